From an optimization exercise on the open Yosys and OpenROAD flow, aimed at small area; shortcuts taken in it are not production practice.
In this exercise RTL edits were held to simulation tests only and were not proved equivalent to the original.
Runs are listed by start time; runs that overlapped did not see each other's results, and the first one shown may already differ from the original design.
Some runs may be left out. An edit can pass the tests and still lose a function that they never use.
Power figures rest on the tool's default switching activity, not on a simulated workload.

**flow/design.v**
```verilog
module bcd_decoder (
                    input [2:0]      bcd_bit_idx ,
                    input [1:0]      bcd_digit_idx ,
                    input            bcd_bit,
                    output [8:0] value);
    reg [6:0]                    bcd_multiplier;
    always @(*) begin
        case (bcd_digit_idx)
          2'd0:
            bcd_multiplier = 7'd1;
          2'd1:
            bcd_multiplier = 7'd10;
          2'd2:
            bcd_multiplier = 7'd100;
          default:
            bcd_multiplier = 7'd0;
          endcase
    end
    assign value = (bcd_bit << bcd_bit_idx) * bcd_multiplier;
endmodule
module irig_timestamp(
                      input             clk,
                      input             rst,
                      input [2:0]       ts_select,
                      input             ts_finish,
                      input [4:0]       bit_idx ,
                      input [1:0]       digit_idx ,
                      input             bit_value,
                      output reg [5:0]  ts_second,
                      output reg [5:0]  ts_minute,
                      output reg [4:0]  ts_hour,
                      output reg [8:0]  ts_day,
                      output reg [6:0]  ts_year,
                      output reg [16:0] ts_sec_day);
    localparam TS_SELECT_SECOND = 3'd1,
      TS_SELECT_MINUTE = 3'd2,
      TS_SELECT_HOUR = 3'd3,
      TS_SELECT_DAY = 3'd4,
      TS_SELECT_YEAR = 3'd5,
      TS_SELECT_SEC_DAY = 3'd6;
    reg [5:0]                           ts_second_int;
    reg [5:0]                           ts_minute_int;
    reg [4:0]                           ts_hour_int;
    reg [8:0]                           ts_day_int;
    reg [6:0]                           ts_year_int;
    reg [16:0]                          ts_sec_day_int;
    reg                                 ts_reset;
    wire [8:0]                        value;
    bcd_decoder bd1(.bcd_bit_idx(bit_idx),
                    .bcd_digit_idx(digit_idx),
                    .bcd_bit(bit_value),
                    .value(value));
    always @(posedge clk) begin
        if (rst | ts_reset) begin
            if (rst) begin
                ts_second <= 6'b0;
                ts_minute <= 6'b0;
                ts_hour <= 5'b0;
                ts_day <= 9'b0;
                ts_year <= 7'b0;
                ts_sec_day <= 17'b0;
            end
            ts_second_int <= 6'b0;
            ts_minute_int <= 6'b0;
            ts_hour_int <= 5'b0;
            ts_day_int <= 9'b0;
            ts_year_int <= 7'b0;
            ts_sec_day_int <= 17'b0;
            ts_reset <= 1'b0;
        end
        else if (ts_finish & ~ts_reset) begin
            ts_second <= ts_second_int;
            ts_minute <= ts_minute_int;
            ts_hour <= ts_hour_int;
            ts_day <= ts_day_int;
            ts_year <= ts_year_int;
            ts_sec_day <= ts_sec_day_int;
            ts_reset <= 1'b1;
        end
        else begin
            case (ts_select)
              TS_SELECT_SECOND:
                ts_second_int <= ts_second_int + value[5:0];
              TS_SELECT_MINUTE:
                ts_minute_int <= ts_minute_int + value[5:0];
              TS_SELECT_HOUR:
                ts_hour_int <= ts_hour_int + value[4:0];
              TS_SELECT_DAY:
                ts_day_int <= ts_day_int + value;
              TS_SELECT_YEAR:
                ts_year_int <= ts_year_int + value[6:0];
              TS_SELECT_SEC_DAY:
                ts_sec_day_int <= ts_sec_day_int | (bit_value << bit_idx);
            endcase
        end
    end
endmodule
module irig_state (
                   input            clk,
                   input            rst,
                   input            irig_d0,
                   input            irig_d1,
                   input            irig_mark,
                   output reg       pps_gate, 
                   output reg       ts_finish,
                   output reg [2:0] ts_select,
                   output reg [4:0] bit_idx,
                   output reg [1:0] digit_idx,
                   output reg       bit_value,
                   output reg [3:0] state_o);
    localparam ST_UNLOCKED = 4'd0,
      ST_PRELOCK  = 4'b1,
      ST_START    = 4'd2,
      ST_SECOND   = 4'd3,
      ST_MINUTE   = 4'd4,
      ST_HOUR     = 4'd5,
      ST_DAY      = 4'd6,
      ST_DAY2     = 4'd7,
      ST_YEAR     = 4'd8,
      ST_UNUSED1  = 4'd9,
      ST_UNUSED2  = 4'd10,
      ST_SEC_DAY  = 4'd11,
      ST_SEC_DAY2 = 4'd12;
    localparam TS_SELECT_SECOND = 3'd1,
      TS_SELECT_MINUTE = 3'd2,
      TS_SELECT_HOUR = 3'd3,
      TS_SELECT_DAY = 3'd4,
      TS_SELECT_YEAR = 3'd5,
      TS_SELECT_SEC_DAY = 3'd6;
    reg [3:0]                       irig_cnt;
    reg                             pps_en;
    reg [3:0]                       state, next_state;
    always @(posedge clk) begin
        if (rst) begin
            state <= ST_UNLOCKED;
            pps_gate <= 1'b0;
            irig_cnt <= 4'b0;
        end
        else begin
            state <= next_state;
            pps_gate <= pps_en;
            if (irig_mark)
              irig_cnt <= 4'b0;
            else 
              irig_cnt <= irig_cnt + (irig_d0 | irig_d1);
        end
    end
    always @(*) begin
        state_o = state;
        next_state = state;
        pps_en = 1'b0;
        ts_finish = 1'b0;
        ts_select = 3'b0;
          bit_idx = 4'b0;
          digit_idx = 2'b0;
          bit_value = 1'b0;
        case (state)
          ST_UNLOCKED: begin
              if (irig_mark)
                next_state = ST_PRELOCK;
          end
          ST_PRELOCK: begin
              if (irig_mark)
                next_state = ST_SECOND;
              else if (irig_d0 || irig_d1)
                next_state = ST_UNLOCKED;          
          end
          ST_START: begin              
              pps_en = 1'b1;
              if (irig_mark)
                next_state = ST_SECOND;
              else if (irig_d0 || irig_d1)
                next_state = ST_UNLOCKED;
          end
          ST_SECOND: begin
              ts_select = TS_SELECT_SECOND;
              bit_idx = (irig_cnt > 4'd4) ? irig_cnt-4'd5 : irig_cnt;
              digit_idx = (irig_cnt > 4'd4) ? 2'b1 : 2'b0;
              bit_value = irig_d1 && !(irig_cnt == 4'd4);                
              if (irig_mark)
                next_state = ST_MINUTE;
          end
          ST_MINUTE: begin
              ts_select = TS_SELECT_MINUTE;
              bit_idx = (irig_cnt > 4'd4) ? irig_cnt-4'd5 : irig_cnt;
              digit_idx = (irig_cnt > 4'd4) ? 2'b1 : 2'b0;
              bit_value = irig_d1 && !(irig_cnt == 4'd4) && !(irig_cnt == 4'd8);
              if (irig_mark)
                next_state = ST_HOUR;
          end       
          ST_HOUR: begin
              ts_select = TS_SELECT_HOUR;
              bit_idx = (irig_cnt > 4'd4) ? irig_cnt-4'd5 : irig_cnt;
              digit_idx = (irig_cnt > 4'd4) ? 2'b1 : 2'b0;
              bit_value = irig_d1 && !(irig_cnt == 4'd4) && !(irig_cnt >= 4'd8);
              if (irig_mark)
                next_state = ST_DAY;
          end
          ST_DAY: begin
              ts_select = TS_SELECT_DAY;
              bit_idx = (irig_cnt > 4'd4) ? irig_cnt-4'd5 : irig_cnt;
              digit_idx = (irig_cnt > 4'd4) ? 2'd1 : 2'd0;
              bit_value = irig_d1 && !(irig_cnt == 4'd4);
              if (irig_mark)
                next_state = ST_DAY2;
          end
          ST_DAY2: begin
              ts_select = TS_SELECT_DAY;
              bit_idx = irig_cnt;
              digit_idx = 2'd2;
              bit_value = irig_d1 && !(irig_cnt > 4'd1);
              if (irig_mark)
                next_state = ST_YEAR;
          end
          ST_YEAR: begin
              ts_select = TS_SELECT_YEAR;
              bit_idx = (irig_cnt > 4'd4) ? irig_cnt-4'd5 : irig_cnt;
              digit_idx = (irig_cnt > 4'd4) ? 2'd1 : 2'd0;
              bit_value = irig_d1 && !(irig_cnt == 4'd4);
              if (irig_mark)
                next_state = ST_UNUSED1;
          end
          ST_UNUSED1: begin
              if (irig_mark)
                next_state = ST_UNUSED2;
          end
          ST_UNUSED2: begin
              if (irig_mark)
                next_state = ST_SEC_DAY;
          end
          ST_SEC_DAY: begin
              ts_select = TS_SELECT_SEC_DAY;
              bit_idx = irig_cnt;
              bit_value = irig_d1;
              if (irig_mark)
                next_state = ST_SEC_DAY2;
          end
          ST_SEC_DAY2: begin
              ts_select = TS_SELECT_SEC_DAY;
              bit_idx = irig_cnt+5'd9;
              bit_value = irig_d1;
              if (irig_mark) begin
                  next_state = ST_START;
                  pps_en = 1'b1;
                  ts_finish = 1'b1;
              end
          end
        endcase
    end
endmodule
module irig_width_decode (
                          input      clk,
                          input      irigb,
                          output reg irig_mark,
                          output reg irig_d0,
                          output reg irig_d1,
                          input      rst
                          );
    localparam CYCLES_ZERO = 17'd19000;
    localparam CYCLES_ONE  = 17'd49000;
    localparam CYCLES_MARK = 17'd79000;
    reg [16:0]                       clk_cnt;
    reg                              irigb_last;
    always @(posedge clk) begin
        if (rst) begin
            clk_cnt <= 17'b0;
            irigb_last <= 1'b0;
            irig_d0 <= 1'b0;
            irig_d1 <= 1'b0;
            irig_mark <= 1'b0;
        end else begin
            irig_mark <= (clk_cnt >= CYCLES_MARK) && !irigb && irigb_last && !irig_mark;
            irig_d1   <= (clk_cnt >= CYCLES_ONE) && (clk_cnt < CYCLES_MARK) && !irigb && irigb_last && !irig_d1;
            irig_d0   <= (clk_cnt >= CYCLES_ZERO) && (clk_cnt < CYCLES_ONE) && !irigb && irigb_last && !irig_d0;
            if (irigb && !irigb_last)
              clk_cnt <= 17'b0;
            else if (!irigb)  
              clk_cnt <= clk_cnt;
            else
              clk_cnt <= clk_cnt + 17'b1;
            irigb_last <= irigb;
        end
    end
endmodule
module irig(input         clk,  
            input         rst,
            input         irigb,
            output        pps,
            output [5:0]  ts_second,
            output [5:0]  ts_minute,
            output [4:0]  ts_hour,
            output [8:0]  ts_day,
            output [6:0]  ts_year,
            output [16:0] ts_sec_day,
            output [3:0]  state);
    wire                  irig_d0;
    wire                  irig_d1;
    wire                  irig_mark;
    wire                  pps_gate;
    wire [2:0]            ts_select;
    wire                  ts_finish;
    wire [4:0]            bit_idx;
    wire [1:0]            digit_idx;
    wire                  bit_value;
    wire [3:0]            state_o;
    irig_width_decode id1(.clk(clk),
                          .rst(rst),
                          .irigb(irigb),
                          .irig_mark(irig_mark),
                          .irig_d0(irig_d0),
                          .irig_d1(irig_d1));
    irig_state is1(.clk(clk),
                   .rst(rst),
                   .irig_d0(irig_d0),
                   .irig_d1(irig_d1),
                   .irig_mark(irig_mark),
                   .pps_gate(pps_gate),
                   .ts_select(ts_select),
                   .ts_finish(ts_finish),
                   .bit_idx(bit_idx),
                   .digit_idx(digit_idx),
                   .bit_value(bit_value),
                   .state_o(state_o));
    irig_timestamp it1(.clk(clk),
                       .rst(rst),
                       .bit_idx(bit_idx),
                       .digit_idx(digit_idx),
                       .bit_value(bit_value),
                       .ts_select(ts_select),
                       .ts_finish(ts_finish),
                       .ts_second(ts_second),
                       .ts_minute(ts_minute),
                       .ts_hour(ts_hour),
                       .ts_day(ts_day),
                       .ts_year(ts_year),
                       .ts_sec_day(ts_sec_day));
    assign pps = irigb & pps_gate;
    assign state = state_o;
endmodule
```
**flow/config.mk**
```make
export PLATFORM = sky130hd
export DESIGN_NAME = irig
export DESIGN_NICKNAME = irig
export VERILOG_FILES = /design/flow/design.v
export SDC_FILE = /design/flow/constraint.sdc
export NUM_CORES = 4
export LEC_CHECK = 0
export CAP_MARGIN = 20
export CORE_MARGIN = 2
export CORE_UTILIZATION = 40
export SLEW_MARGIN = 20
```
**flow/constraint.sdc**
```tcl
create_clock -name core_clock -period 10.0 [get_ports {clk}]
set_input_delay 2.0000 -clock core_clock [delete_from_list [all_inputs] [get_ports {clk}]]
set_output_delay 2.0000 -clock core_clock [all_outputs]
set_load 0.01 [all_outputs]
```
**flow/run.sh**
```bash
#!/bin/bash
# synth_recipe.tcl (not shown) runs the flow's synth.tcl, then flattens the netlist and writes it again
# the make line also repeats each setting of config.mk as NAME=value (left out here)
make -C /OpenROAD-flow-scripts/flow DESIGN_CONFIG=/design/flow/config.mk WORK_HOME=/design/flow/orfs CLKGATE_MAP_FILE= SYNTH_SCRIPT=/design/flow/synth_recipe.tcl finish
```
==> results of run 1 <==
==> worst register-to-register path: cells and delay by family, from the launching register on <==
kind            cells  cell delay (ns)
compound gates      9             2.04
fa+ha+maj           6             2.41
buf+inv             2             0.09
flops               1             0.84
simple gates        8             2.10
==> state kept, by name, indices dropped and copies added (netlist names), 6 cells and up <==
name and cells:
it1.ts_sec_day_int 17, it1.ts_second_int 6, it1.ts_year_int 7, it1.ts_year 7
it1.ts_minute_int 6, it1.ts_minute 6, it1.ts_day 9, id1.clk_cnt 17
it1.ts_second 6, it1.ts_day_int 9, it1.ts_sec_day 17
==> through the flow <==
step	util	setup slack [ns]	hold WS (ns)	std cells	cell area [um^2]
after floorplan	-	3.53	0.400	755	7320
after global placement	0.449	2.67	0.410	1010	8060
after detailed placement	0.449	2.37	0.413	1010	8060
after CTS	0.477	2.35	0.422	1042	8570
after global routing	0.478	1.87	0.446	1042	8590
final	0.478	2.39	0.420	1042	8590
==> how the worst max path moves through the flow <==
stage	cells after the start	slack, ns	endpoint
CTS	25	2.35	it1.ts_day_int[8]
global route	25	1.87	it1.ts_day_int[8]
finish	25	2.39	it1.ts_day_int[8]
detailed placement	25	2.37	it1.ts_day_int[8]
global placement	25	2.67	it1.ts_day_int[8]
floorplan	27	3.53	it1.ts_day_int[8]
==> layer usage <==
layer | wire, um | vias to the layer above
li1 | - | 2735
met1 | 7030 | 2565
met2 | 7640 | 98
met3 | 597 | 28
met4 | 354 | 0
met5 | 0 | -
==> cell families after synthesis <==
logic type      after synthesis
simple gates                278
compound gates              139
flops                       131
buf+inv                      72
fa+ha+maj                    70
xor+xnor                     46
mux                          17
other cells                   2
==> area by class of cell <==
| type | instances | area share |
|---|---|---|
| clock inverter | 11 | 0.00758 |
| tap | 229 | 0.0334 |
| timing repair buffer | 61 | 0.0699 |
| inverter | 37 | 0.0162 |
| multi-input combinational | 552 | 0.457 |
| clock buffer | 21 | 0.0525 |
| sequential | 131 | 0.364 |
==> synth_stat cells, drive strengths merged (17+ instances only) <==
library cell	number	area, um^2
fa	17	340
and2	56	350
a21oi	42	210
inv	37	139
clkbuf	26	97.6
edfxtp	50	1500
nand2	55	206
nor2	86	325
mux2i	17	170
o21ai	23	115
ha	53	663
xnor2	30	263
o21bai	22	165
dfxtp	81	1620
==> report_power, final <==
part	leakage (nW)	switching, W	internal (W)
combinational	1.98	0.0000210	0.0000154
sequential	1.18	0.00000219	0.000560
clock	0.250	0.000226	0.000319
total	3.41	0.000249	0.000894
==> impl_results.html, run 1 <==
<table>
<tr><th>Metric</th><th>Value</th></tr>
<tr><th colspan="2">Worst setup path</th></tr>
<tr><td>Worst R2R Setup Slack</td><td>2.39 ns</td></tr>
<tr><td>R2r startpoint</td><td>is1.state[0]</td></tr>
<tr><td>Critical Path Start</td><td>is1.state[0]</td></tr>
<tr><td>Depth of the most critical reg-to-reg path</td><td>25</td></tr>
<tr><td>Highest cell delay on the worst timing path</td><td>around 0.84 ns</td></tr>
<tr><td>Data required, critical path</td><td>slightly above 10 ns</td></tr>
<tr><td>Arrival time at the worst endpoint</td><td>roughly 8 ns</td></tr>
<tr><td>Worst r2r dst</td><td>it1.ts_day_int[8]</td></tr>
<tr><td>Startpoint class of the critical path</td><td>flop</td></tr>
<tr><td>Top cell family by delay on the critical path</td><td>adder cells</td></tr>
<tr><td>Combined buffer and inverter count along the critical path</td><td>2</td></tr>
<tr><td>Worst-path cell with the longest stage delay</td><td>sky130_fd_sc_hd__dfxtp_1</td></tr>
<tr><td>Setup Crit Path Kind</td><td>reg2reg</td></tr>
<tr><td>Biggest fanout along the worst timing path</td><td>24</td></tr>
<tr><td>Type of element capturing the critical path</td><td>flop</td></tr>
<tr><th colspan="2">Drt</th></tr>
<tr><td>Vias per inst</td><td>approximately 5.2</td></tr>
<tr><td>Count of vias placed by the detailed router</td><td>between 5,000 and 6,000</td></tr>
<tr><td>Routed Wire Length</td><td>~16 mm</td></tr>
<tr><td>Average wire length per cell after detail routing</td><td>around 15 um</td></tr>
<tr><td>Pre-Repair DR Iteration Count</td><td>4</td></tr>
<tr><td>Violation count after the first detailed-route iteration</td><td>291</td></tr>
<tr><td>DRT antenna net count</td><td>0</td></tr>
<tr><td>DRC violations left</td><td>0</td></tr>
<tr><th colspan="2">Synthesis</th></tr>
<tr><td>Sequential element share of the synthesized area</td><td>0.427</td></tr>
<tr><td>Arithmetic-cell share of the synthesized area counting full adders, half adders and majority gates</td><td>0.137</td></tr>
<tr><td>Cell area after synthesis</td><td>~0.0073 mm^2</td></tr>
<tr><td>Proportion of synthesized flip-flops having asynchronous set or reset</td><td>0</td></tr>
<tr><td>Count of cell types in the netlist</td><td>61</td></tr>
<tr><td>XOR/XNOR share of the synthesized area</td><td>0.0551</td></tr>
<tr><td>Yosys reg bits</td><td>approximately 130</td></tr>
<tr><td>Number of warnings issued by yosys</td><td>5</td></tr>
<tr><td>Number of synthesized flops with an enable pin</td><td>50</td></tr>
<tr><td>Mean cell area of the mapped netlist</td><td>roughly 9.7 um^2</td></tr>
<tr><td>Dominant combinational cell family by area after synthesis</td><td>simple AND/OR/NAND/NOR gates</td></tr>
<tr><td>Instance count of the mapped netlist</td><td>around 760</td></tr>
<tr><td>Compound-gate portion of the synthesized area</td><td>0.125</td></tr>
<tr><td>Top_reg_cell synth</td><td>sky130_fd_sc_hd__dfxtp_1</td></tr>
<tr><td>Mux contribution to synthesized area</td><td>0.0233</td></tr>
<tr><td>Post-synthesis share of cell area spent on and, or, nand and nor gates</td><td>0.191</td></tr>
<tr><td>Net Count, Synth</td><td>828</td></tr>
<tr><th colspan="2">STA</th></tr>
<tr><td>Max transition margin</td><td>0.395</td></tr>
<tr><td>Unrepaired setup endpoints after global routing</td><td>false</td></tr>
<tr><td>Final critical-path required period</td><td>7.61 ns</td></tr>
<tr><td>Fin. max-slew vios</td><td>0</td></tr>
<tr><td>Final hold violation count</td><td>0</td></tr>
<tr><td>Max frequency</td><td>between 0.1 and 0.15 GHz</td></tr>
<tr><td>Pin slew with the least headroom to its limit</td><td>0.906 ns</td></tr>
<tr><td>Total Negative Setup Slacks</td><td>0 ns</td></tr>
<tr><td>Final setup violation count</td><td>0</td></tr>
<tr><td>Final critical-path share of the clock period</td><td>0.761</td></tr>
<tr><td>Skew final</td><td>about 0.012 ns</td></tr>
<tr><th colspan="2">Cells and area</th></tr>
<tr><td>Combined area of the multi-input logic cells</td><td>about 0.004 mm^2</td></tr>
<tr><td>Most common cell after layout, fill and taps aside</td><td>sky130_fd_sc_hd__nor2_1</td></tr>
<tr><td>Highest-count cells in the layout ignoring fill and taps</td><td>sky130_fd_sc_hd__nor2_1, sky130_fd_sc_hd__dfxtp_1, sky130_fd_sc_hd__clkdlybuf4s50_1, sky130_fd_sc_hd__and2_1, sky130_fd_sc_hd__nand2_1</td></tr>
<tr><td>Number of fillers in the final layout</td><td>1,683</td></tr>
<tr><td>Diodes inserted</td><td>0</td></tr>
<tr><td>Number of nets in the finished design</td><td>slightly below 900</td></tr>
<tr><td>Synth-to-layout area growth</td><td>17.3%</td></tr>
<tr><td>Share of cells above drive strength 1</td><td>0.0554</td></tr>
<tr><td>Sequential cell area</td><td>0.00312 mm^2</td></tr>
<tr><th colspan="2">Global routing</th></tr>
<tr><td>Wire length of the first global-routing pass</td><td>26.3 mm</td></tr>
<tr><td>Vias in the first global route</td><td>5,379</td></tr>
<tr><td>Total global-route track usage</td><td>0.168</td></tr>
<tr><td>Met3 GRT Util</td><td>0.0461</td></tr>
<tr><td>GRT overflow</td><td>0</td></tr>
<tr><td>Most congested layer reported by global routing</td><td>met2</td></tr>
<tr><td>Pin count of the biggest net entering global routing</td><td>52</td></tr>
<tr><td>Number of antenna violations at the first check in global routing</td><td>0</td></tr>
<tr><td>Met1 routing resource usage after global routing</td><td>0.200</td></tr>
<tr><td>Met2 routing resource usage after global routing</td><td>0.285</td></tr>
<tr><th colspan="2">Job</th></tr>
<tr><td># Max-Cap Violations</td><td>0</td></tr>
<tr><th colspan="2">Floorplanning</th></tr>
<tr><td>Die area</td><td>roughly 0.019 mm^2</td></tr>
<tr><td>Count of boundary I/O pins</td><td>58</td></tr>
<tr><td>Starting density of the core</td><td>0.407</td></tr>
<tr><td>Die H</td><td>between 100 and 150 um</td></tr>
<tr><td>Horizontal die dimension</td><td>139 um</td></tr>
<tr><td>Core footprint</td><td>between 0.015 and 0.02 mm^2</td></tr>
<tr><td>Floorplan row count</td><td>49</td></tr>
<tr><th colspan="2">Placed design</th></tr>
<tr><td>Port Buf Inserts</td><td>57</td></tr>
<tr><td>Gp weighted congestion</td><td>approximately 0.84</td></tr>
<tr><td>Placed wire-length estimate</td><td>~11 mm</td></tr>
<tr><th colspan="2">Clocking</th></tr>
<tr><td>Number of setup buffers added after CTS</td><td>0</td></tr>
<tr><td>Sinks on the clock net</td><td>~130</td></tr>
<tr><td>Number of buffers added to fix hold violations after cts</td><td>0</td></tr>
<tr><td>CTS H-Tree Depth</td><td>4</td></tr>
<tr><td>Clock Tree Buf Depth</td><td>2</td></tr>
<tr><td>CTS root buffer</td><td>sky130_fd_sc_hd__clkbuf_16</td></tr>
<tr><td>Clock latency reported for the late side of the worst-skew pair</td><td>between 0.4 and 0.5 ns</td></tr>
<tr><td>Clock tree from TritonCTS</td><td>done</td></tr>
<tr><td>Quantity of gates resized following cts</td><td>0</td></tr>
<tr><td>CTS clk-pin slew, worst paths</td><td>roughly 0.06 ns</td></tr>
<tr><td>Number of buffers added by the clock tree synthesis step</td><td>17</td></tr>
<tr><th colspan="2">Hold path</th></tr>
<tr><td>Class of the worst hold path</td><td>reg2reg</td></tr>
<tr><td>Start point of the worst hold path</td><td>id1.irig_d0</td></tr>
<tr><td>Hold Crit Depth</td><td>1</td></tr>
<tr><td>Hold Crit Endpoint</td><td>id1.irig_d0</td></tr>
<tr><th colspan="2">Pwr</th></tr>
<tr><td>Total leakage power</td><td>about 3.4 nW</td></tr>
<tr><td>Power density cells</td><td>133 mW/mm^2</td></tr>
<tr><td>Worst ir drop on vdd</td><td>0.113 mV</td></tr>
<tr><td>Power, Total</td><td>roughly 0.0011 W</td></tr>
<tr><th colspan="2">Status</th></tr>
<tr><td>Status</td><td>timing/DRC/antenna clean</td></tr>
</table>
==> inputs of run 2 (changes only) <==
==> flow/design.v (replaced) <==
module irig(input         clk,
            input         rst,
            input         irigb,
            output        pps,
            output reg [5:0]  ts_second,
            output reg [5:0]  ts_minute,
            output reg [4:0]  ts_hour,
            output reg [8:0]  ts_day,
            output reg [6:0]  ts_year,
            output reg [16:0] ts_sec_day,
            output [3:0]  state);
    localparam [16:0] CYCLES_ZERO = 17'd19000,
                      CYCLES_ONE  = 17'd49000,
                      CYCLES_MARK = 17'd79000;
    localparam ST_UNLOCKED = 4'd0, ST_PRELOCK = 4'd1, ST_START = 4'd2,
               ST_SECOND = 4'd3, ST_MINUTE = 4'd4, ST_HOUR = 4'd5,
               ST_DAY = 4'd6, ST_DAY2 = 4'd7, ST_YEAR = 4'd8,
               ST_UNUSED1 = 4'd9, ST_UNUSED2 = 4'd10,
               ST_SEC_DAY = 4'd11, ST_SEC_DAY2 = 4'd12;
    reg [16:0] cnt;
    reg        irigb_last, irigb_last2;
    always @(posedge clk) begin
        cnt <= irigb_last ? cnt + {16'd0, irigb} : 17'd0;
        if (rst) begin
            irigb_last  <= 1'b0;
            irigb_last2 <= 1'b0;
        end else begin
            irigb_last  <= irigb;
            irigb_last2 <= irigb_last;
        end
    end
    wire fall  = irigb_last2 & ~irigb_last;
    wire ge0   = cnt >= CYCLES_ZERO;
    wire ge1   = cnt >= CYCLES_ONE;
    wire ge2   = cnt >= CYCLES_MARK;
    wire mark  = fall & ge2;
    wire d1    = fall & ge1 & ~ge2;
    wire data  = fall & ge0 & ~ge2;
    reg [3:0] st, nst;
    reg       pps_gate, pps_en;
    reg [3:0] icnt;    
    always @(posedge clk) begin
        if (mark)
            icnt <= 4'd0;
        else if (data)
            icnt <= icnt + 4'd1;
        if (rst) begin
            st <= ST_UNLOCKED;
            pps_gate <= 1'b0;
        end else begin
            st <= nst;
            pps_gate <= pps_en;
        end
    end
    always @(*) begin
        nst = st;
        pps_en = 1'b0;
        case (st)
          ST_UNLOCKED: if (mark) nst = ST_PRELOCK;
          ST_PRELOCK:  if (mark) nst = ST_SECOND; else if (data) nst = ST_UNLOCKED;
          ST_START: begin
              pps_en = 1'b1;
              if (mark) nst = ST_SECOND; else if (data) nst = ST_UNLOCKED;
          end
          ST_SECOND:   if (mark) nst = ST_MINUTE;
          ST_MINUTE:   if (mark) nst = ST_HOUR;
          ST_HOUR:     if (mark) nst = ST_DAY;
          ST_DAY:      if (mark) nst = ST_DAY2;
          ST_DAY2:     if (mark) nst = ST_YEAR;
          ST_YEAR:     if (mark) nst = ST_UNUSED1;
          ST_UNUSED1:  if (mark) nst = ST_UNUSED2;
          ST_UNUSED2:  if (mark) nst = ST_SEC_DAY;
          ST_SEC_DAY:  if (mark) nst = ST_SEC_DAY2;
          ST_SEC_DAY2: if (mark) begin nst = ST_START; pps_en = 1'b1; end
          default: ;
        endcase
    end
    wire finish = mark & (st == ST_SEC_DAY2);
    wire clr    = rst | finish;
    reg opb, opc;
    always @(posedge clk) begin
        opb <= d1 & ~rst;
        opc <= opb & ~rst;
    end
    wire [3:0] pa = icnt;              
    wire [3:0] pb = icnt - 4'd1;       
    wire [3:0] ia = {1'b0, pa[2:0] - 3'd5};    
    wire [3:0] ib = {1'b0, pb[2:0] - 3'd5};
    reg [8:0] g;
    reg       bit_ok;
    always @(*) begin
        g = 9'd0;
        if (st == ST_DAY2) begin
            if (d1  && pa < 4'd2) g = 9'd1 << (pa[0] + 4'd2);
            if (opb && pb < 4'd2) g = 9'd1 << (pb[0] + 4'd5);
            if (opc && pb < 4'd2) g = 9'd1 << (pb[0] + 4'd6);
        end else begin
            if (d1)  g = (pa < 4'd4) ? (9'd1 << pa[1:0]) : (pa == 4'd4) ? 9'd0 : (9'd1 << (ia + 4'd1));
            if (opb) g = (pb < 4'd5) ? 9'd0 : (9'd1 << (ib + 4'd3));
        end
        bit_ok = 1'b1;
        if (st == ST_MINUTE && ((d1 && pa == 4'd8) || (opb && pb == 4'd8))) bit_ok = 1'b0;
        if (st == ST_HOUR && ((d1 && pa >= 4'd8) || (opb && pb >= 4'd8))) bit_ok = 1'b0;
    end
    wire [8:0] gm = g & {9{bit_ok}};
    reg [5:0]  sec_i;
    reg [5:0]  min_i;
    reg [4:0]  hour_i;
    reg [8:0]  day_i;
    reg [6:0]  year_i;
    reg [16:0] sbs_i;
    function [8:0] inc9(input [8:0] q, input [8:0] s);
        integer k;
        reg t;
        begin
            t = 1'b0;
            for (k = 0; k < 9; k = k + 1) begin
                t = s[k] | (t & q[k-1 < 0 ? 0 : k-1]);
                inc9[k] = q[k] ^ t;
            end
        end
    endfunction
    wire e_sec  = st == ST_SECOND;
    wire e_min  = st == ST_MINUTE;
    wire e_hour = st == ST_HOUR;
    wire e_day  = st == ST_DAY || st == ST_DAY2;
    wire e_year = st == ST_YEAR;
    wire [8:0] sec_n  = inc9({3'd0, sec_i},  gm & {9{e_sec}});
    wire [8:0] min_n  = inc9({3'd0, min_i},  gm & {9{e_min}});
    wire [8:0] hour_n = inc9({4'd0, hour_i}, gm & {9{e_hour}});
    wire [8:0] day_n  = inc9(day_i,          gm & {9{e_day}});
    wire [8:0] year_n = inc9({2'd0, year_i}, gm & {9{e_year}});
    wire [4:0]  sbs_pos = (st == ST_SEC_DAY2) ? {1'b0, icnt} + 5'd9 : {1'b0, icnt};
    wire        sbs_en  = d1 & (st == ST_SEC_DAY || st == ST_SEC_DAY2);
    wire [16:0] sbs_hit = {16'd0, sbs_en} << sbs_pos;
    always @(posedge clk) begin
        sec_i  <= sec_n[5:0]  & {6{~clr}};
        min_i  <= min_n[5:0]  & {6{~clr}};
        hour_i <= hour_n[4:0] & {5{~clr}};
        day_i  <= day_n       & {9{~clr}};
        year_i <= year_n[6:0] & {7{~clr}};
        sbs_i  <= (sbs_i | sbs_hit) & {17{~clr}};
    end
    wire ld   = finish & ~rst;
    wire hold = ~finish & ~rst;
    always @(posedge clk) begin
        ts_second  <= ({6{ld}}  & sec_i)  | ({6{hold}}  & ts_second);
        ts_minute  <= ({6{ld}}  & min_i)  | ({6{hold}}  & ts_minute);
        ts_hour    <= ({5{ld}}  & hour_i) | ({5{hold}}  & ts_hour);
        ts_day     <= ({9{ld}}  & day_i)  | ({9{hold}}  & ts_day);
        ts_year    <= ({7{ld}}  & year_i) | ({7{hold}}  & ts_year);
        ts_sec_day <= ({17{ld}} & sbs_i)  | ({17{hold}} & ts_sec_day);
    end
    assign pps   = irigb & pps_gate;
    assign state = st;
endmodule
==> impl_results.html, run 2 <==
<table>
<tr><th>Metric</th><th>Value</th></tr>
<tr><th colspan="2">Status</th></tr>
<tr><td>Status</td><td>timing/DRC/antenna clean</td></tr>
<tr><th colspan="2">Synthesis</th></tr>
<tr><td>Cell accounting for the most synthesized area</td><td>sky130_fd_sc_hd__dfxtp_1</td></tr>
<tr><td>Library cell with the highest instance count after synthesis</td><td>sky130_fd_sc_hd__dfxtp_1</td></tr>
<tr><td>Sequential element share of the synthesized area</td><td>0.418 (-0.00882)</td></tr>
<tr><td>Net Count, Synth</td><td>780 (-5.8%)</td></tr>
<tr><td>Number of synthesized flops with an enable pin</td><td>0 (-100%)</td></tr>
<tr><td>Proportion of synthesized flip-flops having asynchronous set or reset</td><td>0 (unchanged)</td></tr>
<tr><td>Number of warnings issued by yosys</td><td>1 (-4)</td></tr>
<tr><td>Mean cell area of the mapped netlist</td><td>8.43 um^2 (-13%)</td></tr>
<tr><td>Cells taking the most area after synthesis</td><td>sky130_fd_sc_hd__dfxtp_1, sky130_fd_sc_hd__nand2_1, sky130_fd_sc_hd__ha_1</td></tr>
<tr><td>Top_reg_cell synth</td><td>sky130_fd_sc_hd__dfxtp_1</td></tr>
<tr><td>Yosys reg bits</td><td>130 (-0.76%)</td></tr>
<tr><td>Top cells by count, synth</td><td>sky130_fd_sc_hd__dfxtp_1, sky130_fd_sc_hd__nand2_1, sky130_fd_sc_hd__a21oi_1, sky130_fd_sc_hd__nor2_1, sky130_fd_sc_hd__ha_1</td></tr>
<tr><td>Count of cell types in the netlist</td><td>70 (+15%)</td></tr>
<tr><td>Top-area cell type share of the netlist area</td><td>0.418 (+0.196)</td></tr>
<tr><td>Cell area after synthesis</td><td>0.00623 mm^2 (-15%)</td></tr>
<tr><td>Instance count of the mapped netlist</td><td>739 (-2.1%)</td></tr>
<tr><th colspan="2">Clocking</th></tr>
<tr><td>Sinks on the clock net</td><td>130 (-0.76%)</td></tr>
<tr><td>CTS clk-pin slew, worst paths</td><td>0.06 ns (about the same)</td></tr>
<tr><td>Clock Tree Buf Depth</td><td>2 (unchanged)</td></tr>
<tr><td>Number of setup buffers added after CTS</td><td>0 (unchanged)</td></tr>
<tr><td>Number of buffers added to fix hold violations after cts</td><td>0 (unchanged)</td></tr>
<tr><td>Clock latency reported for the late side of the worst-skew pair</td><td>0.42 ns (about the same)</td></tr>
<tr><td>Quantity of gates resized following cts</td><td>0 (unchanged)</td></tr>
<tr><td>CTS root buffer</td><td>sky130_fd_sc_hd__clkbuf_16</td></tr>
<tr><td>Number of buffers added by the clock tree synthesis step</td><td>17 (unchanged)</td></tr>
<tr><td>CTS H-Tree Depth</td><td>4 (unchanged)</td></tr>
<tr><td>Clock tree from TritonCTS</td><td>done</td></tr>
<tr><th colspan="2">Placed design</th></tr>
<tr><td>Cell Count Post-Placement</td><td>941 (-6.8%)</td></tr>
<tr><td>Worst slack after detailed placement</td><td>3.92 ns (+1.55 ns)</td></tr>
<tr><td>Port Buf Inserts</td><td>57 (unchanged)</td></tr>
<tr><td>DP Area</td><td>0.00684 mm^2 (-15%)</td></tr>
<tr><td>Placed wire-length estimate</td><td>11.1 mm (about the same)</td></tr>
<tr><td>Gp weighted congestion</td><td>0.904 (+7.0%)</td></tr>
<tr><th colspan="2">Drt</th></tr>
<tr><td>DRC violations left</td><td>0 (unchanged)</td></tr>
<tr><td>Pre-Repair DR Iteration Count</td><td>5 (+1)</td></tr>
<tr><td>DRT antenna net count</td><td>0 (unchanged)</td></tr>
<tr><td>Vias per inst</td><td>5.48 (+5.2%)</td></tr>
<tr><td>Average wire length per cell after detail routing</td><td>16.4 um (+9.3%)</td></tr>
<tr><td>Violation count after the first detailed-route iteration</td><td>348 (+20%)</td></tr>
<tr><td>Count of vias placed by the detailed router</td><td>5,308 (-2.2%)</td></tr>
<tr><td>Routed Wire Length</td><td>15.9 mm (+1.6%)</td></tr>
<tr><th colspan="2">STA</th></tr>
<tr><td>Final hold violation count</td><td>0 (unchanged)</td></tr>
<tr><td>Final critical-path required period</td><td>6.19 ns (-1.42 ns)</td></tr>
<tr><td>Max transition margin</td><td>0.261 (-0.135)</td></tr>
<tr><td>Crit path setup slack, layout</td><td>3.81 ns (+1.42 ns)</td></tr>
<tr><td>Max frequency</td><td>0.161 GHz (+23%)</td></tr>
<tr><td>Pin slew with the least headroom to its limit</td><td>1.10 ns (+0.194 ns)</td></tr>
<tr><td>Total Negative Setup Slacks</td><td>0 ns (unchanged)</td></tr>
<tr><td>Fin. max-slew vios</td><td>0 (unchanged)</td></tr>
<tr><td>Skew final</td><td>0.00745 ns (-0.00449 ns)</td></tr>
<tr><td>Final setup violation count</td><td>0 (unchanged)</td></tr>
<tr><td>Unrepaired setup endpoints after global routing</td><td>false</td></tr>
<tr><td>Final critical-path share of the clock period</td><td>0.619 (-0.142)</td></tr>
<tr><th colspan="2">Global routing</th></tr>
<tr><td>Pin count of the biggest net entering global routing</td><td>65 (+25%)</td></tr>
<tr><td>Wire length of the first global-routing pass</td><td>26.0 mm (-1.2%)</td></tr>
<tr><td>GRT overflow</td><td>0 (unchanged)</td></tr>
<tr><td>Number of antenna violations at the first check in global routing</td><td>0 (unchanged)</td></tr>
<tr><td>Vias in the first global route</td><td>5,052 (-6.1%)</td></tr>
<tr><td>Total global-route track usage</td><td>0.201 (+0.0326)</td></tr>
<tr><th colspan="2">Worst setup path</th></tr>
<tr><td>Biggest fanout along the worst timing path</td><td>20 (-17%)</td></tr>
<tr><td>Arrival time at the worst endpoint</td><td>6.49 ns (-1.40 ns)</td></tr>
<tr><td>Worst R2R Setup Slack</td><td>3.81 ns (+1.42 ns)</td></tr>
<tr><td>Setup Crit Path Kind</td><td>reg2reg</td></tr>
<tr><td>R2r startpoint</td><td>icnt[0]</td></tr>
<tr><td>Startpoint class of the critical path</td><td>flop</td></tr>
<tr><td>Worst r2r dst</td><td>day_i[8]</td></tr>
<tr><td>Type of element capturing the critical path</td><td>flop</td></tr>
<tr><td>Depth of the most critical reg-to-reg path</td><td>25 (unchanged)</td></tr>
<tr><td>Data required, critical path</td><td>10.30 ns (+0.02 ns)</td></tr>
<tr><th colspan="2">Cells and area</th></tr>
<tr><td>Highest-count cells in the layout ignoring fill and taps</td><td>sky130_fd_sc_hd__dfxtp_1, sky130_fd_sc_hd__nand2_1, sky130_fd_sc_hd__a21oi_1, sky130_fd_sc_hd__clkdlybuf4s50_1, sky130_fd_sc_hd__nor2_1</td></tr>
<tr><td>Count of non-filler cells in the finished layout</td><td>969 (-7.0%)</td></tr>
<tr><td>Diodes inserted</td><td>0 (unchanged)</td></tr>
<tr><td>Synth-to-layout area growth</td><td>17.9%</td></tr>
<tr><td>Share of cells above drive strength 1</td><td>0.0589 (+0.00355)</td></tr>
<tr><td>Final standard cell area without fillers</td><td>0.00734 mm^2 (-15%)</td></tr>
<tr><td>Number of nets in the finished design</td><td>813 (-6.9%)</td></tr>
<tr><td>Registers with the most flip-flops</td><td>cnt: 17 flops, sbs_i: 17 flops, ts_sec_day: 17 flops</td></tr>
<tr><td>Most common cell after layout, fill and taps aside</td><td>sky130_fd_sc_hd__dfxtp_1</td></tr>
<tr><th colspan="2">Floorplanning</th></tr>
<tr><td>Starting density of the core</td><td>0.410 (+0.00223)</td></tr>
<tr><td>Die area</td><td>0.0166 mm^2 (-14%)</td></tr>
<tr><td>Die H</td><td>129 um (-7.5%)</td></tr>
<tr><td>Core footprint</td><td>0.0152 mm^2 (-15%)</td></tr>
<tr><td>Horizontal die dimension</td><td>129 um (-7.5%)</td></tr>
<tr><td>Floorplan row count</td><td>45 (-8.2%)</td></tr>
<tr><td>Count of boundary I/O pins</td><td>58 (unchanged)</td></tr>
<tr><th colspan="2">Job</th></tr>
<tr><td># Max-Cap Violations</td><td>0 (unchanged)</td></tr>
<tr><th colspan="2">Pwr</th></tr>
<tr><td>Power, Total</td><td>0.00109 W (-4.9%)</td></tr>
<tr><td>Worst ir drop on vdd</td><td>0.110 mV (-2.4%)</td></tr>
<tr><td>Power density cells</td><td>148 mW/mm^2 (+11%)</td></tr>
<tr><td>Total leakage power</td><td>3.02 nW (-11%)</td></tr>
<tr><th colspan="2">Hold path</th></tr>
<tr><td>Hold Crit Depth</td><td>2 (+1)</td></tr>
<tr><td>Class of the worst hold path</td><td>reg2reg</td></tr>
<tr><td>Start point of the worst hold path</td><td>ts_sec_day[9]</td></tr>
<tr><td>Hold Crit Endpoint</td><td>ts_sec_day[9]</td></tr>
</table>
-- run 2: final cells by class --
type	count	area (um^2)
clock buffers	20	437
clock inverters	8	67.6
fillers	1507	7860
inverters	13	48.8
multi-input cells	549	3350
flip-flops and latches	130	2600
well taps	188	235
repair buffers	61	596
-- run 2: stage by stage --
step	hold WS (ns)	util
after global placement	0.439	0.450
after detailed placement	0.444	0.450
final	0.446	0.483
after CTS	0.449	0.483
after global routing	0.462	0.483
after floorplan	0.436	-
-- run 2: worst max-delay path by stage --
stage,startpoint,to,cells after the start
final,icnt[0],day_i[8],25
after global routing,icnt[0],day_i[8],25
after CTS,icnt[0],day_i[8],25
after detailed placement,icnt[0],day_i[8],26
after global placement,icnt[0],day_i[8],25
after floorplan,cnt[15],day_i[8],27
-- run 2: kinds of logic (layout without fill, tap and decap cells) --
logic type / after synthesis / after routing / share of synthesized area
compound gates: 174 / 174 / 0.185
xor+xnor: 22 / 22 / 0.0332
fa+ha+maj: 38 / 38 / 0.0764
buf+inv: 60 / 102 / 0.0448
flops: 130 / 130 / 0.418
mux: 1 / 1 / 0.00181
simple gates: 314 / 314 / 0.241
-- run 2: layer usage --
layer / up-vias / track usage / routed length, um
met5: - / 0 / 0
met4: 0 / 0.0914 / 458
met3: 30 / 0.0416 / 533
met2: 98 / 0.326 / 7400
met1: 2512 / 0.257 / 7480
li1: 2668 / - / -
-- run 2: power breakdown --
group          internal [W]  total [W]  switching [W]
sequential         0.000519   0.000522     0.00000299
combinational    0.00000450  0.0000161      0.0000116
clock              0.000332   0.000549       0.000217
-- run 2: critical path, stage by stage (launching register included) --
cell	delay, ns
sky130_fd_sc_hd__dfxtp_1	0.74
sky130_fd_sc_hd__clkinv_1	0.50
sky130_fd_sc_hd__ha_1	0.43
sky130_fd_sc_hd__xnor2_1	0.42
sky130_fd_sc_hd__o22ai_1	0.19
sky130_fd_sc_hd__and2_1	0.21
sky130_fd_sc_hd__a32oi_1	0.43
sky130_fd_sc_hd__nor2b_1	0.11
sky130_fd_sc_hd__ha_1	0.20
sky130_fd_sc_hd__a21o_1	0.15
sky130_fd_sc_hd__ha_1	0.17
sky130_fd_sc_hd__a311o_1	0.28
sky130_fd_sc_hd__ha_1	0.18
sky130_fd_sc_hd__a31o_1	0.18
sky130_fd_sc_hd__ha_1	0.17
sky130_fd_sc_hd__a21o_1	0.15
sky130_fd_sc_hd__ha_1	0.17
sky130_fd_sc_hd__a21o_1	0.15
sky130_fd_sc_hd__ha_1	0.18
sky130_fd_sc_hd__a21o_1	0.15
sky130_fd_sc_hd__ha_1	0.17
sky130_fd_sc_hd__a31o_2	0.21
sky130_fd_sc_hd__ha_1	0.18
sky130_fd_sc_hd__a21oi_1	0.14
sky130_fd_sc_hd__xor2_1	0.16
sky130_fd_sc_hd__nor2_1	0.05
==> inputs of run 3 (changes only) <==
==> flow/flow/run.sh (new file) <==
#!/bin/bash
# Own layout flow: the standard synthesis, its combinational logic re-mapped for area
# (flip-flops untouched), then the standard ORFS layout with small port buffers and a
# clock tree without dummy loads. Each tool's output goes to a log file in this folder.
set -uo pipefail
W=$(pwd)
F=$W/flow
YOSYS=$(command -v yosys || echo /OpenROAD-flow-scripts/tools/install/yosys/bin/yosys)
R=$W/orfs/results/$FLOW_PLATFORM/irig/base
export LIB_FILE=$FLOW_HOME/platforms/$FLOW_PLATFORM/lib/sky130_fd_sc_hd__tt_025C_1v80.lib
export FLOW_TOP

bash standard.sh synth > $W/log_1_std_synth.log 2>&1 || exit 1
cp $R/1_2_yosys.v $W/std_1_2_yosys.v

# don't-use cells of the platform
export DONT_USE=$(sed -n '/DONT_USE_CELLS/,/^#/p' $FLOW_HOME/platforms/$FLOW_PLATFORM/config.mk | grep -o 'sky130_fd_sc_hd__[a-z0-9_]*' | tr '\n' ' ')
# cells kept as they are: flip-flops and tie cells
export KEEP_CELLS=$(grep -o 'sky130_fd_sc_hd__\(dfxtp\|dfrtp\|dfstp\|dfbbp\|dfxbp\|edfxtp\|sdf[a-z]*\|conb\)_[0-9]*' $W/std_1_2_yosys.v | sort -u | tr '\n' ' ')

best=""; best_area=""
for s in $F/abc_*.script; do
  n=$(basename $s .script)
  NETLIST_IN=$W/std_1_2_yosys.v NETLIST_OUT=$W/resyn_$n.v ABC_SCRIPT=$s STAT_OUT=$W/resyn_$n.stat \
    $YOSYS -c $F/resyn.tcl > $W/log_2_resyn_$n.log 2>&1 || continue
  a=$(grep -a "Chip area for module" $W/resyn_$n.stat | tail -1 | awk '{print $NF}')
  [ -z "$a" ] && continue
  sed -e "s#@LIB@#$LIB_FILE#" -e "s#@GOLD@#$W/std_1_2_yosys.v#" -e "s#@GATE@#$W/resyn_$n.v#" -e "s#@TOP@#$FLOW_TOP#" $F/equiv.ys > $W/equiv_$n.ys
  timeout 600 $YOSYS -s $W/equiv_$n.ys > $W/log_3_equiv_$n.log 2>&1 || continue
  grep -q "SUCCESS" $W/log_3_equiv_$n.log || continue
  if [ -z "$best" ] || awk "BEGIN{exit !($a < $best_area)}"; then best=$n; best_area=$a; fi
done
echo "best resynthesis: ${best:-none} $best_area" | tee $W/resyn_choice.txt
if [ -n "$best" ]; then
  cp $W/resyn_$best.v $R/1_2_yosys.v
  rm -f $R/1_synth.odb $R/1_synth.sdc
  bash standard.sh synth > $W/log_4_synth_odb.log 2>&1 || exit 1
fi

export BUFFER_PORTS_ARGS="-buffer_cell sky130_fd_sc_hd__buf_1"
export CTS_ARGS="-sink_clustering_enable -repair_clock_nets -dont_use_dummy_load -buf_list sky130_fd_sc_hd__clkbuf_8 -root_buf sky130_fd_sc_hd__clkbuf_8 -sink_clustering_size 40 -sink_clustering_max_diameter 150"
bash standard.sh finish > $W/log_5_layout.log 2>&1 || exit 1
==> flow/flow/abc_a2.script (new file) <==
&get -n
&st
&dch -f
&nf -a
&put
==> flow/flow/abc_a4.script (new file) <==
strash
dc2
dch -f
amap
topo
==> flow/flow/abc_a6.script (new file) <==
strash
dc2
balance; rewrite; refactor; balance; rewrite; rewrite -z; balance; refactor -z; rewrite -z; balance
dc2
dch -f
amap
topo
==> flow/flow/abc_a7.script (new file) <==
strash
balance -l; resub -K 6 -l; rewrite -l; resub -K 6 -N 2 -l; refactor -l; resub -K 8 -l; balance -l; resub -K 8 -N 2 -l; rewrite -l; resub -K 10 -l; rewrite -z -l; resub -K 10 -N 2 -l; balance -l; resub -K 12 -l; refactor -z -l; resub -K 12 -N 2 -l; rewrite -z -l; balance -l
dch -f
amap
strash
balance -l; resub -K 6 -l; rewrite -l; resub -K 6 -N 2 -l; refactor -l; resub -K 8 -l; balance -l; resub -K 8 -N 2 -l; rewrite -l; resub -K 10 -l; rewrite -z -l; resub -K 10 -N 2 -l; balance -l; resub -K 12 -l; refactor -z -l; resub -K 12 -N 2 -l; rewrite -z -l; balance -l
dch -f
amap
topo
==> flow/flow/equiv.ys (new file) <==
# Combinational proof that the re-mapped netlist equals the standard synthesis's: flip-flops
# (same instance and output names in both) are cut into inputs and outputs.
read_liberty -ignore_miss_func @LIB@
read_verilog @GOLD@
rename @TOP@ gold
read_verilog @GATE@
rename @TOP@ gate
flatten gold gate
select -module gold w:_* w:*.* %u
rename -hide
select -clear
select -module gate w:_* w:*.* %u
rename -hide
select -clear
opt_clean -purge gold gate
expose -evert-dff gold/t:$_DFF* gate/t:$_DFF*
opt_clean -purge gold gate
miter -equiv -flatten -make_assert gold gate miter
hierarchy -top miter
sat -verify -prove-asserts miter
==> flow/flow/resyn.tcl (new file) <==
# Re-map the combinational logic of the standard synthesis with an area-oriented ABC script.
# The flip-flops (and their instance names) are kept as the standard synthesis made them.
yosys -import
set lib $::env(LIB_FILE)
set netlist $::env(NETLIST_IN)
set out $::env(NETLIST_OUT)
set script $::env(ABC_SCRIPT)
read_liberty -ignore_miss_func $lib
read_verilog $netlist
hierarchy -top $::env(FLOW_TOP)
foreach m [list {*}[split $::env(KEEP_CELLS)]] { blackbox $m }
flatten
yosys rename -hide w:_* w:*.*
opt_clean -purge
set du {}
foreach c [split $::env(DONT_USE)] { if {$c ne ""} { lappend du -dont_use $c } }
abc -script $script -liberty $lib {*}$du
opt_clean -purge
hilomap -singleton -hicell sky130_fd_sc_hd__conb_1 HI -locell sky130_fd_sc_hd__conb_1 LO
splitnets
opt_clean -purge
hierarchy -top $::env(FLOW_TOP)
tee -o $::env(STAT_OUT) stat -liberty $lib
write_verilog -noattr -noexpr -nohex -nodec $out
==> flow/standard.sh (new file) <==
#!/bin/bash
# synth_recipe.tcl (not shown) runs the flow's synth.tcl, then flattens the netlist and writes it again
# the make line also repeats each setting of config.mk as NAME=value (left out here)
make -C /OpenROAD-flow-scripts/flow DESIGN_CONFIG=/design/flow/config.mk WORK_HOME=/design/flow/orfs CLKGATE_MAP_FILE= SYNTH_SCRIPT=/design/flow/synth_recipe.tcl "${@:-finish}"
removed: flow/run.sh
==> impl_results.html, run 3 <==
<table>
<tr><th>Metric</th><th>Value</th></tr>
<tr><th colspan="2">Drt</th></tr>
<tr><td>Routed Wire Length</td><td>12.2 mm (-23%)</td></tr>
<tr><td>Pre-Repair DR Iteration Count</td><td>5 (unchanged)</td></tr>
<tr><td>Vias per inst</td><td>5.40 (-1.5%)</td></tr>
<tr><td>Count of vias placed by the detailed router</td><td>4,743 (-11%)</td></tr>
<tr><td>Average wire length per cell after detail routing</td><td>13.9 um (-15%)</td></tr>
<tr><td>DRC violations left</td><td>0 (unchanged)</td></tr>
<tr><td>DRT antenna net count</td><td>0 (unchanged)</td></tr>
<tr><td>Violation count after the first detailed-route iteration</td><td>402 (+16%)</td></tr>
<tr><th colspan="2">Cells and area</th></tr>
<tr><td>Number of nets in the finished design</td><td>712 (-12%)</td></tr>
<tr><td>Most common cell after layout, fill and taps aside</td><td>sky130_fd_sc_hd__nor2_1</td></tr>
<tr><td>Final standard cell area without fillers</td><td>0.00584 mm^2 (-20%)</td></tr>
<tr><td>Share of cells above drive strength 1</td><td>0.0311 (-0.0278)</td></tr>
<tr><td>Synth-to-layout area growth</td><td>13.6%</td></tr>
<tr><td>Diodes inserted</td><td>0 (unchanged)</td></tr>
<tr><td>Sequential cell area</td><td>0.00260 mm^2 (unchanged)</td></tr>
<tr><td>Registers with the most flip-flops</td><td>cnt: 17 flops, sbs_i: 17 flops, ts_sec_day: 17 flops</td></tr>
<tr><td>Number of fillers in the final layout</td><td>1,251 (-17%)</td></tr>
<tr><td>Combined area of the multi-input logic cells</td><td>0.00235 mm^2 (-30%)</td></tr>
<tr><td>Highest-count cells in the layout ignoring fill and taps</td><td>sky130_fd_sc_hd__nor2_1, sky130_fd_sc_hd__dfxtp_1, sky130_fd_sc_hd__o21ai_0, sky130_fd_sc_hd__buf_1, sky130_fd_sc_hd__nand2_1</td></tr>
<tr><th colspan="2">Worst setup path</th></tr>
<tr><td>Setup Crit Path Kind</td><td>reg2reg</td></tr>
<tr><td>Data required, critical path</td><td>10.34 ns (+0.04 ns)</td></tr>
<tr><td>Worst-path cell with the longest stage delay</td><td>sky130_fd_sc_hd__or2_0</td></tr>
<tr><td>Highest cell delay on the worst timing path</td><td>0.36 ns (-0.38 ns)</td></tr>
<tr><td>Most frequent cell on the critical path</td><td>sky130_fd_sc_hd__o21ai_0</td></tr>
<tr><td>Startpoint class of the critical path</td><td>flop</td></tr>
<tr><td>Arrival time at the worst endpoint</td><td>4.85 ns (-1.64 ns)</td></tr>
<tr><td>Type of element capturing the critical path</td><td>flop</td></tr>
<tr><td>Biggest fanout along the worst timing path</td><td>6 (-70%)</td></tr>
<tr><th colspan="2">Pwr</th></tr>
<tr><td>Total leakage power</td><td>1.84 nW (-39%)</td></tr>
<tr><td>Power density cells</td><td>147 mW/mm^2 (-0.70%)</td></tr>
<tr><td>Switching part of the total power</td><td>0.218 (+0.00522)</td></tr>
<tr><td>Clock share of power</td><td>0.369 (-0.136)</td></tr>
<tr><td>Sequential cell fraction of total power</td><td>0.606 (+0.126)</td></tr>
<tr><td>Worst ir drop on vdd</td><td>0.0598 mV (-46%)</td></tr>
<tr><td>Cell-internal power</td><td>0.000672 W (-21%)</td></tr>
<tr><td>Share of power burned in combinational logic</td><td>0.025 (+0.010)</td></tr>
<tr><td>Psw</td><td>0.000188 W (-19%)</td></tr>
<tr><th colspan="2">Global routing</th></tr>
<tr><td>Total global-route track usage</td><td>0.183 (-0.0172)</td></tr>
<tr><td>Vias in the first global route</td><td>4,319 (-15%)</td></tr>
<tr><td>GRT overflow</td><td>0 (unchanged)</td></tr>
<tr><td>Number of antenna violations at the first check in global routing</td><td>0 (unchanged)</td></tr>
<tr><td>Pin count of the biggest net entering global routing</td><td>69 (+6.2%)</td></tr>
<tr><td>Wire length of the first global-routing pass</td><td>20.5 mm (-21%)</td></tr>
<tr><th colspan="2">Floorplanning</th></tr>
<tr><td>Core footprint</td><td>0.0126 mm^2 (-17%)</td></tr>
<tr><td>Die area</td><td>0.0138 mm^2 (-17%)</td></tr>
<tr><td>Die H</td><td>117 um (-8.8%)</td></tr>
<tr><td>Horizontal die dimension</td><td>117 um (-8.8%)</td></tr>
<tr><td>Count of boundary I/O pins</td><td>58 (unchanged)</td></tr>
<tr><td>Starting density of the core</td><td>0.409 (about the same)</td></tr>
<tr><td>Floorplan row count</td><td>41 (-8.9%)</td></tr>
<tr><th colspan="2">Placed design</th></tr>
<tr><td>Port Buf Inserts</td><td>57 (unchanged)</td></tr>
<tr><td>Placed wire-length estimate</td><td>8.44 mm (-24%)</td></tr>
<tr><td>DP Area</td><td>0.00561 mm^2 (-18%)</td></tr>
<tr><td>Gp weighted congestion</td><td>0.913 (+1.0%)</td></tr>
<tr><th colspan="2">STA</th></tr>
<tr><td>Unrepaired setup endpoints after global routing</td><td>false</td></tr>
<tr><td>Total Negative Setup Slacks</td><td>0 ns (unchanged)</td></tr>
<tr><td>Max frequency</td><td>0.222 GHz (+37%)</td></tr>
<tr><td>Skew final</td><td>0.0250 ns (+0.0176 ns)</td></tr>
<tr><td>Fin. max-slew vios</td><td>0 (unchanged)</td></tr>
<tr><td>Final critical-path required period</td><td>4.51 ns (-1.68 ns)</td></tr>
<tr><td>Pin slew with the least headroom to its limit</td><td>0.926 ns (-0.174 ns)</td></tr>
<tr><td>Final critical-path share of the clock period</td><td>0.451 (-0.168)</td></tr>
<tr><td>Final hold violation count</td><td>0 (unchanged)</td></tr>
<tr><td>Final setup violation count</td><td>0 (unchanged)</td></tr>
<tr><td>Max transition margin</td><td>0.379 (+0.118)</td></tr>
<tr><th colspan="2">Synthesis</th></tr>
<tr><td>Cell area after synthesis</td><td>0.00514 mm^2 (-17%)</td></tr>
<tr><td>Net Count, Synth</td><td>633 (-19%)</td></tr>
<tr><td>Number of warnings issued by yosys</td><td>1 (unchanged)</td></tr>
<tr><td>Instance count of the mapped netlist</td><td>630 (-15%)</td></tr>
<tr><td>Mean cell area of the mapped netlist</td><td>8.16 um^2 (-3.1%)</td></tr>
<tr><th colspan="2">Clocking</th></tr>
<tr><td>CTS H-Tree Depth</td><td>4 (unchanged)</td></tr>
<tr><td>Clock latency reported for the late side of the worst-skew pair</td><td>0.45 ns (+0.03 ns)</td></tr>
<tr><td>Number of buffers added to fix hold violations after cts</td><td>0 (unchanged)</td></tr>
<tr><td>Clock Tree Buf Depth</td><td>2 (unchanged)</td></tr>
<tr><td>CTS clk-pin slew, worst paths</td><td>0.07 ns (about the same)</td></tr>
<tr><td>Number of buffers added by the clock tree synthesis step</td><td>17 (unchanged)</td></tr>
<tr><td>CTS root buffer</td><td>sky130_fd_sc_hd__clkbuf_8</td></tr>
<tr><td>Sinks on the clock net</td><td>130 (unchanged)</td></tr>
<tr><td>Number of setup buffers added after CTS</td><td>0 (unchanged)</td></tr>
<tr><td>Quantity of gates resized following cts</td><td>0 (unchanged)</td></tr>
<tr><td>Clock tree from TritonCTS</td><td>done</td></tr>
<tr><th colspan="2">Status</th></tr>
<tr><td>Status</td><td>timing/DRC/antenna clean</td></tr>
<tr><th colspan="2">Job</th></tr>
<tr><td># Max-Cap Violations</td><td>0 (unchanged)</td></tr>
<tr><th colspan="2">Hold path</th></tr>
<tr><td>Class of the worst hold path</td><td>reg2reg</td></tr>
</table>
==> run 3: final timing paths <==
kind         endpoint  slack [ns]  cells past startpoint  startpoint
min            cnt[7]        0.45                      2  irigb_last
max reg2reg  day_i[8]        5.49                     29      cnt[3]
max          day_i[8]        5.49                     29      cnt[3]
min reg2reg    cnt[7]        0.45                      2  irigb_last
==> run 3: power by group through the flow <==
stage	clock network [W]	registers, W	logic [W]
final	0.000317	0.000521	0.0000214
after global routing	0.000347	0.000521	0.0000239
after CTS	0.000329	0.000521	0.0000212
after detailed placement	0	0.000532	0.0000212
after global placement	0	0.000532	0.0000205
after floorplan	0	0.000532	0.0000133
==> run 3: final cells by class <==
cell class                      instances  area share
Multi-Input combinational cell        447       0.403
Timing Repair Buffer                   60      0.0405
Clock buffer                           17      0.0401
Inverter                               53      0.0341
Sequential cell                       130       0.445
Tap cell                              172      0.0368
==> run 3: through the flow <==
step	hold slack (ns)	util	worst slack, ns	instances	power [W]
2_1_floorplan	0.435	-	3.73	630	0.000545
3_3_place_gp	0.438	0.446	5.52	862	0.000553
3_5_place_dp	0.446	0.446	5.49	862	0.000554
4_1_cts	0.458	0.465	5.47	879	0.000871
5_1_grt	0.482	0.465	4.74	879	0.000892
6_report	0.453	0.465	5.49	879	0.000860
==> run 3: worst max-delay path: cells and delay by family (launching register included) <==
family	cells	cell delay, ns
and+or+nand+nor	14	1.80
AOI/OAI and AO/OA	15	2.30
DFF	1	0.32
==> run 3: metal layers <==
metal  track usage  share of wire
met1         0.232           0.47
met2         0.284           0.44
met3        0.0569          0.061
met4        0.0896          0.021
met5             0              0
==> inputs of run 4 (changes only) <==
--- a/flow/design.v
+++ b/flow/design.v
@@ -20,7 +20,7 @@
     reg [16:0] cnt;
     reg        irigb_last, irigb_last2;
     always @(posedge clk) begin
-        cnt <= irigb_last ? cnt + {16'd0, irigb} : 17'd0;
+        cnt <= (irigb_last & ~rst) ? cnt + {16'd0, irigb} : 17'd0;
         if (rst) begin
             irigb_last  <= 1'b0;
             irigb_last2 <= 1'b0;
@@ -40,7 +40,7 @@
     reg       pps_gate, pps_en;
     reg [3:0] icnt;    
     always @(posedge clk) begin
-        if (mark)
+        if (mark | rst)
             icnt <= 4'd0;
         else if (data)
             icnt <= icnt + 4'd1;
@@ -77,30 +77,27 @@
     end
     wire finish = mark & (st == ST_SEC_DAY2);
     wire clr    = rst | finish;
-    reg opb, opc;
-    always @(posedge clk) begin
+    wire pre = ~irigb & irigb_last & ge1 & ~ge2;
+    reg opb;
+    always @(posedge clk)
         opb <= d1 & ~rst;
-        opc <= opb & ~rst;
-    end
-    wire [3:0] pa = icnt;              
-    wire [3:0] pb = icnt - 4'd1;       
-    wire [3:0] ia = {1'b0, pa[2:0] - 3'd5};    
-    wire [3:0] ib = {1'b0, pb[2:0] - 3'd5};
+    wire [3:0] p  = icnt;                        
+    wire [3:0] ia = {1'b0, p[2:0] - 3'd5};       
     reg [8:0] g;
     reg       bit_ok;
     always @(*) begin
         g = 9'd0;
         if (st == ST_DAY2) begin
-            if (d1  && pa < 4'd2) g = 9'd1 << (pa[0] + 4'd2);
-            if (opb && pb < 4'd2) g = 9'd1 << (pb[0] + 4'd5);
-            if (opc && pb < 4'd2) g = 9'd1 << (pb[0] + 4'd6);
+            if (pre && p < 4'd2) g = 9'd1 << (p[0] + 4'd2);
+            if (d1  && p < 4'd2) g = 9'd1 << (p[0] + 4'd5);
+            if (opb && (icnt == 4'd1 || icnt == 4'd2)) g = 9'd1 << (icnt[1:0] + 4'd5);
         end else begin
-            if (d1)  g = (pa < 4'd4) ? (9'd1 << pa[1:0]) : (pa == 4'd4) ? 9'd0 : (9'd1 << (ia + 4'd1));
-            if (opb) g = (pb < 4'd5) ? 9'd0 : (9'd1 << (ib + 4'd3));
+            if (pre) g = (p < 4'd4) ? (9'd1 << p[1:0]) : (p == 4'd4) ? 9'd0 : (9'd1 << (ia + 4'd1));
+            if (d1)  g = (p < 4'd5) ? 9'd0 : (9'd1 << (ia + 4'd3));
         end
         bit_ok = 1'b1;
-        if (st == ST_MINUTE && ((d1 && pa == 4'd8) || (opb && pb == 4'd8))) bit_ok = 1'b0;
-        if (st == ST_HOUR && ((d1 && pa >= 4'd8) || (opb && pb >= 4'd8))) bit_ok = 1'b0;
+        if (st == ST_MINUTE && p == 4'd8) bit_ok = 1'b0;
+        if (st == ST_HOUR && p >= 4'd8) bit_ok = 1'b0;
     end
     wire [8:0] gm = g & {9{bit_ok}};
     reg [5:0]  sec_i;
@@ -130,9 +127,10 @@
     wire [8:0] hour_n = inc9({4'd0, hour_i}, gm & {9{e_hour}});
     wire [8:0] day_n  = inc9(day_i,          gm & {9{e_day}});
     wire [8:0] year_n = inc9({2'd0, year_i}, gm & {9{e_year}});
-    wire [4:0]  sbs_pos = (st == ST_SEC_DAY2) ? {1'b0, icnt} + 5'd9 : {1'b0, icnt};
-    wire        sbs_en  = d1 & (st == ST_SEC_DAY || st == ST_SEC_DAY2);
-    wire [16:0] sbs_hit = {16'd0, sbs_en} << sbs_pos;
+    wire [15:0] dec     = 16'd1 << icnt;
+    wire        sd1     = d1 & (st == ST_SEC_DAY);
+    wire        sd2     = d1 & (st == ST_SEC_DAY2);
+    wire [16:0] sbs_hit = ({1'b0, dec} & {17{sd1}}) | ({dec[7:0], 9'd0} & {17{sd2}});
     always @(posedge clk) begin
         sec_i  <= sec_n[5:0]  & {6{~clr}};
         min_i  <= min_n[5:0]  & {6{~clr}};
==> flow/run.sh (new file) <==
#!/bin/bash
# synth_recipe.tcl (not shown) runs the flow's synth.tcl, then flattens the netlist and writes it again
# the make line also repeats each setting of config.mk as NAME=value (left out here)
make -C /OpenROAD-flow-scripts/flow DESIGN_CONFIG=/design/flow/config.mk WORK_HOME=/design/flow/orfs CLKGATE_MAP_FILE= SYNTH_SCRIPT=/design/flow/synth_recipe.tcl finish
removed: flow/flow/run.sh
removed: flow/flow/abc_a2.script
removed: flow/flow/abc_a4.script
removed: flow/flow/abc_a6.script
removed: flow/flow/abc_a7.script
removed: flow/flow/equiv.ys
removed: flow/flow/resyn.tcl
removed: flow/standard.sh
==> impl_results.html, run 4 <==
<table>
<tr><th>Metric</th><th>Value</th></tr>
<tr><th colspan="2">Drt</th></tr>
<tr><td>DRT antenna net count</td><td>0 (unchanged)</td></tr>
<tr><td>Vias per inst</td><td>5.45 (+1.1%)</td></tr>
<tr><td>Violation count after the first detailed-route iteration</td><td>332 (-17%)</td></tr>
<tr><td>Routed Wire Length</td><td>14.9 mm (+22%)</td></tr>
<tr><td>Average wire length per cell after detail routing</td><td>15.3 um (+10%)</td></tr>
<tr><td>Count of vias placed by the detailed router</td><td>5,313 (+12%)</td></tr>
<tr><td>DRC violations left</td><td>0 (unchanged)</td></tr>
<tr><td>Pre-Repair DR Iteration Count</td><td>5 (unchanged)</td></tr>
<tr><th colspan="2">Worst setup path</th></tr>
<tr><td>Biggest fanout along the worst timing path</td><td>5 (-1)</td></tr>
<tr><td>Combined buffer and inverter count along the critical path</td><td>2 (+2)</td></tr>
<tr><td>Startpoint class of the critical path</td><td>input pin</td></tr>
<tr><td>Arrival time at the worst endpoint</td><td>6.76 ns (+1.91 ns)</td></tr>
<tr><td>Setup Crit Path Kind</td><td>in2reg</td></tr>
<tr><td>Data required, critical path</td><td>10.33 ns (about the same)</td></tr>
<tr><td>Top cell family by delay on the critical path</td><td>compound AO/OA/AOI/OAI gates</td></tr>
<tr><td>Highest cell delay on the worst timing path</td><td>0.50 ns (+0.14 ns)</td></tr>
<tr><td>Worst R2R Setup Slack</td><td>3.74 ns (-1.75 ns)</td></tr>
<tr><td>Most frequent cell on the critical path</td><td>sky130_fd_sc_hd__ha_1</td></tr>
<tr><td>Worst-path cell with the longest stage delay</td><td>sky130_fd_sc_hd__clkdlybuf4s50_1</td></tr>
<tr><td>Type of element capturing the critical path</td><td>flop</td></tr>
<tr><th colspan="2">Synthesis</th></tr>
<tr><td>Cell area after synthesis</td><td>0.00620 mm^2 (+21%)</td></tr>
<tr><td>Top_reg_cell synth</td><td>sky130_fd_sc_hd__dfxtp_1</td></tr>
<tr><td>Yosys reg bits</td><td>129</td></tr>
<tr><td>Net Count, Synth</td><td>780 (+23%)</td></tr>
<tr><td>Top-area cell type share of the netlist area</td><td>0.416</td></tr>
<tr><td>Library cell with the highest instance count after synthesis</td><td>sky130_fd_sc_hd__nand2_1</td></tr>
<tr><td>Number of synthesized flops with an enable pin</td><td>0</td></tr>
<tr><td>Count of cell types in the netlist</td><td>65</td></tr>
<tr><td>Number of warnings issued by yosys</td><td>1 (unchanged)</td></tr>
<tr><td>Arithmetic-cell share of the synthesized area counting full adders, half adders and majority gates</td><td>0.0847</td></tr>
<tr><td>Post-synthesis share of cell area spent on and, or, nand and nor gates</td><td>0.229</td></tr>
<tr><td>Compound-gate portion of the synthesized area</td><td>0.190</td></tr>
<tr><td>Top cells by count, synth</td><td>sky130_fd_sc_hd__nand2_1, sky130_fd_sc_hd__dfxtp_1, sky130_fd_sc_hd__a21oi_1, sky130_fd_sc_hd__nor2_1, sky130_fd_sc_hd__ha_1</td></tr>
<tr><td>Dominant combinational cell family by area after synthesis</td><td>simple AND/OR/NAND/NOR gates</td></tr>
<tr><td>Cells taking the most area after synthesis</td><td>sky130_fd_sc_hd__dfxtp_1, sky130_fd_sc_hd__ha_1, sky130_fd_sc_hd__nand2_1</td></tr>
<tr><td>Mux contribution to synthesized area</td><td>0.00807</td></tr>
<tr><td>Mean cell area of the mapped netlist</td><td>8.44 um^2 (+3.4%)</td></tr>
<tr><td>Instance count of the mapped netlist</td><td>735 (+17%)</td></tr>
<tr><td>Cell accounting for the most synthesized area</td><td>sky130_fd_sc_hd__dfxtp_1</td></tr>
<tr><td>XOR/XNOR share of the synthesized area</td><td>0.0268</td></tr>
<tr><td>Proportion of synthesized flip-flops having asynchronous set or reset</td><td>0</td></tr>
<tr><td>Sequential element share of the synthesized area</td><td>0.416</td></tr>
<tr><th colspan="2">Clocking</th></tr>
<tr><td>CTS H-Tree Depth</td><td>4 (unchanged)</td></tr>
<tr><td>Clock Tree Buf Depth</td><td>2 (unchanged)</td></tr>
<tr><td>Sinks on the clock net</td><td>129 (-0.77%)</td></tr>
<tr><td>Quantity of gates resized following cts</td><td>0 (unchanged)</td></tr>
<tr><td>Number of buffers added by the clock tree synthesis step</td><td>17 (unchanged)</td></tr>
<tr><td>CTS clk-pin slew, worst paths</td><td>0.06 ns (about the same)</td></tr>
<tr><td>Clock latency reported for the late side of the worst-skew pair</td><td>0.41 ns (-0.04 ns)</td></tr>
<tr><td>Number of buffers added to fix hold violations after cts</td><td>0 (unchanged)</td></tr>
<tr><td>CTS root buffer</td><td>sky130_fd_sc_hd__clkbuf_16</td></tr>
<tr><td>Clock tree from TritonCTS</td><td>done</td></tr>
<tr><td>Number of setup buffers added after CTS</td><td>0 (unchanged)</td></tr>
<tr><th colspan="2">STA</th></tr>
<tr><td>Pin slew with the least headroom to its limit</td><td>0.821 ns (-0.105 ns)</td></tr>
<tr><td>Fin. max-slew vios</td><td>0 (unchanged)</td></tr>
<tr><td>Max transition margin</td><td>0.453 (+0.0742)</td></tr>
<tr><td>Skew final</td><td>0.00791 ns (-0.0171 ns)</td></tr>
<tr><td>Final setup violation count</td><td>0 (unchanged)</td></tr>
<tr><td>Final hold violation count</td><td>0 (unchanged)</td></tr>
<tr><td>Crit path setup slack, layout</td><td>3.57 ns (-1.92 ns)</td></tr>
<tr><td>Unrepaired setup endpoints after global routing</td><td>false</td></tr>
<tr><td>Max frequency</td><td>0.156 GHz (-30%)</td></tr>
<tr><td>Total Negative Setup Slacks</td><td>0 ns (unchanged)</td></tr>
<tr><td>Final critical-path share of the clock period</td><td>0.643 (+0.192)</td></tr>
<tr><td>Final critical-path required period</td><td>6.43 ns (+1.92 ns)</td></tr>
<tr><th colspan="2">Placed design</th></tr>
<tr><td>Port Buf Inserts</td><td>57 (unchanged)</td></tr>
<tr><td>Gp weighted congestion</td><td>0.876 (-4.1%)</td></tr>
<tr><td>DP Area</td><td>0.00684 mm^2 (+22%)</td></tr>
<tr><td>Placed wire-length estimate</td><td>10.5 mm (+24%)</td></tr>
<tr><td>Worst slack after detailed placement</td><td>3.13 ns (-2.36 ns)</td></tr>
<tr><th colspan="2">Cells and area</th></tr>
<tr><td>Share of cells above drive strength 1</td><td>0.0738 (+0.0427)</td></tr>
<tr><td>Registers with the most flip-flops</td><td>cnt: 17 flops, sbs_i: 17 flops, ts_sec_day: 17 flops</td></tr>
<tr><td>Combined area of the multi-input logic cells</td><td>0.00335 mm^2 (+42%)</td></tr>
<tr><td>Synth-to-layout area growth</td><td>19.7%</td></tr>
<tr><td>Most common cell after layout, fill and taps aside</td><td>sky130_fd_sc_hd__nand2_1</td></tr>
<tr><td>Number of fillers in the final layout</td><td>1,451 (+16%)</td></tr>
<tr><td>Number of nets in the finished design</td><td>818 (+15%)</td></tr>
<tr><td>Highest-count cells in the layout ignoring fill and taps</td><td>sky130_fd_sc_hd__nand2_1, sky130_fd_sc_hd__dfxtp_1, sky130_fd_sc_hd__a21oi_1, sky130_fd_sc_hd__clkdlybuf4s50_1, sky130_fd_sc_hd__nor2_1</td></tr>
<tr><td>Sequential cell area</td><td>0.00258 mm^2 (-0.77%)</td></tr>
<tr><td>Final standard cell area without fillers</td><td>0.00743 mm^2 (+27%)</td></tr>
<tr><td>Diodes inserted</td><td>0 (unchanged)</td></tr>
<tr><td>Share of the core filled with cells in the final layout</td><td>0.488 (+0.0237)</td></tr>
<tr><th colspan="2">Floorplanning</th></tr>
<tr><td>Count of boundary I/O pins</td><td>58 (unchanged)</td></tr>
<tr><td>Floorplan row count</td><td>45 (+9.8%)</td></tr>
<tr><td>Core footprint</td><td>0.0152 mm^2 (+21%)</td></tr>
<tr><td>Starting density of the core</td><td>0.408 (-0.00111)</td></tr>
<tr><td>Horizontal die dimension</td><td>129 um (+9.5%)</td></tr>
<tr><td>Die area</td><td>0.0165 mm^2 (+20%)</td></tr>
<tr><td>Die H</td><td>129 um (+9.5%)</td></tr>
<tr><th colspan="2">Global routing</th></tr>
<tr><td>GRT overflow</td><td>0 (unchanged)</td></tr>
<tr><td>Vias in the first global route</td><td>5,113 (+18%)</td></tr>
<tr><td>Wire length of the first global-routing pass</td><td>25.0 mm (+22%)</td></tr>
<tr><td>Number of antenna violations at the first check in global routing</td><td>0 (unchanged)</td></tr>
<tr><td>Pin count of the biggest net entering global routing</td><td>62 (-10%)</td></tr>
<tr><td>Total global-route track usage</td><td>0.188 (+0.00426)</td></tr>
<tr><th colspan="2">Status</th></tr>
<tr><td>Status</td><td>timing/DRC/antenna clean</td></tr>
<tr><th colspan="2">Hold path</th></tr>
<tr><td>Class of the worst hold path</td><td>reg2reg</td></tr>
<tr><th colspan="2">Job</th></tr>
<tr><td># Max-Cap Violations</td><td>0 (unchanged)</td></tr>
</table>
==> run 4: cells by family (layout without fill, tap and decap cells) <==
group | after synthesis | after routing
AOI/OAI and AO/OA | 176 | 176
DFF | 129 | 129
xor gates and xnor gates | 19 | 19
and+or+nand+nor | 302 | 302
adders and majority gates | 42 | 42
buffers and inverters | 62 | 113
muxes | 5 | 5
==> run 4: cell type report <==
type / instances / area share
flip-flops and latches: 129 / 0.348
repair buffers: 63 / 0.0827
clock inverters: 12 / 0.0148
inverters: 18 / 0.00910
well taps: 188 / 0.0317
multi-input cells: 544 / 0.451
clock buffers: 20 / 0.0628
==> run 4: final timing paths <==
path,startpoint,endpoint,cells past startpoint
setup reg to reg,icnt[0],day_i[8],29
setup / recovery,irigb,day_i[8],26
hold reg to reg,ts_sec_day[15],ts_sec_day[15],2
hold / removal,ts_sec_day[15],ts_sec_day[15],2
==> run 4: stage by stage <==
step / std cells / hold WS [ns]
2_1_floorplan: 735 / 0.431
5_1_grt: 974 / 0.476
3_3_place_gp: 941 / 0.443
4_1_cts: 973 / 0.454
6_report: 974 / 0.452
3_5_place_dp: 941 / 0.446
==> run 4: worst reg2reg max path: cells and delay by family (launching register included) <==
family                     cells  cell delay [ns]
adders and majority gates      9             1.85
buffers and inverters          2             0.43
DFF                            1             0.60
and+or+nand+nor                3             0.48
xor gates and xnor gates       1             0.30
AOI/OAI and AO/OA             14             2.53
==> run 4: layer usage <==
metal	global-route usage	vias to the layer above	routed length, um
met3	0.0491	21	726
met2	0.289	150	6740
li1	-	2678	-
met4	0.0607	0	229
met5	0	-	0
met1	0.257	2464	7190
Power of run 4 is not shown: the default activity estimate is doubtful for this run.

[afterwards: timing with drivers on the ports]
How much do the figures lean on ideal ports? The routed layouts below were timed once more, with nothing changed but the port constraints. Step 1 (the two cells are an assumption about what drives the block):
set clk [get_ports {clk}]
set_driving_cell -lib_cell sky130_fd_sc_hd__clkbuf_16 $clk
set_driving_cell -lib_cell sky130_fd_sc_hd__buf_2 [delete_from_list [all_inputs] $clk]
Step 2 also shifts input and output timing later by t, the mid clock arrival at the registers, as if the neighbouring blocks saw the same clock. Slacks: no drivers / after step 1 / after step 2; pairs: no drivers / after step 1.
| run | shift t [ns] | setup WS [ns] | hold WS [ns] | worst data-port slew with drivers (ns) |
|---|---|---|---|---|
| run 1 | 0.458 | 2.387 / 2.387 / 2.387 | 0.420 / 0.420 / 0.420 | 0.04 |
| run 2 | 0.458 | 3.806 / 3.806 / 3.806 | 0.446 / 0.446 / 0.446 | 0.03 |
| run 3 | 0.473 | 5.490 / 5.479 / 5.479 | 0.453 / 0.453 / 0.453 | 0.03 |
| run 4 | 0.450 | 3.572 / 3.587 / 3.137 | 0.452 / 0.452 / 0.452 | 0.03 |
After both steps setup and hold are still met in every run listed. For run 4, which loses most, drivers alone change the setup slack by +0.015 ns; drivers and shift together by -0.435 ns.
